Context: an optimization exercise on an open-source flow, tuned for small area and a short achievable clock period. The choices shown serve that exercise and are no tape-out recipe.
Only simulation tests tie the RTL to the original design; equivalence was not proved.
Runs are listed by start time; runs that overlapped did not see each other's results, and the first one shown may already differ from the original design.
Some runs may be left out. An edit can pass the tests and still lose a function that they never use.

==> design.v <==
module fft008(
              fo_000,fo_001,fo_002,fo_003,fo_004,fo_005,fo_006,fo_007,
              xi_000,xi_001,xi_002,xi_003,xi_004,xi_005,xi_006,xi_007,
              Wi000,Wi001,Wi002,Wi003,ck,rst,vi,vo);
    input ck;
    input rst, vi;
    output reg vo;
    reg v_x;
    always @(posedge ck) begin
        if (rst) begin
            v_x <= 1'b0;
            vo  <= 1'b0;
        end else begin
            v_x <= vi;
            vo  <= v_x;
        end
    end
    output [31:0]
                  fo_000,fo_001,fo_002,fo_003,fo_004,fo_005,fo_006,fo_007;
    input [31:0]
                 xi_000,xi_001,xi_002,xi_003,xi_004,xi_005,xi_006,xi_007;
    input [31:0]
                 Wi000,Wi001,Wi002,Wi003;
    reg [31:0]
               x_000,x_001,x_002,x_003,x_004,x_005,x_006,x_007;
    reg [31:0]
               W000,W001,W002,W003;
    reg [31:0]
               fo_000,fo_001,fo_002,fo_003,fo_004,fo_005,fo_006,fo_007;
    wire [31:0]
                f_000,f_001,f_002,f_003,f_004,f_005,f_006,f_007;
    wire [31:0]
               x_00_000,x_00_001,x_00_002,x_00_003,x_00_004,x_00_005,x_00_006,x_00_007,
               x_01_000,x_01_001,x_01_002,x_01_003,x_01_004,x_01_005,x_01_006,x_01_007,
               x_02_000,x_02_001,x_02_002,x_02_003,x_02_004,x_02_005,x_02_006,x_02_007,
               x_03_000,x_03_001,x_03_002,x_03_003,x_03_004,x_03_005,x_03_006,x_03_007;
    assign x_00_000 = x_000;
    assign x_00_001 = x_001;
    assign x_00_002 = x_002;
    assign x_00_003 = x_003;
    assign x_00_004 = x_004;
    assign x_00_005 = x_005;
    assign x_00_006 = x_006;
    assign x_00_007 = x_007;
    always @(posedge ck) begin
        x_000 <= xi_000;
        fo_000 <= f_000;
        x_001 <= xi_001;
        fo_001 <= f_001;
        x_002 <= xi_002;
        fo_002 <= f_002;
        x_003 <= xi_003;
        fo_003 <= f_003;
        x_004 <= xi_004;
        fo_004 <= f_004;
        x_005 <= xi_005;
        fo_005 <= f_005;
        x_006 <= xi_006;
        fo_006 <= f_006;
        x_007 <= xi_007;
        fo_007 <= f_007;
        W000 <= Wi000;
        W001 <= Wi001;
        W002 <= Wi002;
        W003 <= Wi003;
    end
    butt2 xx_00_000( .x0(x_00_000), .x1(x_00_004), .y0(x_01_000), .y1(x_01_004), .W(W000) );
    butt2 xx_00_001( .x0(x_00_002), .x1(x_00_006), .y0(x_01_002), .y1(x_01_006), .W(W000) );
    butt2 xx_00_002( .x0(x_00_001), .x1(x_00_005), .y0(x_01_001), .y1(x_01_005), .W(W000) );
    butt2 xx_00_003( .x0(x_00_003), .x1(x_00_007), .y0(x_01_003), .y1(x_01_007), .W(W000) );
    butt2 xx_01_000( .x0(x_01_000), .x1(x_01_002), .y0(x_02_000), .y1(x_02_002), .W(W000) );
    butt2 xx_01_001( .x0(x_01_004), .x1(x_01_006), .y0(x_02_004), .y1(x_02_006), .W(W002) );
    butt2 xx_01_002( .x0(x_01_001), .x1(x_01_003), .y0(x_02_001), .y1(x_02_003), .W(W000) );
    butt2 xx_01_003( .x0(x_01_005), .x1(x_01_007), .y0(x_02_005), .y1(x_02_007), .W(W002) );
    butt2 xx_02_000( .x0(x_02_000), .x1(x_02_001), .y0(x_03_000), .y1(x_03_001), .W(W000) );
    assign f_000 = x_03_000;
    assign f_004 = x_03_001;
    butt2 xx_02_001( .x0(x_02_004), .x1(x_02_005), .y0(x_03_004), .y1(x_03_005), .W(W001) );
    assign f_001 = x_03_004;
    assign f_005 = x_03_005;
    butt2 xx_02_002( .x0(x_02_002), .x1(x_02_003), .y0(x_03_002), .y1(x_03_003), .W(W002) );
    assign f_002 = x_03_002;
    assign f_006 = x_03_003;
    butt2 xx_02_003( .x0(x_02_006), .x1(x_02_007), .y0(x_03_006), .y1(x_03_007), .W(W003) );
    assign f_003 = x_03_006;
    assign f_007 = x_03_007;
endmodule
module butt2(y0,y1,x0,x1,W);
    input [31:0] x0,x1,W;
    output[31:0] y0,y1;
    wire [31:0] x11;
    assign x11 = mulc(x1, W);
    assign y0 = addc( x0, x11 );
    assign y1 = subc( x0, x11 );
    function [31:0] addc;
        input [31:0] a, b;
        reg [15:0] yr, yi;
        begin
            yr = a[31:16] + b[31:16];
            yi = a[15:0] + b[15:0];
            addc = {yr, yi};
        end
    endfunction
    function [31:0] subc;
        input [31:0] a, b;
        reg [15:0] yr, yi;
        begin
            yr = a[31:16] - b[31:16];
            yi = a[15:0] - b[15:0];
            subc = {yr, yi};
        end
    endfunction
    function [31:0] mulc;
        input [31:0] a, b;
        reg [31:0] yr1, yr2, yi1, yi2;
        reg [15:0] ar, ai, br, bi, yyr1, yyr2, yyi1, yyi2, yr, yi;
        begin
            if( a[31] == 0 ) ar = a[31:16]; else ar = ~(a[31:16]-1);
            if( a[15] == 0 ) ai = a[15:0]; else ai = ~(a[15:0]-1);
            if( b[31] == 0 ) br = b[31:16]; else br = ~(b[31:16]-1);
            if( b[15] == 0 ) bi = b[15:0]; else bi = ~(b[15:0]-1);
            yr1 = ar * br;
            yr2 = ai * bi;
            yi1 = ar * bi;
            yi2 = ai * br;
            if( (a[31]^b[31])==0 ) yyr1 = yr1[26:11]; else yyr1 = ~yr1[26:11] + 1;
            if( (a[15]^b[15])==0 ) yyr2 = yr2[26:11]; else yyr2 = ~yr2[26:11] + 1;
            yr = yyr1 - yyr2;
            if( (a[31]^b[15])==0 ) yyi1 = yi1[26:11]; else yyi1 = ~yi1[26:11] + 1;
            if( (a[15]^b[31])==0 ) yyi2 = yi2[26:11]; else yyi2 = ~yi2[26:11] + 1;
            yi = yyi1 + yyi2;
            mulc = {yr, yi};
        end
    endfunction
endmodule
==> run.sh <==
#!/bin/bash
# synth_recipe.tcl (not shown) runs the flow's synth.tcl, then flattens the netlist and writes it again
# the make line also repeats each setting of config.mk as NAME=value (left out here)
make -C /OpenROAD-flow-scripts/flow DESIGN_CONFIG=/design/flow/config.mk WORK_HOME=/design/flow/orfs CLKGATE_MAP_FILE= SYNTH_SCRIPT=/design/flow/synth_recipe.tcl finish
==> config.mk <==
export PLATFORM = sky130hd
export DESIGN_NAME = fft008
export DESIGN_NICKNAME = fft008
export VERILOG_FILES = /design/flow/design.v
export SDC_FILE = /design/flow/constraint.sdc
export NUM_CORES = 8
export LEC_CHECK = 0
export CAP_MARGIN = 20
export CORE_MARGIN = 2
export CORE_UTILIZATION = 40
export SLEW_MARGIN = 20
==> constraint.sdc <==
create_clock -name core_clock -period 40.0 [get_ports {ck}]
set_input_delay 8.0000 -clock core_clock [delete_from_list [all_inputs] [get_ports {ck}]]
set_output_delay 8.0000 -clock core_clock [all_outputs]
set_load 0.01 [all_outputs]
==> out/qor.yml, run 1 <==
status:
  outcome: "finished clean"
sta:
  skew_ns: 0.111
  maxSlewViolCount: 0
  rsz0062_at_grt: "no"
  hold_viol_final: 0
  fmax_mhz: 26.9
  period_share_pct: 92.8
  setup_violations: 0
  tightest_slew_ns: 1.30
  period_minus_slack_ns: 37.13
  setup_tns_ns: 0
  max_slew_margin_pct: 13.4
global_route:
  globalRouteOverflowTotal: 0
  grt_pass1_wl_um: 2440000
  grtUsageTotal_pct: 30.6
  grt_max_degree: 85
  antenna_found_initial: 146
  grt_pass1_vias: 360000
logic_synthesis:
  yosys_warnings: 2
  synth_nets: 66500
  synthArstFlopShare_pct: 0
  seq_area_frac_synth_pct: 2.94
  synth_top_flop_cell: "dfxtp_1"
  syn_inst: 52400
  yosysTopAreaCell: "fa_1"
  synth_edf_count: 0
  synth_top_area_share_pct: 41.5
  syn_avg_cell_area_um2: 8.23
  synth_seq_cells: 634
  synth_area_um2: 431000
  yosysUniqueCellTypes: 125
  synth.top_cells.by_count: "inv_1 (11.6k), fa_1 (8952), nand2_1 (7341)"
  synth_area_leaders: "fa_1 (42%), ha_1 (14%), inv_1 (10%)"
  yosys.cell_count.top_type: "inv_1"
critical_path:
  crit_fanout: 38
  crit_path_top_delay_cell: "xor2_2"
  arrival_ns: 37.87
  cp-end-kind: "flop"
  path_depth: 142
  cp-start-kind: "flop"
  required_ns: 40.74
  worst_r2r_path_depth: 142
  crit_buf_inv: 14
  slowest_delay_ns: 0.92
  worst-setup-path-type: "reg2reg"
  crit_family: "adder cells"
clock_network:
  path_clk_slew_ns: 0.06
  cts.sinks: 634
  cts_hold_buf: 0
  clk_path_buf_depth: 4
  cts_tree: "built"
  post_cts_buffers: 0
  cts_root_buf: "clkbuf_16"
  cts_resized: 0
  cts_made_buffers: 96
  cts.htree.levels: 3
  clk_latency_ns: 0.98
placed_design:
  gp_congestion: 0.988
  hpwl_um: 1350000
  portBuffers: 643
drt:
  drt_iter0_drc: 31800
  wl_um: 1670000
  wl_per_cell_um: 25.1
  antenna_left: 0
  firstDrtPassIters: 7
  vias: 356000
  drc: 0
  vias_per_cell: 5.33
min_path:
  whs_path_depth: 1
  holdCritPathClass: "reg2reg"
floorplan:
  fp.dieW_um: 1040
  rows: 381
  die_area_um2: 1090000
  start_util_pct: 40.1
  core_area_um2: 1080000
  die_h_um: 1040
  io_pins: 644
final_layout:
  areaGrowthSynthToFinish_pct: 8.21
  final_layout_size_suffix_gt1_share_pct: 4.63
  nNetsFinal: 66300
  fillCellCount: 108000
job:
  max_cap_violations: 0
==> through the flow <==
step	setup slack (ns)	instances	util [%]	hold WS, ns	area, um2
after CTS	2.94	66600	43.3	0.453	466000
final	2.87	66800	43.4	0.448	467000
after global routing	0.690	66700	43.4	0.457	466000
after detailed placement	3.19	66400	43.0	0.437	463000
after floorplan	7.29	52400	-	0.414	431000
after global placement	3.56	66400	43.0	0.424	462000
==> final timing paths <==
check	startpoint	to	slack, ns
max	W000[16]	fo_005[31]	2.87
min	v_x	vo	0.45
max reg2reg	W000[16]	fo_005[31]	2.87
min reg2reg	v_x	vo	0.45
==> metal layers <==
layer,vias to the layer above,track usage [%],wire (um)
met2,18000,46.1,707000
met5,-,0,586
met4,86,20.3,143000
met1,179000,38.8,640000
met3,3785,7.97,184000
li1,155000,-,-
==> kinds of logic after synthesis <==
logic type      share of synthesized area [%]
simple gates                             15.0
buf+inv                                  12.2
fa+ha+maj                                55.4
compound gates                           6.70
xor+xnor                                 7.58
flops                                    2.94
mux                                     0.172
==> area by class of cell <==
cell class | count | area (um2) | area share, %
Antenna cell | 163 | 408 | 0.0874
Clock buffer | 115 | 2580 | 0.554
Clock inverter | 59 | 701 | 0.150
Inverter | 11600 | 43500 | 9.32
Multi-Input combinational cell | 37800 | 371000 | 79.6
Sequential cell | 634 | 12700 | 2.72
Tap cell | 14400 | 18000 | 3.85
Timing Repair Buffer | 2060 | 17400 | 3.73
==> placed cells by master (no fill, tap or decap), types with 165 or more instances in the layout <==
cell,netlist,routed
inv_1,11600,11600
fa_1,8952,8951
nand2_1,7341,7339
nor2_1,6398,6395
ha_1,4768,4763
xnor2_1,2328,1975
a21oi_1,1417,1416
buf_4,19,1386
xor2_1,1258,1081
o21ai_0,652,648
clkdlybuf4s50_1,0,643
dfxtp_1,634,626
a21o_1,600,600
o21bai_1,564,564
and2_1,382,382
xnor2_2,2,333
nor3_1,305,305
nand2b_1,292,292
nor2b_1,221,221
nand3_1,206,205
o31ai_1,165,165
Power of run 1 is not shown: default switching activity piles up to over one toggle a cycle in this logic, so the estimate is an artifact.
--- run 2: outline of the changes from run 1 ---
design.v: 135 -> 2804 lines; modules unchanged: 0
  fft008: edited, 87 -> 97 lines
  fft8_bfly: new, 2707 lines, shown in part
  removed: butt2
==> module fft008 as of run 2 <==
module fft008(fo_000,fo_001,fo_002,fo_003,fo_004,fo_005,fo_006,fo_007,xi_000,xi_001,xi_002,xi_003,xi_004,xi_005,xi_006,xi_007,Wi000,Wi001,Wi002,Wi003,ck,rst,vi,vo);
  input ck, rst, vi;
  output reg vo;
  input [31:0] xi_000,xi_001,xi_002,xi_003,xi_004,xi_005,xi_006,xi_007;
  input [31:0] Wi000,Wi001,Wi002,Wi003;
  output reg [31:0] fo_000,fo_001,fo_002,fo_003,fo_004,fo_005,fo_006,fo_007;
  reg [2:0] v_p;
  always @(posedge ck) begin
    if (rst) begin
      v_p <= 0; vo <= 1'b0;
    end else begin
      v_p <= {v_p[1:0], vi}; vo <= v_p[2];
    end
  end
  reg [31:0] x0_0,x0_1,x0_2,x0_3,x0_4,x0_5,x0_6,x0_7;
  reg [31:0] w0_0,w0_1,w0_2,w0_3;
  always @(posedge ck) begin
    x0_0 <= xi_000;
    x0_1 <= xi_001;
    x0_2 <= xi_002;
    x0_3 <= xi_003;
    x0_4 <= xi_004;
    x0_5 <= xi_005;
    x0_6 <= xi_006;
    x0_7 <= xi_007;
    w0_0 <= Wi000;
    w0_1 <= Wi001;
    w0_2 <= Wi002;
    w0_3 <= Wi003;
  end
  wire [31:0] y1_0, y1_4;
  fft8_bfly u_b00(.x0(x0_0), .x1(x0_4), .w(w0_0), .y0(y1_0), .y1(y1_4));
  wire [31:0] y1_2, y1_6;
  fft8_bfly u_b01(.x0(x0_2), .x1(x0_6), .w(w0_0), .y0(y1_2), .y1(y1_6));
  wire [31:0] y1_1, y1_5;
  fft8_bfly u_b02(.x0(x0_1), .x1(x0_5), .w(w0_0), .y0(y1_1), .y1(y1_5));
  wire [31:0] y1_3, y1_7;
  fft8_bfly u_b03(.x0(x0_3), .x1(x0_7), .w(w0_0), .y0(y1_3), .y1(y1_7));
  reg [31:0] x1_0,x1_1,x1_2,x1_3,x1_4,x1_5,x1_6,x1_7;
  reg [31:0] w1_0,w1_1,w1_2,w1_3;
  always @(posedge ck) begin
    x1_0 <= y1_0;
    x1_1 <= y1_1;
    x1_2 <= y1_2;
    x1_3 <= y1_3;
    x1_4 <= y1_4;
    x1_5 <= y1_5;
    x1_6 <= y1_6;
    x1_7 <= y1_7;
    w1_0 <= w0_0;
    w1_1 <= w0_1;
    w1_2 <= w0_2;
    w1_3 <= w0_3;
  end
  wire [31:0] y2_0, y2_2;
  fft8_bfly u_b10(.x0(x1_0), .x1(x1_2), .w(w1_0), .y0(y2_0), .y1(y2_2));
  wire [31:0] y2_4, y2_6;
  fft8_bfly u_b11(.x0(x1_4), .x1(x1_6), .w(w1_2), .y0(y2_4), .y1(y2_6));
  wire [31:0] y2_1, y2_3;
  fft8_bfly u_b12(.x0(x1_1), .x1(x1_3), .w(w1_0), .y0(y2_1), .y1(y2_3));
  wire [31:0] y2_5, y2_7;
  fft8_bfly u_b13(.x0(x1_5), .x1(x1_7), .w(w1_2), .y0(y2_5), .y1(y2_7));
  reg [31:0] x2_0,x2_1,x2_2,x2_3,x2_4,x2_5,x2_6,x2_7;
  reg [31:0] w2_0,w2_1,w2_2,w2_3;
  always @(posedge ck) begin
    x2_0 <= y2_0;
    x2_1 <= y2_1;
    x2_2 <= y2_2;
    x2_3 <= y2_3;
    x2_4 <= y2_4;
    x2_5 <= y2_5;
    x2_6 <= y2_6;
    x2_7 <= y2_7;
    w2_0 <= w1_0;
    w2_1 <= w1_1;
    w2_2 <= w1_2;
    w2_3 <= w1_3;
  end
  wire [31:0] y3_0, y3_1;
  fft8_bfly u_b20(.x0(x2_0), .x1(x2_1), .w(w2_0), .y0(y3_0), .y1(y3_1));
  wire [31:0] y3_4, y3_5;
  fft8_bfly u_b21(.x0(x2_4), .x1(x2_5), .w(w2_1), .y0(y3_4), .y1(y3_5));
  wire [31:0] y3_2, y3_3;
  fft8_bfly u_b22(.x0(x2_2), .x1(x2_3), .w(w2_2), .y0(y3_2), .y1(y3_3));
  wire [31:0] y3_6, y3_7;
  fft8_bfly u_b23(.x0(x2_6), .x1(x2_7), .w(w2_3), .y0(y3_6), .y1(y3_7));
  always @(posedge ck) begin
    fo_000 <= y3_0;
    fo_001 <= y3_4;
    fo_002 <= y3_2;
    fo_003 <= y3_6;
    fo_004 <= y3_1;
    fo_005 <= y3_5;
    fo_006 <= y3_3;
    fo_007 <= y3_7;
  end
endmodule
==> module fft8_bfly as of run 2, first 45 of 2707 lines <==
module fft8_bfly(input [31:0] x0, input [31:0] x1, input [31:0] w,
                 output [31:0] y0, output [31:0] y1);
  wire [15:0] ar = x1[31:16], ai = x1[15:0], br = w[31:16], bi = w[15:0];
  wire [15:0] x0r = x0[31:16], x0i = x0[15:0];
  wire [16:0] br_e = {br, 1'b0};
  wire [7:0] br_one, br_two, br_neg, br_ngn;
  genvar br_k;
  generate for (br_k = 0; br_k < 8; br_k = br_k + 1) begin : g_br
    wire b2 = br_e[2*br_k+2], b1 = br_e[2*br_k+1], b0 = br_e[2*br_k];
    assign br_one[br_k] = b1 ^ b0;
    assign br_two[br_k] = (b2 & ~b1 & ~b0) | (~b2 & b1 & b0);
    assign br_neg[br_k] = b2;
    assign br_ngn[br_k] = ~b2;
  end endgenerate
  wire [16:0] bi_e = {bi, 1'b0};
  wire [7:0] bi_one, bi_two, bi_neg, bi_ngn;
  genvar bi_k;
  generate for (bi_k = 0; bi_k < 8; bi_k = bi_k + 1) begin : g_bi
    wire b2 = bi_e[2*bi_k+2], b1 = bi_e[2*bi_k+1], b0 = bi_e[2*bi_k];
    assign bi_one[bi_k] = b1 ^ b0;
    assign bi_two[bi_k] = (b2 & ~b1 & ~b0) | (~b2 & b1 & b0);
    assign bi_neg[bi_k] = b2;
    assign bi_ngn[bi_k] = ~b2;
  end endgenerate
  wire [11:0] ar_z;
  assign ar_z[0] = 1'b1;
  assign ar_z[1] = ar_z[0] & ~ar[0];
  assign ar_z[2] = ar_z[1] & ~ar[1];
  assign ar_z[3] = ar_z[2] & ~ar[2];
  assign ar_z[4] = ar_z[3] & ~ar[3];
  assign ar_z[5] = ar_z[4] & ~ar[4];
  assign ar_z[6] = ar_z[5] & ~ar[5];
  assign ar_z[7] = ar_z[6] & ~ar[6];
  assign ar_z[8] = ar_z[7] & ~ar[7];
  assign ar_z[9] = ar_z[8] & ~ar[8];
  assign ar_z[10] = ar_z[9] & ~ar[9];
  assign ar_z[11] = ar_z[10] & ~ar[10];
  wire [11:0] ai_z;
  assign ai_z[0] = 1'b1;
  assign ai_z[1] = ai_z[0] & ~ai[0];
  assign ai_z[2] = ai_z[1] & ~ai[1];
  assign ai_z[3] = ai_z[2] & ~ai[2];
  assign ai_z[4] = ai_z[3] & ~ai[3];
  assign ai_z[5] = ai_z[4] & ~ai[4];
  assign ai_z[6] = ai_z[5] & ~ai[5];
--- a/config.mk
+++ b/config.mk
@@ -6,4 +6,5 @@
 export NUM_CORES = 8
 export LEC_CHECK = 0
+export ABC_AREA = 1
 export CAP_MARGIN = 20
 export CORE_MARGIN = 2
==> out/qor.yml, run 2 <==
floorplan:
  fp.dieW_um: 878
  rows: 321
  core_area_um2: 763000
  io_pins: 644
  die_h_um: 878
  die_area_um2: 771000
  start_util_pct: 40.1
clock_network:
  clk_latency_ns: 1.09
  cts.sinks: 1388
  path_clk_slew_ns: 0.06
  post_cts_buffers: 0
  clk_path_buf_depth: 4
  cts_hold_buf: 0
  cts_made_buffers: 184
  cts.htree.levels: 4
  cts_tree: "built"
  cts_root_buf: "clkbuf_16"
  cts_resized: 0
min_path:
  hold_path_startpoint: "w0_3[15]"
  min_to: "w1_3[15]"
  holdCritPathClass: "reg2reg"
  whs_path_depth: 0
logic_synthesis:
  seq_area_frac_synth_pct: 9.09
  syn_avg_cell_area_um2: 8.87
  synth_seq_cells: 1388
  synth_top_flop_cell: "dfxtp_1"
  synth_top_area_share_pct: 34.9
  syn_inst: 34500
  synth_area_um2: 306000
  yosysUniqueCellTypes: 64
  synth.top_cells.by_count: "xor2_1 (6051), o22ai_1 (5393), fa_1 (5328)"
  synth_edf_count: 0
  synth_area_leaders: "fa_1 (35%), xor2_1 (17%), o22ai_1 (11%)"
  synth_nets: 41900
  synthArstFlopShare_pct: 0
  yosysTopAreaCell: "fa_1"
  yosys_warnings: 1
  yosys.cell_count.top_type: "xor2_1"
global_route:
  antenna_found_initial: 185
  grtUsageTotal_pct: 37.5
  grt_max_degree: 97
  grt_pass1_wl_um: 2100000
  gr-max-usage-layer: "met2"
  grt_pass1_vias: 282000
  globalRouteOverflowTotal: 0
  use_met2_pct: 51.3
  met1_usage_pct: 45.4
  grt_util_met3_pct: 15.6
critical_path:
  cp-end-kind: "flop"
  r2r_slack_ns: 27.91
  arrival_ns: 13.00
  cp-start-kind: "flop"
  crit_buf_inv: 9
  required_ns: 40.90
  crit_fanout: 46
  crit_path_frequent_cell: "fa_1"
  worst_r2r_path_depth: 37
  crit_path_top_delay_cell: "dfxtp_4"
  slowest_delay_ns: 0.84
  worst_r2r_endpoint: "x1_4[15]"
  worst-setup-path-type: "reg2reg"
  crit_family: "adder cells"
  rr_startpoint: "w0_0[7]"
sta:
  setup_ws_ns: 27.91
  period_share_pct: 30.2
  maxSlewViolCount: 20
  period_minus_slack_ns: 12.09
  rsz0062_at_grt: "no"
  max_slew_margin_pct: -0.980
  tightest_slew_ns: 1.51
  fmax_mhz: 82.7
  setup_violations: 0
  setup_tns_ns: 0
  skew_ns: 0.132
  hold_viol_final: 0
drt:
  firstDrtPassIters: 8
  vias: 278000
  wl_um: 1490000
  wl_per_cell_um: 33.8
  drt_iter0_drc: 38100
  drc: 0
  vias_per_cell: 6.29
  antenna_left: 0
status:
  outcome: "finished with violations"
  violations: "max-capacitance violations, max-slew violations"
placed_design:
  hpwl_um: 1040000
  dp_slack_ns: 28.41
  portBuffers: 643
  gp_congestion: 1.05
  placedInstanceArea_um2: 322000
final_layout:
  final_layout_size_suffix_gt1_share_pct: 5.65
  nNetsFinal: 40700
  fillCellCount: 74600
  layout_commonest_cell: "xor2_1"
  regArea_um2: 27900
  most-common-layout-cells: "xor2_1 (6048), o22ai_1 (5393), fa_1 (5326)"
  multi_input_area_um2: 249000
  fin_area_um2: 329000
  areaGrowthSynthToFinish_pct: 7.77
job:
  max_cap_violations: 1
[run 2: worst max path at each step]
stage / from / to / depth (start not counted)
global placement: w0_0[21] / x1_4[31] / 38
finish: w0_0[7] / x1_4[15] / 37
CTS: w0_0[21] / x1_5[31] / 37
global route: w0_0[7] / x1_4[15] / 37
detailed placement: w0_0[21] / x1_5[31] / 37
floorplan: w0_0[23] / x1_5[30] / 31
[run 2: per-layer routing]
layer  share of wire (%)  up-vias
met5               0.061        -
met4                  11       96
met3                  15     6402
met2                  39    23500
met1                  35   137000
li1                    -   110000
[run 2: final cells by class]
type,instances,area share [%]
inverter,4730,5.41
antenna,523,0.397
multi-input combinational,25300,75.6
sequential,1388,8.47
timing repair buffer,1661,4.33
clock buffer,228,1.53
tap,10200,3.86
clock inverter,111,0.447
[run 2: cells by family after synthesis]
family | count (synthesis) | share of synthesized area, %
buffers and inverters | 7779 | 9.75
AO/OA/AOI/OAI | 7040 | 14.5
adder cells (fa/ha/maj) | 7008 | 41.8
XOR/XNOR | 6460 | 18.5
AND/OR/NAND/NOR | 4799 | 6.40
flip-flops | 1388 | 9.09
[run 2: through the flow]
| stage | std cells | util (%) | hold slack (ns) |
|---|---|---|---|
| floorplan | 34500 | - | 0.310 |
| global placement | 43300 | 42.2 | 0.312 |
| detailed placement | 43300 | 42.2 | 0.312 |
| CTS | 43600 | 43.0 | 0.305 |
| global route | 44000 | 43.2 | 0.328 |
| finish | 44100 | 43.2 | 0.320 |
Power of run 2 is left out for the same reason.
## Run 3: large edit since run 2, in outline
design.v: 2804 -> 2793 lines; modules unchanged: 1
  fft8_bfly: edited, 2707 -> 2696 lines, shown in part
==> module fft8_bfly, changes in run 3, first 43 of 4707 lines <==
@@ -23,4 +23,113 @@
     assign bi_ngn[bi_k] = ~b2;
   end endgenerate
+  wire [7:0] br_c;
+  wire [6:0] br_g, br_p, br_s1, br_s2, br_s3;
+  assign br_g[0] = br[1] & br[0];
+  assign br_p[0] = br[1];
+  assign br_g[1] = br[3] & br[2];
+  assign br_p[1] = br[3];
+  assign br_g[2] = br[5] & br[4];
+  assign br_p[2] = br[5];
+  assign br_g[3] = br[7] & br[6];
+  assign br_p[3] = br[7];
+  assign br_g[4] = br[9] & br[8];
+  assign br_p[4] = br[9];
+  assign br_g[5] = br[11] & br[10];
+  assign br_p[5] = br[11];
+  assign br_g[6] = br[13] & br[12];
+  assign br_p[6] = br[13];
+  assign br_c[0] = 1'b0;
+  assign br_c[1] = br_g[0];
+  wire br_G10 = br_g[1] | (br_p[1] & br_g[0]);
+  wire br_G32 = br_g[3] | (br_p[3] & br_g[2]);
+  wire br_P32 = br_p[3] & br_p[2];
+  wire br_G54 = br_g[5] | (br_p[5] & br_g[4]);
+  wire br_P54 = br_p[5] & br_p[4];
+  assign br_c[2] = br_G10;
+  assign br_c[3] = br_g[2] | (br_p[2] & br_G10);
+  assign br_c[4] = br_G32 | (br_P32 & br_G10);
+  assign br_c[5] = br_g[4] | (br_p[4] & br_c[4]);
+  assign br_c[6] = br_G54 | (br_P54 & br_c[4]);
+  assign br_c[7] = br_g[6] | (br_p[6] & br_c[6]);
+  assign br_s1[0] = ~br[1] & (br[0] ^ br_c[0]);
+  assign br_s2[0] = (br[1] & ~br[0] & ~br_c[0]) | (~br[1] & br[0] & br_c[0]);
+  assign br_s3[0] = br[1] & (br[0] ^ br_c[0]);
+  assign br_s1[1] = ~br[3] & (br[2] ^ br_c[1]);
+  assign br_s2[1] = (br[3] & ~br[2] & ~br_c[1]) | (~br[3] & br[2] & br_c[1]);
+  assign br_s3[1] = br[3] & (br[2] ^ br_c[1]);
+  assign br_s1[2] = ~br[5] & (br[4] ^ br_c[2]);
+  assign br_s2[2] = (br[5] & ~br[4] & ~br_c[2]) | (~br[5] & br[4] & br_c[2]);
+  assign br_s3[2] = br[5] & (br[4] ^ br_c[2]);
+  assign br_s1[3] = ~br[7] & (br[6] ^ br_c[3]);
+  assign br_s2[3] = (br[7] & ~br[6] & ~br_c[3]) | (~br[7] & br[6] & br_c[3]);
removed: run.sh
==> flow/run.sh (new file) <==
#!/bin/bash
# Standard ORFS layout, with timing repair (CTS and global route) asked to reach
# more setup slack than the default, so that the achieved period shrinks. The
# clock period and constraints are the design's.
set -uo pipefail
bash standard.sh finish SETUP_SLACK_MARGIN=31 > standard_finish.log 2>&1
==> standard.sh (new file) <==
#!/bin/bash
# synth_recipe.tcl (not shown) runs the flow's synth.tcl, then flattens the netlist and writes it again
# the make line also repeats each setting of config.mk as NAME=value (left out here)
make -C /OpenROAD-flow-scripts/flow DESIGN_CONFIG=/design/flow/config.mk WORK_HOME=/design/flow/orfs CLKGATE_MAP_FILE= SYNTH_SCRIPT=/design/flow/synth_recipe.tcl "${@:-finish}"
--- a/config.mk
+++ b/config.mk
@@ -7,6 +7,6 @@
 export LEC_CHECK = 0
 export ABC_AREA = 1
-export CAP_MARGIN = 20
+export CAP_MARGIN = 30
 export CORE_MARGIN = 2
 export CORE_UTILIZATION = 40
-export SLEW_MARGIN = 20
+export SLEW_MARGIN = 30
==> out/qor.yml, run 3 <==
status:
  outcome: "finished clean"
logic_synthesis:
  seq_area_frac_synth_pct: 9.25
  synth_seq_cells: 1388
  synth_area_um2: 300000
  synth_edf_count: 0
  yosys_warnings: 1
  yosysTopAreaCell: "fa_1"
  yosysUniqueCellTypes: 68
  syn_avg_cell_area_um2: 8.24
  syn_inst: 36500
  synth.top_cells.by_count: "inv_1 (6322), fa_1 (5736), a21oi_1 (4409)"
  synth_nets: 44100
  synth_area_leaders: "fa_1 (38%), dfxtp_1 (9.3%), o22ai_1 (8.7%)"
  synth_top_area_share_pct: 38.2
  synthArstFlopShare_pct: 0
  synth_top_flop_cell: "dfxtp_1"
  yosys.cell_count.top_type: "inv_1"
critical_path:
  cp-start-kind: "flop"
  cp-end-kind: "output port"
  crit_fanout: 2
  crit_path_top_delay_cell: "dfxtp_4"
  crit_path_cell_trace: "buf_6"
  crit_family: "flip-flops"
  slowest_delay_ns: 0.45
  arrival_ns: 1.69
  crit_buf_inv: 1
  worst-setup-path-type: "reg2out"
  required_ns: 32.00
global_route:
  grt_max_degree: 64
  grtUsageTotal_pct: 48.9
  grt_pass1_vias: 305000
  globalRouteOverflowTotal: 0
  gr-max-usage-layer: "met2"
  grt_pass1_wl_um: 2580000
  use_met2_pct: 65.9
  grt_util_met3_pct: 26.3
  antenna_found_initial: 254
  met1_usage_pct: 56.4
floorplan:
  core_area_um2: 749000
  start_util_pct: 40.1
  fp.dieW_um: 871
  rows: 318
  die_h_um: 871
  die_area_um2: 758000
  io_pins: 644
final_layout:
  final_layout_size_suffix_gt1_share_pct: 11.3
  fillCellCount: 73600
  layout_commonest_cell: "inv_1"
  most-common-layout-cells: "inv_1 (6192), fa_1 (5621), a21oi_1 (4314)"
  areaGrowthSynthToFinish_pct: 13.2
  nNetsFinal: 43600
clock_network:
  cts.htree.levels: 4
  cts_made_buffers: 193
  clk_path_buf_depth: 4
  cts_root_buf: "clkbuf_16"
  cts_tree: "built"
  path_clk_slew_ns: 0.08
  cts.sinks: 1388
  cts_hold_buf: 0
  clk_latency_ns: 1.12
drt:
  vias_per_cell: 6.87
  antenna_left: 0
  wl_um: 1940000
  firstDrtPassIters: 14
  wl_per_cell_um: 41.9
  drt_iter0_drc: 55300
  drc: 0
  vias: 318000
placed_design:
  gp_congestion: 1.11
  hpwl_um: 1360000
  portBuffers: 643
sta:
  skew_ns: 0.145
  tightest_slew_ns: 1.30
  period_minus_slack_ns: 9.69
  max_slew_margin_pct: 13.2
  period_share_pct: 24.2
  setup_violations: 0
  setup_tns_ns: 0
  hold_viol_final: 0
  fmax_mhz: 103
  maxSlewViolCount: 0
  rsz0062_at_grt: "yes"
job:
  max_cap_violations: 0
min_path:
  holdCritPathClass: "reg2reg"
## run 3: cell count changes after synthesis, moves of 227 or more
cell,previous run,this run
xor2_1,6051,871
a21oi_1,347,4409
inv_1,4503,6322
o22ai_1,5393,4180
o221ai_1,16,764
clkbuf_1,2233,2786
o21ai_0,494,1012
fa_1,5328,5736
a22oi_1,6,382
nand2_1,2981,3270
buf_2,316,89
## run 3: layout make-up
type                            instances  area [um2]  share of cell area (%)
Clock buffer                          223        5090                    1.50
Clock inverter                        129        1640                   0.482
Antenna cell                          349         873                   0.257
Tap cell                             9920       12400                    3.65
Timing Repair inverter                 11        77.6                  0.0228
Multi-Input combinational cell      25100      241000                    70.7
Inverter                             6592       25500                    7.50
Timing Repair Buffer                 2559       25700                    7.54
Sequential cell                      1388       28300                    8.33
## run 3: logic make-up (layout without fill, tap and decap cells)
family / Yosys count / count (layout) / share of synthesized area, %
AND/OR/NAND/NOR: 5094 / 5107 / 7.01
flip-flops: 1388 / 1388 / 9.25
AO/OA/AOI/OAI: 11600 / 11600 / 23.3
XOR/XNOR: 1126 / 1126 / 3.29
other: 0 / 349 / 0
adder cells (fa/ha/maj): 7277 / 7277 / 44.6
buffers and inverters: 9932 / 9514 / 12.5
## run 3: worst paths after layout
path,startpoint,slack [ns],depth (start not counted),endpoint
setup / recovery,fo_005[3],30.31,1,fo_005[3]
hold / removal,w0_1[31],0.32,0,w1_1[31]
hold reg to reg,w0_1[31],0.32,0,w1_1[31]
setup reg to reg,w0_0[0],30.69,38,x1_3[15]
## run 3: through the flow
stage	setup slack [ns]	hold WS, ns	area (um2)	utilization [%]	instances
global placement	28.89	0.310	318000	42.5	45100
global route	30.31	0.312	340000	45.3	46100
CTS	30.29	0.299	332000	44.3	45700
floorplan	31.36	0.310	300000	-	36500
finish	30.31	0.320	340000	45.4	46300
detailed placement	28.83	0.312	319000	42.5	45100
## run 3: per-layer routing
metal | wire length (um) | vias up
li1 | - | 121000
met1 | 651000 | 155000
met2 | 738000 | 32100
met3 | 328000 | 10100
met4 | 224000 | 153
met5 | 1820 | -
## run 3: timing repair
item / 4_1_cts / 5_1_grt
pin swaps: 98 / 168
cloned: 38 / 40
resized for setup: 2392 / 1165
endpoints found under the setup margin: 738 / 488
setup buffers: 176 / 245
## run 3: worst register-to-register path, delay by kind of cell, from the launching register on
family	cells	cell delay, ns
adders and majority gates	9	3.90
buffers and inverters	11	2.25
and+or+nand+nor	14	2.01
AOI/OAI and AO/OA	3	0.47
DFF	1	0.38
xor gates and xnor gates	1	0.22
Power of run 3 is left out for the same reason.
==> run 4: too many edits to list; what changed since run 3 <==
design.v: 2793 -> 2804 lines; modules unchanged: 0
  fft008: edited, 97 -> 173 lines
  fft8_wpre: new, 118 lines
  fft8_wsel: new, 253 lines
  fft8_bfly: edited, 2696 -> 2260 lines, shown in part
==> module fft008 as of run 4 <==
module fft008(fo_000,fo_001,fo_002,fo_003,fo_004,fo_005,fo_006,fo_007,xi_000,xi_001,xi_002,xi_003,xi_004,xi_005,xi_006,xi_007,Wi000,Wi001,Wi002,Wi003,ck,rst,vi,vo);
  input ck, rst, vi;
  output reg vo;
  input [31:0] xi_000,xi_001,xi_002,xi_003,xi_004,xi_005,xi_006,xi_007;
  input [31:0] Wi000,Wi001,Wi002,Wi003;
  output [31:0] fo_000,fo_001,fo_002,fo_003,fo_004,fo_005,fo_006,fo_007;
  reg [2:0] v_p;
  reg [31:0] x0_0,x0_1,x0_2,x0_3,x0_4,x0_5,x0_6,x0_7;
  reg [31:0] w0_0,w0_1,w0_2,w0_3;
  reg [31:0] x1_0;
  reg [31:0] x1_1;
  reg [31:0] x1_2;
  reg [31:0] x1_3;
  reg [29:0] x1_4;
  reg [29:0] x1_5;
  reg [29:0] x1_6;
  reg [29:0] x1_7;
  reg [31:0] w1_0;
  reg [31:0] w1_1;
  reg [31:0] w1_2;
  reg [31:0] w1_3;
  reg [31:0] x2_0;
  reg [31:0] x2_1;
  reg [29:0] x2_2;
  reg [29:0] x2_3;
  reg [31:0] x2_4;
  reg [31:0] x2_5;
  reg [29:0] x2_6;
  reg [29:0] x2_7;
  reg [31:0] w2_0;
  reg [31:0] w2_1;
  reg [31:0] w2_2;
  reg [31:0] w2_3;
  reg [31:0] r_fo0;
  reg [31:0] r_fo1;
  reg [31:0] r_fo2;
  reg [31:0] r_fo3;
  reg [29:0] r_fo4;
  reg [29:0] r_fo5;
  reg [29:0] r_fo6;
  reg [29:0] r_fo7;
  wire [35:0] p0_0;
  wire [117:0] e00;
  wire [31:0] y0_0, y0_4;
  wire [117:0] e01;
  wire [31:0] y0_2, y0_6;
  wire [117:0] e02;
  wire [31:0] y0_1, y0_5;
  wire [117:0] e03;
  wire [31:0] y0_3, y0_7;
  wire [31:0] v1_4 = {x1_4[29:15], x1_0[16], x1_4[14:0], x1_0[0]};
  wire [31:0] v1_6 = {x1_6[29:15], x1_2[16], x1_6[14:0], x1_2[0]};
  wire [31:0] v1_5 = {x1_5[29:15], x1_1[16], x1_5[14:0], x1_1[0]};
  wire [31:0] v1_7 = {x1_7[29:15], x1_3[16], x1_7[14:0], x1_3[0]};
  wire [35:0] p1_0;
  wire [35:0] p1_2;
  wire [117:0] e10;
  wire [31:0] y1_0, y1_2;
  wire [117:0] e11;
  wire [31:0] y1_4, y1_6;
  wire [117:0] e12;
  wire [31:0] y1_1, y1_3;
  wire [117:0] e13;
  wire [31:0] y1_5, y1_7;
  wire [31:0] v2_2 = {x2_2[29:15], x2_0[16], x2_2[14:0], x2_0[0]};
  wire [31:0] v2_6 = {x2_6[29:15], x2_4[16], x2_6[14:0], x2_4[0]};
  wire [31:0] v2_3 = {x2_3[29:15], x2_1[16], x2_3[14:0], x2_1[0]};
  wire [31:0] v2_7 = {x2_7[29:15], x2_5[16], x2_7[14:0], x2_5[0]};
  wire [35:0] p2_0;
  wire [35:0] p2_1;
  wire [35:0] p2_2;
  wire [35:0] p2_3;
  wire [117:0] e20;
  wire [31:0] y2_0, y2_1;
  wire [117:0] e21;
  wire [31:0] y2_4, y2_5;
  wire [117:0] e22;
  wire [31:0] y2_2, y2_3;
  wire [117:0] e23;
  wire [31:0] y2_6, y2_7;
  always @(posedge ck) begin
    if (rst) begin
      v_p <= 3'b000; vo <= 1'b0;
    end else begin
      v_p <= {v_p[1:0], vi}; vo <= v_p[2];
    end
  end
  always @(posedge ck) begin
    x0_0 <= xi_000;
    x0_1 <= xi_001;
    x0_2 <= xi_002;
    x0_3 <= xi_003;
    x0_4 <= xi_004;
    x0_5 <= xi_005;
    x0_6 <= xi_006;
    x0_7 <= xi_007;
    w0_0 <= Wi000;
    w0_1 <= Wi001;
    w0_2 <= Wi002;
    w0_3 <= Wi003;
    x1_0 <= y0_0;
    x1_1 <= y0_1;
    x1_2 <= y0_2;
    x1_3 <= y0_3;
    x1_4 <= {y0_4[31:17], y0_4[15:1]};
    x1_5 <= {y0_5[31:17], y0_5[15:1]};
    x1_6 <= {y0_6[31:17], y0_6[15:1]};
    x1_7 <= {y0_7[31:17], y0_7[15:1]};
    w1_0 <= w0_0;
    w1_1 <= w0_1;
    w1_2 <= w0_2;
    w1_3 <= w0_3;
    x2_0 <= y1_0;
    x2_1 <= y1_1;
    x2_2 <= {y1_2[31:17], y1_2[15:1]};
    x2_3 <= {y1_3[31:17], y1_3[15:1]};
    x2_4 <= y1_4;
    x2_5 <= y1_5;
    x2_6 <= {y1_6[31:17], y1_6[15:1]};
    x2_7 <= {y1_7[31:17], y1_7[15:1]};
    w2_0 <= w1_0;
    w2_1 <= w1_1;
    w2_2 <= w1_2;
    w2_3 <= w1_3;
    r_fo0 <= y2_0;
    r_fo1 <= y2_4;
    r_fo2 <= y2_2;
    r_fo3 <= y2_6;
    r_fo4 <= {y2_1[31:17], y2_1[15:1]};
    r_fo5 <= {y2_5[31:17], y2_5[15:1]};
    r_fo6 <= {y2_3[31:17], y2_3[15:1]};
    r_fo7 <= {y2_7[31:17], y2_7[15:1]};
  end
  fft8_wpre u_p0_0(.w(w0_0), .p(p0_0));
  fft8_wsel u_s00(.w(w0_0), .p(p0_0), .e(e00));
  fft8_wsel u_s01(.w(w0_0), .p(p0_0), .e(e01));
  fft8_wsel u_s02(.w(w0_0), .p(p0_0), .e(e02));
  fft8_wsel u_s03(.w(w0_0), .p(p0_0), .e(e03));
  fft8_wpre u_p1_0(.w(w1_0), .p(p1_0));
  fft8_wpre u_p1_2(.w(w1_2), .p(p1_2));
  fft8_wsel u_s10(.w(w1_0), .p(p1_0), .e(e10));
  fft8_wsel u_s11(.w(w1_2), .p(p1_2), .e(e11));
  fft8_wsel u_s12(.w(w1_0), .p(p1_0), .e(e12));
  fft8_wsel u_s13(.w(w1_2), .p(p1_2), .e(e13));
  fft8_wpre u_p2_0(.w(w2_0), .p(p2_0));
  fft8_wpre u_p2_1(.w(w2_1), .p(p2_1));
  fft8_wpre u_p2_2(.w(w2_2), .p(p2_2));
  fft8_wpre u_p2_3(.w(w2_3), .p(p2_3));
  fft8_wsel u_s20(.w(w2_0), .p(p2_0), .e(e20));
  fft8_wsel u_s21(.w(w2_1), .p(p2_1), .e(e21));
  fft8_wsel u_s22(.w(w2_2), .p(p2_2), .e(e22));
  fft8_wsel u_s23(.w(w2_3), .p(p2_3), .e(e23));
  fft8_bfly u_b00(.x0(x0_0), .x1(x0_4), .w(w0_0), .e(e00), .y0(y0_0), .y1(y0_4));
  fft8_bfly u_b01(.x0(x0_2), .x1(x0_6), .w(w0_0), .e(e01), .y0(y0_2), .y1(y0_6));
  fft8_bfly u_b02(.x0(x0_1), .x1(x0_5), .w(w0_0), .e(e02), .y0(y0_1), .y1(y0_5));
  fft8_bfly u_b03(.x0(x0_3), .x1(x0_7), .w(w0_0), .e(e03), .y0(y0_3), .y1(y0_7));
  fft8_bfly u_b10(.x0(x1_0), .x1(x1_2), .w(w1_0), .e(e10), .y0(y1_0), .y1(y1_2));
  fft8_bfly u_b11(.x0(v1_4), .x1(v1_6), .w(w1_2), .e(e11), .y0(y1_4), .y1(y1_6));
  fft8_bfly u_b12(.x0(x1_1), .x1(x1_3), .w(w1_0), .e(e12), .y0(y1_1), .y1(y1_3));
  fft8_bfly u_b13(.x0(v1_5), .x1(v1_7), .w(w1_2), .e(e13), .y0(y1_5), .y1(y1_7));
  fft8_bfly u_b20(.x0(x2_0), .x1(x2_1), .w(w2_0), .e(e20), .y0(y2_0), .y1(y2_1));
  fft8_bfly u_b21(.x0(x2_4), .x1(x2_5), .w(w2_1), .e(e21), .y0(y2_4), .y1(y2_5));
  fft8_bfly u_b22(.x0(v2_2), .x1(v2_3), .w(w2_2), .e(e22), .y0(y2_2), .y1(y2_3));
  fft8_bfly u_b23(.x0(v2_6), .x1(v2_7), .w(w2_3), .e(e23), .y0(y2_6), .y1(y2_7));
  assign fo_000 = r_fo0;
  assign fo_004 = {r_fo4[29:15], r_fo0[16], r_fo4[14:0], r_fo0[0]};
  assign fo_001 = r_fo1;
  assign fo_005 = {r_fo5[29:15], r_fo1[16], r_fo5[14:0], r_fo1[0]};
  assign fo_002 = r_fo2;
  assign fo_006 = {r_fo6[29:15], r_fo2[16], r_fo6[14:0], r_fo2[0]};
  assign fo_003 = r_fo3;
  assign fo_007 = {r_fo7[29:15], r_fo3[16], r_fo7[14:0], r_fo3[0]};
endmodule
==> module fft8_wpre as of run 4 <==
module fft8_wpre(w, p);
  input [31:0] w;
  output [35:0] p;
  wire n1 = ~(w[17] & w[16]);
  wire n2 = ~(w[19] & w[18]);
  wire n3 = ~(w[21] & w[20]);
  wire n4 = ~(w[23] & w[22]);
  wire n5 = ~(w[25] & w[24]);
  wire n6 = ~(w[27] & w[26]);
  wire n7 = ~(w[29] & w[28]);
  wire n8 = ~n1;
  wire n9 = ~((w[19] & n8) | ~n2);
  wire n10 = ~n3;
  wire n11 = ~((w[23] & n10) | ~n4);
  wire n12 = ~(w[23] & w[21]);
  wire n13 = ~n5;
  wire n14 = ~((w[27] & n13) | ~n6);
  wire n15 = ~(w[27] & w[25]);
  wire n16 = ~n9;
  wire n17 = ~((w[21] & n16) | ~n3);
  wire n18 = ~((n12 | n9) & n11);
  wire n19 = ~n14;
  wire n20 = ~((w[29] & n19) | ~n7);
  wire n21 = ~n15 & w[29];
  wire n22 = ~((w[25] & n18) | ~n5);
  wire n23 = ~n18;
  wire n24 = ~((n15 | n23) & n14);
  wire n25 = ~((n21 & n18) | ~n20);
  wire n26 = ~n17;
  wire n27 = ~n22;
  wire n28 = ~n25;
  wire n29 = ~w[16];
  wire n30 = ~w[17] & n29;
  wire n31 = ~w[18] & n30;
  wire n32 = ~w[19] & n31;
  wire n33 = ~w[20] & n32;
  wire n34 = ~w[21] & n33;
  wire n35 = ~w[22] & n34;
  wire n36 = ~w[23] & n35;
  wire n37 = ~w[24] & n36;
  wire n38 = ~w[25] & n37;
  wire n39 = ~w[26] & n38;
  wire n40 = ~(w[1] & w[0]);
  wire n41 = ~(w[3] & w[2]);
  wire n42 = ~(w[5] & w[4]);
  wire n43 = ~(w[7] & w[6]);
  wire n44 = ~(w[9] & w[8]);
  wire n45 = ~(w[11] & w[10]);
  wire n46 = ~(w[13] & w[12]);
  wire n47 = ~n40;
  wire n48 = ~((w[3] & n47) | ~n41);
  wire n49 = ~n42;
  wire n50 = ~((w[7] & n49) | ~n43);
  wire n51 = ~(w[7] & w[5]);
  wire n52 = ~n44;
  wire n53 = ~((w[11] & n52) | ~n45);
  wire n54 = ~(w[11] & w[9]);
  wire n55 = ~n48;
  wire n56 = ~((w[5] & n55) | ~n42);
  wire n57 = ~((n51 | n48) & n50);
  wire n58 = ~n53;
  wire n59 = ~((w[13] & n58) | ~n46);
  wire n60 = ~n54 & w[13];
  wire n61 = ~((w[9] & n57) | ~n44);
  wire n62 = ~n57;
  wire n63 = ~((n54 | n62) & n53);
  wire n64 = ~((n60 & n57) | ~n59);
  wire n65 = ~n56;
  wire n66 = ~n61;
  wire n67 = ~n64;
  wire n68 = ~w[0];
  wire n69 = ~w[1] & n68;
  wire n70 = ~w[2] & n69;
  wire n71 = ~w[3] & n70;
  wire n72 = ~w[4] & n71;
  wire n73 = ~w[5] & n72;
  wire n74 = ~w[6] & n73;
  wire n75 = ~w[7] & n74;
  wire n76 = ~w[8] & n75;
  wire n77 = ~w[9] & n76;
  wire n78 = ~w[10] & n77;
  assign p[0] = n8;
  assign p[1] = n16;
  assign p[2] = n26;
  assign p[3] = n18;
  assign p[4] = n27;
  assign p[5] = n24;
  assign p[6] = n28;
  assign p[7] = n29;
  assign p[8] = n30;
  assign p[9] = n31;
  assign p[10] = n32;
  assign p[11] = n33;
  assign p[12] = n34;
  assign p[13] = n35;
  assign p[14] = n36;
  assign p[15] = n37;
  assign p[16] = n38;
  assign p[17] = n39;
  assign p[18] = n47;
  assign p[19] = n55;
  assign p[20] = n65;
  assign p[21] = n57;
  assign p[22] = n66;
  assign p[23] = n63;
  assign p[24] = n67;
  assign p[25] = n68;
  assign p[26] = n69;
  assign p[27] = n70;
  assign p[28] = n71;
  assign p[29] = n72;
  assign p[30] = n73;
  assign p[31] = n74;
  assign p[32] = n75;
  assign p[33] = n76;
  assign p[34] = n77;
  assign p[35] = n78;
endmodule
==> module fft8_wsel as of run 4 <==
module fft8_wsel(w, p, e);
  input [31:0] w;
  input [35:0] p;
  output [117:0] e;
  wire n1 = ~w[17] & w[16];
  wire n2 = w[17] & w[16];
  wire n3 = ~(w[17] & w[16]);
  wire n4 = w[17] ^ w[16];
  wire n5 = ~w[16] & n4;
  wire n6 = ~(n1 | n5);
  wire n7 = ~n6;
  wire n8 = w[18] ^ p[0];
  wire n9 = ~w[19] & n8;
  wire n10 = w[19] & n8;
  wire n11 = ~(w[19] & n8);
  wire n12 = w[19] ^ w[18];
  wire n13 = ~n8 & n12;
  wire n14 = ~(n9 | n13);
  wire n15 = ~n14;
  wire n16 = w[20] ^ p[1];
  wire n17 = ~w[21] & n16;
  wire n18 = w[21] & n16;
  wire n19 = ~(w[21] & n16);
  wire n20 = w[21] ^ w[20];
  wire n21 = ~n16 & n20;
  wire n22 = ~(n17 | n21);
  wire n23 = ~n22;
  wire n24 = w[22] ^ p[2];
  wire n25 = ~w[23] & n24;
  wire n26 = w[23] & n24;
  wire n27 = ~(w[23] & n24);
  wire n28 = w[23] ^ w[22];
  wire n29 = ~n24 & n28;
  wire n30 = ~(n25 | n29);
  wire n31 = ~n30;
  wire n32 = w[24] ^ p[3];
  wire n33 = ~w[25] & n32;
  wire n34 = w[25] & n32;
  wire n35 = ~(w[25] & n32);
  wire n36 = w[25] ^ w[24];
  wire n37 = ~n32 & n36;
  wire n38 = ~(n33 | n37);
  wire n39 = ~n38;
  wire n40 = w[26] ^ p[4];
  wire n41 = ~w[27] & n40;
  wire n42 = w[27] & n40;
  wire n43 = ~(w[27] & n40);
  wire n44 = w[27] ^ w[26];
  wire n45 = ~n40 & n44;
  wire n46 = ~(n41 | n45);
  wire n47 = ~n46;
  wire n48 = w[28] ^ p[5];
  wire n49 = ~w[29] & n48;
  wire n50 = w[29] & n48;
  wire n51 = ~(w[29] & n48);
  wire n52 = w[29] ^ w[28];
  wire n53 = ~n48 & n52;
  wire n54 = ~(n49 | n53);
  wire n55 = ~n54;
  wire n56 = w[30] ^ p[6];
  wire n57 = w[30] & p[6];
  wire n58 = ~w[31] & n57;
  wire n59 = w[30] | p[6];
  wire n60 = ~n59 & w[31];
  wire n61 = n58 | n60;
  wire n62 = ~n57 & w[31];
  wire n63 = ~w[31] & n59;
  wire n64 = ~n62;
  wire n65 = ~n63;
  wire n66 = ~w[1] & w[0];
  wire n67 = w[1] & w[0];
  wire n68 = ~(w[1] & w[0]);
  wire n69 = w[1] ^ w[0];
  wire n70 = ~w[0] & n69;
  wire n71 = ~(n66 | n70);
  wire n72 = ~n71;
  wire n73 = w[2] ^ p[18];
  wire n74 = ~w[3] & n73;
  wire n75 = w[3] & n73;
  wire n76 = ~(w[3] & n73);
  wire n77 = w[3] ^ w[2];
  wire n78 = ~n73 & n77;
  wire n79 = ~(n74 | n78);
  wire n80 = ~n79;
  wire n81 = w[4] ^ p[19];
  wire n82 = ~w[5] & n81;
  wire n83 = w[5] & n81;
  wire n84 = ~(w[5] & n81);
  wire n85 = w[5] ^ w[4];
  wire n86 = ~n81 & n85;
  wire n87 = ~(n82 | n86);
  wire n88 = ~n87;
  wire n89 = w[6] ^ p[20];
  wire n90 = ~w[7] & n89;
  wire n91 = w[7] & n89;
  wire n92 = ~(w[7] & n89);
  wire n93 = w[7] ^ w[6];
  wire n94 = ~n89 & n93;
  wire n95 = ~(n90 | n94);
  wire n96 = ~n95;
  wire n97 = w[8] ^ p[21];
  wire n98 = ~w[9] & n97;
  wire n99 = w[9] & n97;
  wire n100 = ~(w[9] & n97);
  wire n101 = w[9] ^ w[8];
  wire n102 = ~n97 & n101;
  wire n103 = ~(n98 | n102);
  wire n104 = ~n103;
  wire n105 = w[10] ^ p[22];
  wire n106 = ~w[11] & n105;
  wire n107 = w[11] & n105;
  wire n108 = ~(w[11] & n105);
  wire n109 = w[11] ^ w[10];
  wire n110 = ~n105 & n109;
  wire n111 = ~(n106 | n110);
  wire n112 = ~n111;
  wire n113 = w[12] ^ p[23];
  wire n114 = ~w[13] & n113;
  wire n115 = w[13] & n113;
  wire n116 = ~(w[13] & n113);
  wire n117 = w[13] ^ w[12];
  wire n118 = ~n113 & n117;
  wire n119 = ~(n114 | n118);
  wire n120 = ~n119;
  wire n121 = w[14] ^ p[24];
  wire n122 = w[14] & p[24];
  wire n123 = ~w[15] & n122;
  wire n124 = w[14] | p[24];
  wire n125 = ~n124 & w[15];
  wire n126 = n123 | n125;
  wire n127 = ~n122 & w[15];
  wire n128 = ~w[15] & n124;
  wire n129 = ~n127;
  wire n130 = ~n128;
  assign e[0] = n1;
  assign e[1] = n9;
  assign e[2] = n17;
  assign e[3] = n25;
  assign e[4] = n33;
  assign e[5] = n41;
  assign e[6] = n49;
  assign e[7] = n5;
  assign e[8] = n13;
  assign e[9] = n21;
  assign e[10] = n29;
  assign e[11] = n37;
  assign e[12] = n45;
  assign e[13] = n53;
  assign e[14] = n2;
  assign e[15] = n10;
  assign e[16] = n18;
  assign e[17] = n26;
  assign e[18] = n34;
  assign e[19] = n42;
  assign e[20] = n50;
  assign e[21] = n7;
  assign e[22] = n15;
  assign e[23] = n23;
  assign e[24] = n31;
  assign e[25] = n39;
  assign e[26] = n47;
  assign e[27] = n55;
  assign e[28] = n3;
  assign e[29] = n11;
  assign e[30] = n19;
  assign e[31] = n27;
  assign e[32] = n35;
  assign e[33] = n43;
  assign e[34] = n51;
  assign e[35] = n6;
  assign e[36] = n14;
  assign e[37] = n22;
  assign e[38] = n30;
  assign e[39] = n38;
  assign e[40] = n46;
  assign e[41] = n54;
  assign e[42] = n56;
  assign e[43] = n61;
  assign e[44] = n62;
  assign e[45] = n63;
  assign e[46] = n64;
  assign e[47] = n65;
  assign e[48] = p[7];
  assign e[49] = p[8];
  assign e[50] = p[9];
  assign e[51] = p[10];
  assign e[52] = p[11];
  assign e[53] = p[12];
  assign e[54] = p[13];
  assign e[55] = p[14];
  assign e[56] = p[15];
  assign e[57] = p[16];
  assign e[58] = p[17];
  assign e[59] = n66;
  assign e[60] = n74;
  assign e[61] = n82;
  assign e[62] = n90;
  assign e[63] = n98;
  assign e[64] = n106;
  assign e[65] = n114;
  assign e[66] = n70;
  assign e[67] = n78;
  assign e[68] = n86;
  assign e[69] = n94;
  assign e[70] = n102;
  assign e[71] = n110;
  assign e[72] = n118;
  assign e[73] = n67;
  assign e[74] = n75;
  assign e[75] = n83;
  assign e[76] = n91;
  assign e[77] = n99;
  assign e[78] = n107;
  assign e[79] = n115;
  assign e[80] = n72;
  assign e[81] = n80;
  assign e[82] = n88;
  assign e[83] = n96;
  assign e[84] = n104;
  assign e[85] = n112;
  assign e[86] = n120;
  assign e[87] = n68;
  assign e[88] = n76;
  assign e[89] = n84;
  assign e[90] = n92;
  assign e[91] = n100;
  assign e[92] = n108;
  assign e[93] = n116;
  assign e[94] = n71;
  assign e[95] = n79;
  assign e[96] = n87;
  assign e[97] = n95;
  assign e[98] = n103;
  assign e[99] = n111;
  assign e[100] = n119;
  assign e[101] = n121;
  assign e[102] = n126;
  assign e[103] = n127;
  assign e[104] = n128;
  assign e[105] = n129;
  assign e[106] = n130;
  assign e[107] = p[25];
  assign e[108] = p[26];
  assign e[109] = p[27];
  assign e[110] = p[28];
  assign e[111] = p[29];
  assign e[112] = p[30];
  assign e[113] = p[31];
  assign e[114] = p[32];
  assign e[115] = p[33];
  assign e[116] = p[34];
  assign e[117] = p[35];
endmodule
==> module fft8_bfly as of run 4, first 70 of 2260 lines <==
module fft8_bfly(x0, x1, w, e, y0, y1);
  input [31:0] x0;
  input [31:0] x1;
  input [31:0] w;
  input [117:0] e;
  output [31:0] y0;
  output [31:0] y1;
  wire n1 = ~x1[16];
  wire n2 = ~x1[17];
  wire n3 = ~x1[18];
  wire n4 = ~x1[19];
  wire n5 = ~x1[20];
  wire n6 = ~x1[21];
  wire n7 = ~x1[22];
  wire n8 = ~x1[23];
  wire n9 = ~x1[24];
  wire n10 = ~x1[25];
  wire n11 = ~x1[26];
  wire n12 = ~x1[27];
  wire n13 = ~x1[28];
  wire n14 = ~x1[29];
  wire n15 = ~x1[30];
  wire n16 = ~x1[31];
  wire n17 = ~x1[0];
  wire n18 = ~x1[1];
  wire n19 = ~x1[2];
  wire n20 = ~x1[3];
  wire n21 = ~x1[4];
  wire n22 = ~x1[5];
  wire n23 = ~x1[6];
  wire n24 = ~x1[7];
  wire n25 = ~x1[8];
  wire n26 = ~x1[9];
  wire n27 = ~x1[10];
  wire n28 = ~x1[11];
  wire n29 = ~x1[12];
  wire n30 = ~x1[13];
  wire n31 = ~x1[14];
  wire n32 = ~x1[15];
  wire n33 = ~x1[17] & n1;
  wire n34 = ~x1[18] & n33;
  wire n35 = ~x1[19] & n34;
  wire n36 = ~x1[20] & n35;
  wire n37 = ~x1[21] & n36;
  wire n38 = ~x1[22] & n37;
  wire n39 = ~x1[23] & n38;
  wire n40 = ~x1[24] & n39;
  wire n41 = ~x1[25] & n40;
  wire n42 = ~x1[26] & n41;
  wire n43 = ~x1[1] & n17;
  wire n44 = ~x1[2] & n43;
  wire n45 = ~x1[3] & n44;
  wire n46 = ~x1[4] & n45;
  wire n47 = ~x1[5] & n46;
  wire n48 = ~x1[6] & n47;
  wire n49 = ~x1[7] & n48;
  wire n50 = ~x1[8] & n49;
  wire n51 = ~x1[9] & n50;
  wire n52 = ~x1[10] & n51;
  wire n53 = x1[31] ^ w[31];
  wire n54 = ~((n1 & e[57]) | (n33 & e[56]));
  wire n55 = ~((n34 & e[55]) | (n35 & e[54]));
  wire n56 = ~((n36 & e[53]) | (n37 & e[52]));
  wire n57 = ~((n38 & e[51]) | (n39 & e[50]));
  wire n58 = ~((n40 & e[49]) | (n41 & e[48]));
  wire n59 = ~(n42 | e[58]);
  wire n60 = ~(n54 & n55 & n56);
  wire n61 = ~(n57 & n58 & n59);
  wire n62 = ~(n60 | n61);
  wire n63 = n53 & n62;
new, not shown: flow/gen2.py
==> flow/run.sh (replaced) <==
#!/bin/bash
set -uo pipefail
R=orfs/results/${FLOW_PLATFORM:-sky130hd}/fft008/base
bash standard.sh synth > log_1_synth.txt 2>&1 || exit 1
python3 flow/gen2.py -o gen_rtl.v --netlist gen_net.v > log_2_gen.txt 2>&1
if python3 flow/check.py design.v gen_rtl.v $R/1_2_yosys.v gen_net.v > log_3_check.txt 2>&1; then
  cp $R/1_2_yosys.v std_1_2_yosys.v
  cp gen_net.v $R/1_2_yosys.v
  rm -f $R/1_synth.odb $R/1_synth.sdc
fi
CTS="-sink_clustering_enable -repair_clock_nets -sink_clustering_size 25 -sink_clustering_max_diameter 100 -dont_use_dummy_load -distance_between_buffers 400"
bash standard.sh ${STOP_AT:-finish} SETUP_SLACK_MARGIN=${MARGIN:-31} "CTS_ARGS=$CTS" \
  "BUFFER_PORTS_ARGS=-buffer_cell sky130_fd_sc_hd__buf_1" > log_4_layout.txt 2>&1
==> flow/check.py (new file) <==
#!/usr/bin/env python3
"""check.py DESIGN GENRTL STDNET GENNET: exit 0 when the generated netlist may replace the
standard synthesis: the generator's RTL is the design (up to white space) and both netlists
hold the same flip-flops (instance names and cell types)."""
import re
import sys

design, genrtl, stdnet, gennet = sys.argv[1:5]


def norm(p):
    return re.sub(r'\s+', ' ', open(p).read()).strip()


if norm(design) != norm(genrtl):
    print('design.v differs from the generator RTL')
    sys.exit(1)


def flops(p):
    txt = open(p).read()
    out = {}
    for m in re.finditer(r'^\s*(sky130_fd_sc_hd__\w+)\s+(\\\S+|\w+)\s*\(', txt, re.M):
        ct, nm = m.group(1), m.group(2)
        if re.search(r'__(df|sdf|edf|dl)', ct):
            out[nm.lstrip('\\')] = re.sub(r'_\d+$', '', ct)
    return out


a, b = flops(stdnet), flops(gennet)
if a != b:
    print('flip-flops differ:', len(a), len(b))
    print(' only in standard:', sorted(set(a) - set(b))[:10])
    print(' only in generated:', sorted(set(b) - set(a))[:10])
    print(' type differs:', [k for k in a if k in b and a[k] != b[k]][:10])
    sys.exit(1)
print('ok', len(a), 'flip-flops')
--- a/config.mk
+++ b/config.mk
@@ -8,5 +8,8 @@
 export ABC_AREA = 1
 export CAP_MARGIN = 30
+export CELL_PAD_IN_SITES_DETAIL_PLACEMENT = 2
+export CELL_PAD_IN_SITES_GLOBAL_PLACEMENT = 2
 export CORE_MARGIN = 2
-export CORE_UTILIZATION = 40
+export CORE_UTILIZATION = 28
+export GPL_ROUTABILITY_DRIVEN = 1
 export SLEW_MARGIN = 30
==> out/qor.yml, run 4 <==
status:
  outcome: "finished clean"
clock_network:
  clk_latency_ns: 1.17
  cts_tree: "built"
  cts.htree.levels: 4
  cts.sinks: 1388
  clk_path_buf_depth: 4
  cts_root_buf: "clkbuf_16"
  path_clk_slew_ns: 0.09
  cts_made_buffers: 135
final_layout:
  instances_no_fill: 37800
  regArea_um2: 28300
  most-common-layout-cells: "fa_1 (5205), a222oi_1 (4992), inv_1 (1499)"
  layout_commonest_cell: "fa_1"
  areaGrowthSynthToFinish_pct: 14.6
  fillCellCount: 100000
  final_layout_size_suffix_gt1_share_pct: 12.1
  nNetsFinal: 31800
  multi_input_area_um2: 232000
sta:
  hold_viol_final: 0
  period_share_pct: 24.0
  setup_violations: 0
  tightest_slew_ns: 1.20
  maxSlewViolCount: 0
  period_minus_slack_ns: 9.59
  setup_ws_ns: 30.41
  fmax_mhz: 104
  max_slew_margin_pct: 20.0
  skew_ns: 0.183
  setup_tns_ns: 0
  rsz0062_at_grt: "yes"
floorplan:
  start_util_pct: 28.1
  io_pins: 644
  rows: 355
  die_h_um: 973
  core_area_um2: 935000
  fp.dieW_um: 973
  die_area_um2: 946000
global_route:
  grt_pass1_vias: 287000
  globalRouteOverflowTotal: 0
  grtUsageTotal_pct: 32.9
  grt_pass1_wl_um: 2250000
  grt_max_degree: 35
  antenna_found_initial: 131
critical_path:
  worst-setup-path-type: "reg2out"
  cp-start-kind: "flop"
  slowest_delay_ns: 0.39
  r2r_slack_ns: 31.05
  worst_r2r_endpoint: "x2_4[15]"
  crit_family: "flip-flops"
  crit_path_cell_trace: "buf_6"
  crit_fanout: 1
  required_ns: 32.00
  worst_r2r_path_depth: 25
  rr_startpoint: "w1_2[21]"
  arrival_ns: 1.59
  crit_buf_inv: 1
  cp-end-kind: "output port"
  crit_path_top_delay_cell: "dfxtp_4"
drt:
  wl_um: 1640000
  firstDrtPassIters: 22
  drc: 0
  vias_per_cell: 7.06
  antenna_left: 0
  vias: 267000
  wl_per_cell_um: 43.3
  drt_iter0_drc: 61900
logic_synthesis:
  synth_nets: 29800
  yosys_warnings: 1
  syn_inst: 23100
  synth_area_um2: 263000
  syn_avg_cell_area_um2: 11.4
min_path:
  holdCritPathClass: "reg2reg"
  min_to: "w2_1[15]"
  hold_path_startpoint: "w1_1[15]"
  whs_path_depth: 0
placed_design:
  hpwl_um: 1110000
  gp_congestion: 0.961
  dp_slack_ns: 27.31
  portBuffers: 643
  place_inst: 37400
job:
  max_cap_violations: 0
## run 4: worst max-delay path by stage
stage,start,endpoint,slack (ns),depth (start not counted)
6_report,r_fo5[27],fo_005[29],30.41,1
5_1_grt,r_fo5[27],fo_005[29],30.36,1
4_1_cts,r_fo1[27],fo_001[27],30.40,1
3_5_place_dp,w0_0[16],x1_0[31],27.31,31
3_3_place_gp,w0_0[0],x1_0[31],27.51,29
2_1_floorplan,w0_0[0],x1_0[15],31.05,30
## run 4: routing by layer
layer	up-vias	track usage, %	share of wire, %
met5	-	0.0849	0.030
met1	139000	38.7	35
met4	62	22.7	8.7
met3	6267	12.3	14
li1	97900	-	-
met2	23400	49.7	43
## run 4: area by class of cell
class                           count  share of cell area [%]
Multi-Input combinational cell  20000                    77.0
Sequential cell                  1388                    9.39
Tap cell                        12500                    5.19
Timing Repair Buffer             2105                    5.17
Inverter                         1520                    1.90
Clock buffer                      135                    1.12
Antenna cell                      221                   0.184
## run 4: per-stage QoR
| stage | hold WS (ns) | utilization [%] | cell area, um2 |
|---|---|---|---|
| 2_1_floorplan | 0.310 | - | 263000 |
| 3_3_place_gp | 0.313 | 31.2 | 292000 |
| 3_5_place_dp | 0.313 | 31.3 | 292000 |
| 4_1_cts | 0.275 | 32.0 | 299000 |
| 5_1_grt | 0.271 | 32.2 | 301000 |
| 6_report | 0.269 | 32.2 | 301000 |
## run 4: repair_timing
action,CTS,global route
buffers inserted,39,34
gates cloned,2,0
endpoints found under the setup margin,797,583
gates resized for setup,923,381
pin swaps,15,20
hold buffers,0,0
Power of run 4 is left out for the same reason.
==> run 5, diff against run 4 <==
--- a/design.v
+++ b/design.v
@@ -40,12 +40,8 @@
   reg [29:0] r_fo6;
   reg [29:0] r_fo7;
-  wire [35:0] p0_0;
-  wire [117:0] e00;
+  wire [117:0] e0_0;
   wire [31:0] y0_0, y0_4;
-  wire [117:0] e01;
   wire [31:0] y0_2, y0_6;
-  wire [117:0] e02;
   wire [31:0] y0_1, y0_5;
-  wire [117:0] e03;
   wire [31:0] y0_3, y0_7;
   wire [31:0] v1_4 = {x1_4[29:15], x1_0[16], x1_4[14:0], x1_0[0]};
@@ -53,13 +49,9 @@
   wire [31:0] v1_5 = {x1_5[29:15], x1_1[16], x1_5[14:0], x1_1[0]};
   wire [31:0] v1_7 = {x1_7[29:15], x1_3[16], x1_7[14:0], x1_3[0]};
-  wire [35:0] p1_0;
-  wire [35:0] p1_2;
-  wire [117:0] e10;
+  wire [117:0] e1_0;
+  wire [117:0] e1_2;
   wire [31:0] y1_0, y1_2;
-  wire [117:0] e11;
   wire [31:0] y1_4, y1_6;
-  wire [117:0] e12;
   wire [31:0] y1_1, y1_3;
-  wire [117:0] e13;
   wire [31:0] y1_5, y1_7;
   wire [31:0] v2_2 = {x2_2[29:15], x2_0[16], x2_2[14:0], x2_0[0]};
@@ -67,15 +59,11 @@
   wire [31:0] v2_3 = {x2_3[29:15], x2_1[16], x2_3[14:0], x2_1[0]};
   wire [31:0] v2_7 = {x2_7[29:15], x2_5[16], x2_7[14:0], x2_5[0]};
-  wire [35:0] p2_0;
-  wire [35:0] p2_1;
-  wire [35:0] p2_2;
-  wire [35:0] p2_3;
-  wire [117:0] e20;
+  wire [117:0] e2_0;
+  wire [117:0] e2_1;
+  wire [117:0] e2_2;
+  wire [117:0] e2_3;
   wire [31:0] y2_0, y2_1;
-  wire [117:0] e21;
   wire [31:0] y2_4, y2_5;
-  wire [117:0] e22;
   wire [31:0] y2_2, y2_3;
-  wire [117:0] e23;
   wire [31:0] y2_6, y2_7;
   always @(posedge ck) begin
@@ -132,35 +120,23 @@
     r_fo7 <= {y2_7[31:17], y2_7[15:1]};
   end
-  fft8_wpre u_p0_0(.w(w0_0), .p(p0_0));
-  fft8_wsel u_s00(.w(w0_0), .p(p0_0), .e(e00));
-  fft8_wsel u_s01(.w(w0_0), .p(p0_0), .e(e01));
-  fft8_wsel u_s02(.w(w0_0), .p(p0_0), .e(e02));
-  fft8_wsel u_s03(.w(w0_0), .p(p0_0), .e(e03));
-  fft8_wpre u_p1_0(.w(w1_0), .p(p1_0));
-  fft8_wpre u_p1_2(.w(w1_2), .p(p1_2));
-  fft8_wsel u_s10(.w(w1_0), .p(p1_0), .e(e10));
-  fft8_wsel u_s11(.w(w1_2), .p(p1_2), .e(e11));
-  fft8_wsel u_s12(.w(w1_0), .p(p1_0), .e(e12));
-  fft8_wsel u_s13(.w(w1_2), .p(p1_2), .e(e13));
-  fft8_wpre u_p2_0(.w(w2_0), .p(p2_0));
-  fft8_wpre u_p2_1(.w(w2_1), .p(p2_1));
-  fft8_wpre u_p2_2(.w(w2_2), .p(p2_2));
-  fft8_wpre u_p2_3(.w(w2_3), .p(p2_3));
-  fft8_wsel u_s20(.w(w2_0), .p(p2_0), .e(e20));
-  fft8_wsel u_s21(.w(w2_1), .p(p2_1), .e(e21));
-  fft8_wsel u_s22(.w(w2_2), .p(p2_2), .e(e22));
-  fft8_wsel u_s23(.w(w2_3), .p(p2_3), .e(e23));
-  fft8_bfly u_b00(.x0(x0_0), .x1(x0_4), .w(w0_0), .e(e00), .y0(y0_0), .y1(y0_4));
-  fft8_bfly u_b01(.x0(x0_2), .x1(x0_6), .w(w0_0), .e(e01), .y0(y0_2), .y1(y0_6));
-  fft8_bfly u_b02(.x0(x0_1), .x1(x0_5), .w(w0_0), .e(e02), .y0(y0_1), .y1(y0_5));
-  fft8_bfly u_b03(.x0(x0_3), .x1(x0_7), .w(w0_0), .e(e03), .y0(y0_3), .y1(y0_7));
-  fft8_bfly u_b10(.x0(x1_0), .x1(x1_2), .w(w1_0), .e(e10), .y0(y1_0), .y1(y1_2));
-  fft8_bfly u_b11(.x0(v1_4), .x1(v1_6), .w(w1_2), .e(e11), .y0(y1_4), .y1(y1_6));
-  fft8_bfly u_b12(.x0(x1_1), .x1(x1_3), .w(w1_0), .e(e12), .y0(y1_1), .y1(y1_3));
-  fft8_bfly u_b13(.x0(v1_5), .x1(v1_7), .w(w1_2), .e(e13), .y0(y1_5), .y1(y1_7));
-  fft8_bfly u_b20(.x0(x2_0), .x1(x2_1), .w(w2_0), .e(e20), .y0(y2_0), .y1(y2_1));
-  fft8_bfly u_b21(.x0(x2_4), .x1(x2_5), .w(w2_1), .e(e21), .y0(y2_4), .y1(y2_5));
-  fft8_bfly u_b22(.x0(v2_2), .x1(v2_3), .w(w2_2), .e(e22), .y0(y2_2), .y1(y2_3));
-  fft8_bfly u_b23(.x0(v2_6), .x1(v2_7), .w(w2_3), .e(e23), .y0(y2_6), .y1(y2_7));
+  fft8_wenc u_e0_0(.w(w0_0), .e(e0_0));
+  fft8_wenc u_e1_0(.w(w1_0), .e(e1_0));
+  fft8_wenc u_e1_2(.w(w1_2), .e(e1_2));
+  fft8_wenc u_e2_0(.w(w2_0), .e(e2_0));
+  fft8_wenc u_e2_1(.w(w2_1), .e(e2_1));
+  fft8_wenc u_e2_2(.w(w2_2), .e(e2_2));
+  fft8_wenc u_e2_3(.w(w2_3), .e(e2_3));
+  fft8_bfly u_b00(.x0(x0_0), .x1(x0_4), .w(w0_0), .e(e0_0), .y0(y0_0), .y1(y0_4));
+  fft8_bfly u_b01(.x0(x0_2), .x1(x0_6), .w(w0_0), .e(e0_0), .y0(y0_2), .y1(y0_6));
+  fft8_bfly u_b02(.x0(x0_1), .x1(x0_5), .w(w0_0), .e(e0_0), .y0(y0_1), .y1(y0_5));
+  fft8_bfly u_b03(.x0(x0_3), .x1(x0_7), .w(w0_0), .e(e0_0), .y0(y0_3), .y1(y0_7));
+  fft8_bfly u_b10(.x0(x1_0), .x1(x1_2), .w(w1_0), .e(e1_0), .y0(y1_0), .y1(y1_2));
+  fft8_bfly u_b11(.x0(v1_4), .x1(v1_6), .w(w1_2), .e(e1_2), .y0(y1_4), .y1(y1_6));
+  fft8_bfly u_b12(.x0(x1_1), .x1(x1_3), .w(w1_0), .e(e1_0), .y0(y1_1), .y1(y1_3));
+  fft8_bfly u_b13(.x0(v1_5), .x1(v1_7), .w(w1_2), .e(e1_2), .y0(y1_5), .y1(y1_7));
+  fft8_bfly u_b20(.x0(x2_0), .x1(x2_1), .w(w2_0), .e(e2_0), .y0(y2_0), .y1(y2_1));
+  fft8_bfly u_b21(.x0(x2_4), .x1(x2_5), .w(w2_1), .e(e2_1), .y0(y2_4), .y1(y2_5));
+  fft8_bfly u_b22(.x0(v2_2), .x1(v2_3), .w(w2_2), .e(e2_2), .y0(y2_2), .y1(y2_3));
+  fft8_bfly u_b23(.x0(v2_6), .x1(v2_7), .w(w2_3), .e(e2_3), .y0(y2_6), .y1(y2_7));
   assign fo_000 = r_fo0;
   assign fo_004 = {r_fo4[29:15], r_fo0[16], r_fo4[14:0], r_fo0[0]};
@@ -172,7 +148,7 @@
   assign fo_007 = {r_fo7[29:15], r_fo3[16], r_fo7[14:0], r_fo3[0]};
 endmodule
-module fft8_wpre(w, p);
+module fft8_wenc(w, e);
   input [31:0] w;
-  output [35:0] p;
+  output [117:0] e;
   wire n1 = ~(w[17] & w[16]);
   wire n2 = ~(w[19] & w[18]);
@@ -203,343 +179,300 @@
   wire n27 = ~n22;
   wire n28 = ~n25;
-  wire n29 = ~w[16];
-  wire n30 = ~w[17] & n29;
-  wire n31 = ~w[18] & n30;
-  wire n32 = ~w[19] & n31;
-  wire n33 = ~w[20] & n32;
-  wire n34 = ~w[21] & n33;
-  wire n35 = ~w[22] & n34;
-  wire n36 = ~w[23] & n35;
-  wire n37 = ~w[24] & n36;
-  wire n38 = ~w[25] & n37;
-  wire n39 = ~w[26] & n38;
-  wire n40 = ~(w[1] & w[0]);
-  wire n41 = ~(w[3] & w[2]);
-  wire n42 = ~(w[5] & w[4]);
-  wire n43 = ~(w[7] & w[6]);
-  wire n44 = ~(w[9] & w[8]);
-  wire n45 = ~(w[11] & w[10]);
-  wire n46 = ~(w[13] & w[12]);
-  wire n47 = ~n40;
-  wire n48 = ~((w[3] & n47) | ~n41);
-  wire n49 = ~n42;
-  wire n50 = ~((w[7] & n49) | ~n43);
-  wire n51 = ~(w[7] & w[5]);
-  wire n52 = ~n44;
-  wire n53 = ~((w[11] & n52) | ~n45);
-  wire n54 = ~(w[11] & w[9]);
-  wire n55 = ~n48;
-  wire n56 = ~((w[5] & n55) | ~n42);
-  wire n57 = ~((n51 | n48) & n50);
-  wire n58 = ~n53;
-  wire n59 = ~((w[13] & n58) | ~n46);
-  wire n60 = ~n54 & w[13];
-  wire n61 = ~((w[9] & n57) | ~n44);
-  wire n62 = ~n57;
-  wire n63 = ~((n54 | n62) & n53);
-  wire n64 = ~((n60 & n57) | ~n59);
-  wire n65 = ~n56;
-  wire n66 = ~n61;
-  wire n67 = ~n64;
-  wire n68 = ~w[0];
-  wire n69 = ~w[1] & n68;
-  wire n70 = ~w[2] & n69;
-  wire n71 = ~w[3] & n70;
-  wire n72 = ~w[4] & n71;
-  wire n73 = ~w[5] & n72;
-  wire n74 = ~w[6] & n73;
-  wire n75 = ~w[7] & n74;
-  wire n76 = ~w[8] & n75;
-  wire n77 = ~w[9] & n76;
-  wire n78 = ~w[10] & n77;
-  assign p[0] = n8;
-  assign p[1] = n16;
-  assign p[2] = n26;
-  assign p[3] = n18;
-  assign p[4] = n27;
-  assign p[5] = n24;
-  assign p[6] = n28;
-  assign p[7] = n29;
-  assign p[8] = n30;
-  assign p[9] = n31;
-  assign p[10] = n32;
-  assign p[11] = n33;
-  assign p[12] = n34;
-  assign p[13] = n35;
-  assign p[14] = n36;
-  assign p[15] = n37;
-  assign p[16] = n38;
-  assign p[17] = n39;
-  assign p[18] = n47;
-  assign p[19] = n55;
-  assign p[20] = n65;
-  assign p[21] = n57;
-  assign p[22] = n66;
-  assign p[23] = n63;
-  assign p[24] = n67;
-  assign p[25] = n68;
-  assign p[26] = n69;
-  assign p[27] = n70;
-  assign p[28] = n71;
-  assign p[29] = n72;
-  assign p[30] = n73;
-  assign p[31] = n74;
-  assign p[32] = n75;
-  assign p[33] = n76;
-  assign p[34] = n77;
-  assign p[35] = n78;
-endmodule
-module fft8_wsel(w, p, e);
-  input [31:0] w;
-  input [35:0] p;
-  output [117:0] e;
-  wire n1 = ~w[17] & w[16];
-  wire n2 = w[17] & w[16];
-  wire n3 = ~(w[17] & w[16]);
-  wire n4 = w[17] ^ w[16];
-  wire n5 = ~w[16] & n4;
-  wire n6 = ~(n1 | n5);
-  wire n7 = ~n6;
-  wire n8 = w[18] ^ p[0];
-  wire n9 = ~w[19] & n8;
-  wire n10 = w[19] & n8;
-  wire n11 = ~(w[19] & n8);
-  wire n12 = w[19] ^ w[18];
-  wire n13 = ~n8 & n12;
-  wire n14 = ~(n9 | n13);
-  wire n15 = ~n14;
-  wire n16 = w[20] ^ p[1];
-  wire n17 = ~w[21] & n16;
-  wire n18 = w[21] & n16;
-  wire n19 = ~(w[21] & n16);
-  wire n20 = w[21] ^ w[20];
-  wire n21 = ~n16 & n20;
-  wire n22 = ~(n17 | n21);
-  wire n23 = ~n22;
-  wire n24 = w[22] ^ p[2];
-  wire n25 = ~w[23] & n24;
-  wire n26 = w[23] & n24;
-  wire n27 = ~(w[23] & n24);
-  wire n28 = w[23] ^ w[22];
-  wire n29 = ~n24 & n28;
-  wire n30 = ~(n25 | n29);
-  wire n31 = ~n30;
-  wire n32 = w[24] ^ p[3];
-  wire n33 = ~w[25] & n32;
-  wire n34 = w[25] & n32;
-  wire n35 = ~(w[25] & n32);
-  wire n36 = w[25] ^ w[24];
-  wire n37 = ~n32 & n36;
-  wire n38 = ~(n33 | n37);
-  wire n39 = ~n38;
-  wire n40 = w[26] ^ p[4];
-  wire n41 = ~w[27] & n40;
-  wire n42 = w[27] & n40;
-  wire n43 = ~(w[27] & n40);
-  wire n44 = w[27] ^ w[26];
-  wire n45 = ~n40 & n44;
-  wire n46 = ~(n41 | n45);
-  wire n47 = ~n46;
-  wire n48 = w[28] ^ p[5];
-  wire n49 = ~w[29] & n48;
-  wire n50 = w[29] & n48;
-  wire n51 = ~(w[29] & n48);
-  wire n52 = w[29] ^ w[28];
-  wire n53 = ~n48 & n52;
-  wire n54 = ~(n49 | n53);
-  wire n55 = ~n54;
-  wire n56 = w[30] ^ p[6];
-  wire n57 = w[30] & p[6];
-  wire n58 = ~w[31] & n57;
-  wire n59 = w[30] | p[6];
-  wire n60 = ~n59 & w[31];
-  wire n61 = n58 | n60;
-  wire n62 = ~n57 & w[31];
-  wire n63 = ~w[31] & n59;
-  wire n64 = ~n62;
-  wire n65 = ~n63;
-  wire n66 = ~w[1] & w[0];
-  wire n67 = w[1] & w[0];
-  wire n68 = ~(w[1] & w[0]);
-  wire n69 = w[1] ^ w[0];
-  wire n70 = ~w[0] & n69;
-  wire n71 = ~(n66 | n70);
-  wire n72 = ~n71;
-  wire n73 = w[2] ^ p[18];
-  wire n74 = ~w[3] & n73;
-  wire n75 = w[3] & n73;
-  wire n76 = ~(w[3] & n73);
-  wire n77 = w[3] ^ w[2];
-  wire n78 = ~n73 & n77;
-  wire n79 = ~(n74 | n78);
-  wire n80 = ~n79;
-  wire n81 = w[4] ^ p[19];
-  wire n82 = ~w[5] & n81;
-  wire n83 = w[5] & n81;
-  wire n84 = ~(w[5] & n81);
-  wire n85 = w[5] ^ w[4];
-  wire n86 = ~n81 & n85;
-  wire n87 = ~(n82 | n86);
-  wire n88 = ~n87;
-  wire n89 = w[6] ^ p[20];
-  wire n90 = ~w[7] & n89;
-  wire n91 = w[7] & n89;
-  wire n92 = ~(w[7] & n89);
-  wire n93 = w[7] ^ w[6];
-  wire n94 = ~n89 & n93;
-  wire n95 = ~(n90 | n94);
-  wire n96 = ~n95;
-  wire n97 = w[8] ^ p[21];
-  wire n98 = ~w[9] & n97;
-  wire n99 = w[9] & n97;
-  wire n100 = ~(w[9] & n97);
-  wire n101 = w[9] ^ w[8];
-  wire n102 = ~n97 & n101;
-  wire n103 = ~(n98 | n102);
-  wire n104 = ~n103;
-  wire n105 = w[10] ^ p[22];
-  wire n106 = ~w[11] & n105;
-  wire n107 = w[11] & n105;
-  wire n108 = ~(w[11] & n105);
-  wire n109 = w[11] ^ w[10];
-  wire n110 = ~n105 & n109;
-  wire n111 = ~(n106 | n110);
-  wire n112 = ~n111;
-  wire n113 = w[12] ^ p[23];
-  wire n114 = ~w[13] & n113;
-  wire n115 = w[13] & n113;
-  wire n116 = ~(w[13] & n113);
-  wire n117 = w[13] ^ w[12];
-  wire n118 = ~n113 & n117;
-  wire n119 = ~(n114 | n118);
-  wire n120 = ~n119;
-  wire n121 = w[14] ^ p[24];
-  wire n122 = w[14] & p[24];
-  wire n123 = ~w[15] & n122;
-  wire n124 = w[14] | p[24];
-  wire n125 = ~n124 & w[15];
-  wire n126 = n123 | n125;
-  wire n127 = ~n122 & w[15];
-  wire n128 = ~w[15] & n124;
-  wire n129 = ~n127;
-  wire n130 = ~n128;
-  assign e[0] = n1;
-  assign e[1] = n9;
-  assign e[2] = n17;
-  assign e[3] = n25;
-  assign e[4] = n33;
-  assign e[5] = n41;
-  assign e[6] = n49;
-  assign e[7] = n5;
-  assign e[8] = n13;
-  assign e[9] = n21;
-  assign e[10] = n29;
-  assign e[11] = n37;
-  assign e[12] = n45;
-  assign e[13] = n53;
-  assign e[14] = n2;
-  assign e[15] = n10;
-  assign e[16] = n18;
-  assign e[17] = n26;
-  assign e[18] = n34;
-  assign e[19] = n42;
-  assign e[20] = n50;
-  assign e[21] = n7;
-  assign e[22] = n15;
-  assign e[23] = n23;
-  assign e[24] = n31;
-  assign e[25] = n39;
-  assign e[26] = n47;
-  assign e[27] = n55;
-  assign e[28] = n3;
-  assign e[29] = n11;
-  assign e[30] = n19;
-  assign e[31] = n27;
-  assign e[32] = n35;
-  assign e[33] = n43;
-  assign e[34] = n51;
-  assign e[35] = n6;
-  assign e[36] = n14;
-  assign e[37] = n22;
-  assign e[38] = n30;
-  assign e[39] = n38;
-  assign e[40] = n46;
-  assign e[41] = n54;
-  assign e[42] = n56;
-  assign e[43] = n61;
-  assign e[44] = n62;
-  assign e[45] = n63;
-  assign e[46] = n64;
-  assign e[47] = n65;
-  assign e[48] = p[7];
-  assign e[49] = p[8];
-  assign e[50] = p[9];
-  assign e[51] = p[10];
-  assign e[52] = p[11];
-  assign e[53] = p[12];
-  assign e[54] = p[13];
-  assign e[55] = p[14];
-  assign e[56] = p[15];
-  assign e[57] = p[16];
-  assign e[58] = p[17];
-  assign e[59] = n66;
-  assign e[60] = n74;
-  assign e[61] = n82;
-  assign e[62] = n90;
-  assign e[63] = n98;
-  assign e[64] = n106;
-  assign e[65] = n114;
-  assign e[66] = n70;
-  assign e[67] = n78;
-  assign e[68] = n86;
-  assign e[69] = n94;
-  assign e[70] = n102;
-  assign e[71] = n110;
-  assign e[72] = n118;
-  assign e[73] = n67;
-  assign e[74] = n75;
-  assign e[75] = n83;
-  assign e[76] = n91;
-  assign e[77] = n99;
-  assign e[78] = n107;
-  assign e[79] = n115;
-  assign e[80] = n72;
-  assign e[81] = n80;
-  assign e[82] = n88;
-  assign e[83] = n96;
-  assign e[84] = n104;
-  assign e[85] = n112;
-  assign e[86] = n120;
-  assign e[87] = n68;
-  assign e[88] = n76;
-  assign e[89] = n84;
-  assign e[90] = n92;
-  assign e[91] = n100;
-  assign e[92] = n108;
-  assign e[93] = n116;
-  assign e[94] = n71;
-  assign e[95] = n79;
-  assign e[96] = n87;
-  assign e[97] = n95;
-  assign e[98] = n103;
-  assign e[99] = n111;
-  assign e[100] = n119;
-  assign e[101] = n121;
-  assign e[102] = n126;
-  assign e[103] = n127;
-  assign e[104] = n128;
-  assign e[105] = n129;
-  assign e[106] = n130;
-  assign e[107] = p[25];
-  assign e[108] = p[26];
-  assign e[109] = p[27];
-  assign e[110] = p[28];
-  assign e[111] = p[29];
-  assign e[112] = p[30];
-  assign e[113] = p[31];
-  assign e[114] = p[32];
-  assign e[115] = p[33];
-  assign e[116] = p[34];
-  assign e[117] = p[35];
+  wire n29 = ~w[17] & w[16];
+  wire n30 = w[17] & w[16];
+  wire n31 = w[17] ^ w[16];
+  wire n32 = ~w[16] & n31;
+  wire n33 = ~(n29 | n32);
+  wire n34 = ~n33;
+  wire n35 = w[18] ^ n8;
+  wire n36 = ~w[19] & n35;
+  wire n37 = w[19] & n35;
+  wire n38 = ~(w[19] & n35);
+  wire n39 = w[19] ^ w[18];
+  wire n40 = ~n35 & n39;
+  wire n41 = ~(n36 | n40);
+  wire n42 = ~n41;
+  wire n43 = w[20] ^ n16;
+  wire n44 = ~w[21] & n43;
+  wire n45 = w[21] & n43;
+  wire n46 = ~(w[21] & n43);
+  wire n47 = w[21] ^ w[20];
+  wire n48 = ~n43 & n47;
+  wire n49 = ~(n44 | n48);
+  wire n50 = ~n49;
+  wire n51 = w[22] ^ n26;
+  wire n52 = ~w[23] & n51;
+  wire n53 = w[23] & n51;
+  wire n54 = ~(w[23] & n51);
+  wire n55 = w[23] ^ w[22];
+  wire n56 = ~n51 & n55;
+  wire n57 = ~(n52 | n56);
+  wire n58 = ~n57;
+  wire n59 = w[24] ^ n18;
+  wire n60 = ~w[25] & n59;
+  wire n61 = w[25] & n59;
+  wire n62 = ~(w[25] & n59);
+  wire n63 = w[25] ^ w[24];
+  wire n64 = ~n59 & n63;
+  wire n65 = ~(n60 | n64);
+  wire n66 = ~n65;
+  wire n67 = w[26] ^ n27;
+  wire n68 = ~w[27] & n67;
+  wire n69 = w[27] & n67;
+  wire n70 = ~(w[27] & n67);
+  wire n71 = w[27] ^ w[26];
+  wire n72 = ~n67 & n71;
+  wire n73 = ~(n68 | n72);
+  wire n74 = ~n73;
+  wire n75 = w[28] ^ n24;
+  wire n76 = ~w[29] & n75;
+  wire n77 = w[29] & n75;
+  wire n78 = ~(w[29] & n75);
+  wire n79 = w[29] ^ w[28];
+  wire n80 = ~n75 & n79;
+  wire n81 = ~(n76 | n80);
+  wire n82 = ~n81;
+  wire n83 = w[30] ^ n28;
+  wire n84 = w[30] & n28;
+  wire n85 = ~w[31] & n84;
+  wire n86 = w[30] | n28;
+  wire n87 = ~n86 & w[31];
+  wire n88 = n85 | n87;
+  wire n89 = ~n84 & w[31];
+  wire n90 = ~w[31] & n86;
+  wire n91 = ~w[16];
+  wire n92 = ~w[17] & n91;
+  wire n93 = ~w[18] & n92;
+  wire n94 = ~w[19] & n93;
+  wire n95 = ~w[20] & n94;
+  wire n96 = ~w[21] & n95;
+  wire n97 = ~w[22] & n96;
+  wire n98 = ~w[23] & n97;
+  wire n99 = ~w[24] & n98;
+  wire n100 = ~w[25] & n99;
+  wire n101 = ~w[26] & n100;
+  wire n102 = ~n89;
+  wire n103 = ~n90;
+  wire n104 = ~(w[1] & w[0]);
+  wire n105 = ~(w[3] & w[2]);
+  wire n106 = ~(w[5] & w[4]);
+  wire n107 = ~(w[7] & w[6]);
+  wire n108 = ~(w[9] & w[8]);
+  wire n109 = ~(w[11] & w[10]);
+  wire n110 = ~(w[13] & w[12]);
+  wire n111 = ~n104;
+  wire n112 = ~((w[3] & n111) | ~n105);
+  wire n113 = ~n106;
+  wire n114 = ~((w[7] & n113) | ~n107);
+  wire n115 = ~(w[7] & w[5]);
+  wire n116 = ~n108;
+  wire n117 = ~((w[11] & n116) | ~n109);
+  wire n118 = ~(w[11] & w[9]);
+  wire n119 = ~n112;
+  wire n120 = ~((w[5] & n119) | ~n106);
+  wire n121 = ~((n115 | n112) & n114);
+  wire n122 = ~n117;
+  wire n123 = ~((w[13] & n122) | ~n110);
+  wire n124 = ~n118 & w[13];
+  wire n125 = ~((w[9] & n121) | ~n108);
+  wire n126 = ~n121;
+  wire n127 = ~((n118 | n126) & n117);
+  wire n128 = ~((n124 & n121) | ~n123);
+  wire n129 = ~n120;
+  wire n130 = ~n125;
+  wire n131 = ~n128;
+  wire n132 = ~w[1] & w[0];
+  wire n133 = w[1] & w[0];
+  wire n134 = w[1] ^ w[0];
+  wire n135 = ~w[0] & n134;
+  wire n136 = ~(n132 | n135);
+  wire n137 = ~n136;
+  wire n138 = w[2] ^ n111;
+  wire n139 = ~w[3] & n138;
+  wire n140 = w[3] & n138;
+  wire n141 = ~(w[3] & n138);
+  wire n142 = w[3] ^ w[2];
+  wire n143 = ~n138 & n142;
+  wire n144 = ~(n139 | n143);
+  wire n145 = ~n144;
+  wire n146 = w[4] ^ n119;
+  wire n147 = ~w[5] & n146;
+  wire n148 = w[5] & n146;
+  wire n149 = ~(w[5] & n146);
+  wire n150 = w[5] ^ w[4];
+  wire n151 = ~n146 & n150;
+  wire n152 = ~(n147 | n151);
+  wire n153 = ~n152;
+  wire n154 = w[6] ^ n129;
+  wire n155 = ~w[7] & n154;
+  wire n156 = w[7] & n154;
+  wire n157 = ~(w[7] & n154);
+  wire n158 = w[7] ^ w[6];
+  wire n159 = ~n154 & n158;
+  wire n160 = ~(n155 | n159);
+  wire n161 = ~n160;
+  wire n162 = w[8] ^ n121;
+  wire n163 = ~w[9] & n162;
+  wire n164 = w[9] & n162;
+  wire n165 = ~(w[9] & n162);
+  wire n166 = w[9] ^ w[8];
+  wire n167 = ~n162 & n166;
+  wire n168 = ~(n163 | n167);
+  wire n169 = ~n168;
+  wire n170 = w[10] ^ n130;
+  wire n171 = ~w[11] & n170;
+  wire n172 = w[11] & n170;
+  wire n173 = ~(w[11] & n170);
+  wire n174 = w[11] ^ w[10];
+  wire n175 = ~n170 & n174;
+  wire n176 = ~(n171 | n175);
+  wire n177 = ~n176;
+  wire n178 = w[12] ^ n127;
+  wire n179 = ~w[13] & n178;
+  wire n180 = w[13] & n178;
+  wire n181 = ~(w[13] & n178);
+  wire n182 = w[13] ^ w[12];
+  wire n183 = ~n178 & n182;
+  wire n184 = ~(n179 | n183);
+  wire n185 = ~n184;
+  wire n186 = w[14] ^ n131;
+  wire n187 = w[14] & n131;
+  wire n188 = ~w[15] & n187;
+  wire n189 = w[14] | n131;
+  wire n190 = ~n189 & w[15];
+  wire n191 = n188 | n190;
+  wire n192 = ~n187 & w[15];
+  wire n193 = ~w[15] & n189;
+  wire n194 = ~w[0];
+  wire n195 = ~w[1] & n194;
+  wire n196 = ~w[2] & n195;
+  wire n197 = ~w[3] & n196;
+  wire n198 = ~w[4] & n197;
+  wire n199 = ~w[5] & n198;
+  wire n200 = ~w[6] & n199;
+  wire n201 = ~w[7] & n200;
+  wire n202 = ~w[8] & n201;
+  wire n203 = ~w[9] & n202;
+  wire n204 = ~w[10] & n203;
+  wire n205 = ~n192;
+  wire n206 = ~n193;
+  assign e[0] = n29;
+  assign e[1] = n36;
+  assign e[2] = n44;
+  assign e[3] = n52;
+  assign e[4] = n60;
+  assign e[5] = n68;
+  assign e[6] = n76;
+  assign e[7] = n32;
+  assign e[8] = n40;
+  assign e[9] = n48;
+  assign e[10] = n56;
+  assign e[11] = n64;
+  assign e[12] = n72;
+  assign e[13] = n80;
+  assign e[14] = n30;
+  assign e[15] = n37;
+  assign e[16] = n45;
+  assign e[17] = n53;
+  assign e[18] = n61;
+  assign e[19] = n69;
+  assign e[20] = n77;
+  assign e[21] = n34;
+  assign e[22] = n42;
+  assign e[23] = n50;
+  assign e[24] = n58;
+  assign e[25] = n66;
+  assign e[26] = n74;
+  assign e[27] = n82;
+  assign e[28] = n1;
+  assign e[29] = n38;
+  assign e[30] = n46;
+  assign e[31] = n54;
+  assign e[32] = n62;
+  assign e[33] = n70;
+  assign e[34] = n78;
+  assign e[35] = n33;
+  assign e[36] = n41;
+  assign e[37] = n49;
+  assign e[38] = n57;
+  assign e[39] = n65;
+  assign e[40] = n73;
+  assign e[41] = n81;
+  assign e[42] = n83;
+  assign e[43] = n88;
+  assign e[44] = n89;
+  assign e[45] = n90;
+  assign e[46] = n102;
+  assign e[47] = n103;
+  assign e[48] = n91;
+  assign e[49] = n92;
+  assign e[50] = n93;
+  assign e[51] = n94;
+  assign e[52] = n95;
+  assign e[53] = n96;
+  assign e[54] = n97;
+  assign e[55] = n98;
+  assign e[56] = n99;
+  assign e[57] = n100;
+  assign e[58] = n101;
+  assign e[59] = n132;
+  assign e[60] = n139;
+  assign e[61] = n147;
+  assign e[62] = n155;
+  assign e[63] = n163;
+  assign e[64] = n171;
+  assign e[65] = n179;
+  assign e[66] = n135;
+  assign e[67] = n143;
+  assign e[68] = n151;
+  assign e[69] = n159;
+  assign e[70] = n167;
+  assign e[71] = n175;
+  assign e[72] = n183;
+  assign e[73] = n133;
+  assign e[74] = n140;
+  assign e[75] = n148;
+  assign e[76] = n156;
+  assign e[77] = n164;
+  assign e[78] = n172;
+  assign e[79] = n180;
+  assign e[80] = n137;
+  assign e[81] = n145;
+  assign e[82] = n153;
+  assign e[83] = n161;
+  assign e[84] = n169;
+  assign e[85] = n177;
+  assign e[86] = n185;
+  assign e[87] = n104;
+  assign e[88] = n141;
+  assign e[89] = n149;
+  assign e[90] = n157;
+  assign e[91] = n165;
+  assign e[92] = n173;
+  assign e[93] = n181;
+  assign e[94] = n136;
+  assign e[95] = n144;
+  assign e[96] = n152;
+  assign e[97] = n160;
+  assign e[98] = n168;
+  assign e[99] = n176;
+  assign e[100] = n184;
+  assign e[101] = n186;
+  assign e[102] = n191;
+  assign e[103] = n192;
+  assign e[104] = n193;
+  assign e[105] = n205;
+  assign e[106] = n206;
+  assign e[107] = n194;
+  assign e[108] = n195;
+  assign e[109] = n196;
+  assign e[110] = n197;
+  assign e[111] = n198;
+  assign e[112] = n199;
+  assign e[113] = n200;
+  assign e[114] = n201;
+  assign e[115] = n202;
+  assign e[116] = n203;
+  assign e[117] = n204;
 endmodule
 module fft8_bfly(x0, x1, w, e, y0, y1);
--- a/flow/gen2.py
+++ b/flow/gen2.py
@@ -469,7 +469,7 @@
 # twiddle encoder (module fft8_wenc): per 16-bit half b of w
 
-def wpre(nl, w):
-    """recoding carries and trailing-zero thermometers of both halves of w."""
-    P = {}
+def wenc(nl, w):
+    """Returns dict of nets for the two halves 'r' (w[31:16]) and 'i' (w[15:0])."""
+    E = {}
     for h, base in (('r', 16), ('i', 0)):
         b = [f'{w}[{base + k}]' for k in range(16)]
@@ -480,28 +480,4 @@
         grp = prefix(nl, gp, 'sk')
         c = ['0'] + [Pol(nl).get(grp[k][0], 0) for k in range(7)]
-        # trailing-zero thermometer z[k] = (b[k-1:0] == 0)
-        z = ['1']
-        for k in range(1, 12):
-            z.append(nl.andnot(b[k - 1], z[k - 1]) if k > 1 else nl.inv(b[0]))
-        P[h] = dict(c=c, z=z)
-    return P
-
-
-def pre_port_list():
-    L = []
-    for h in ('r', 'i'):
-        for k in range(1, 8):
-            L.append((h, 'c', k))
-        for k in range(1, 12):
-            L.append((h, 'z', k))
-    return L
-
-
-def wsel(nl, w, P):
-    """digit selects of both halves of w, given the carries and thermometers P."""
-    E = {}
-    for h, base in (('r', 16), ('i', 0)):
-        b = [f'{w}[{base + k}]' for k in range(16)]
-        c = P[h]['c']
         s1, s2, s3, s12, ns3, ns12 = [], [], [], [], [], []
         for k in range(7):
@@ -520,6 +496,10 @@
         en7 = nl.andnot(nl.and2(b14, c7), b15)
         ep7 = nl.andnot(b15, nl.or2(b14, c7))
+        # trailing-zero thermometer z[k] = (b[k-1:0] == 0)
+        z = ['1']
+        for k in range(1, 12):
+            z.append(nl.andnot(b[k - 1], z[k - 1]) if k > 1 else nl.inv(b[0]))
         E[h] = dict(s1=s1, s2=s2, s3=s3, s12=s12, ns3=ns3, ns12=ns12, one7=one7, two7=two7,
-                    en7=en7, ep7=ep7, nen7=nl.inv(en7), nep7=nl.inv(ep7), z=P[h]['z'], b15=b15)
+                    en7=en7, ep7=ep7, nen7=nl.inv(en7), nep7=nl.inv(ep7), z=z, b15=b15)
     return E
 
@@ -717,22 +697,17 @@
 
 def build_all():
-    sect('wpre')
-    pnl = NL('n')
-    P = wpre(pnl, 'w')
-    pre_nets = [P[h][f][k] for (h, f, k) in pre_port_list()]
-    sect('wsel')
-    snl = NL('n')
-    Pin = {'r': {'c': ['0'] + [None] * 7, 'z': ['1'] + [None] * 11},
-           'i': {'c': ['0'] + [None] * 7, 'z': ['1'] + [None] * 11}}
-    for idx, (h, f, k) in enumerate(pre_port_list()):
-        Pin[h][f][k] = f'p[{idx}]'
-    E = wsel(snl, 'w', Pin)
+    # encoder module
+    sect('wenc')
+    enl = NL('n')
+    E = wenc(enl, 'w')
+    EP = enc_port_list()
     enc_nets = []
-    for (h, f, k) in enc_port_list():
-        enc_nets.append(E[h][f] if k is None else E[h][f][k])
+    for (h, f, k) in EP:
+        v = E[h][f] if k is None else E[h][f][k]
+        enc_nets.append(v)
     sect('bfly')
     bnl = NL('n')
     y0, y1 = bfly(bnl)
-    return pnl, pre_nets, snl, enc_nets, bnl, y0, y1
+    return enl, enc_nets, bnl, y0, y1
 
 
@@ -744,5 +719,4 @@
 FMAP = {0: 0, 1: 4, 2: 2, 3: 6, 4: 1, 5: 5, 6: 3, 7: 7}   # fo_00f = stage-3 value FMAP[f]
 NENC = len(enc_port_list())
-NPRE = len(pre_port_list())
 
 
@@ -763,12 +737,10 @@
         used = sorted(set(w for (_, _, w) in STAGES[s]))
         for wi in used:
-            wires.append(f'  wire [{NPRE-1}:0] p{s}_{wi};')
-            einst.append(('pre', f'u_p{s}_{wi}', curw[wi], None, f'p{s}_{wi}'))
+            wires.append(f'  wire [{NENC-1}:0] e{s}_{wi};')
+            einst.append((f'u_e{s}_{wi}', curw[wi], f'e{s}_{wi}'))
         nx = [None] * 8
         for b, (i0, i1, wi) in enumerate(STAGES[s]):
-            wires.append(f'  wire [{NENC-1}:0] e{s}{b};')
-            einst.append(('sel', f'u_s{s}{b}', curw[wi], f'p{s}_{wi}', f'e{s}{b}'))
             wires.append(f'  wire [31:0] y{s}_{i0}, y{s}_{i1};')
-            binst.append((f'u_b{s}{b}', cur[i0], cur[i1], curw[wi], f'e{s}{b}',
+            binst.append((f'u_b{s}{b}', cur[i0], cur[i1], curw[wi], f'e{s}_{wi}',
                           f'y{s}_{i0}', f'y{s}_{i1}'))
             nx[i0], nx[i1] = (f'y{s}_{i0}', 'y0'), (f'y{s}_{i1}', 'y1')
@@ -811,5 +783,5 @@
 
 
-def gen_rtl(pnl, pre_nets, snl, enc_nets, bnl, y0, y1):
+def gen_rtl(enl, enc_nets, bnl, y0, y1):
     ports = ('fo_000,fo_001,fo_002,fo_003,fo_004,fo_005,fo_006,fo_007,'
              'xi_000,xi_001,xi_002,xi_003,xi_004,xi_005,xi_006,xi_007,'
@@ -834,9 +806,6 @@
     o += alw
     o.append('  end')
-    for (kind, nm, w, p, e) in einst:
-        if kind == 'pre':
-            o.append(f'  fft8_wpre {nm}(.w({w}), .p({e}));')
-        else:
-            o.append(f'  fft8_wsel {nm}(.w({w}), .p({p}), .e({e}));')
+    for (nm, w, e) in einst:
+        o.append(f'  fft8_wenc {nm}(.w({w}), .e({e}));')
     for (nm, x0, x1, w, e, y0n, y1n) in binst:
         o.append(f'  fft8_bfly {nm}(.x0({x0}), .x1({x1}), .w({w}), .e({e}), .y0({y0n}), .y1({y1n}));')
@@ -844,10 +813,6 @@
     o.append('endmodule')
     text = '\n'.join(o) + '\n\n'
-    asg = [f'  assign p[{i}] = {fix(n)};' for i, n in enumerate(pre_nets)]
-    text += emit_module_rtl('fft8_wpre', [('input', 'w', 32), ('output', 'p', NPRE)], pnl, asg)
-    text += '\n'
     asg = [f'  assign e[{i}] = {fix(n)};' for i, n in enumerate(enc_nets)]
-    text += emit_module_rtl('fft8_wsel', [('input', 'w', 32), ('input', 'p', NPRE),
-                                          ('output', 'e', NENC)], snl, asg)
+    text += emit_module_rtl('fft8_wenc', [('input', 'w', 32), ('output', 'e', NENC)], enl, asg)
     text += '\n'
     asg = [f'  assign y0[{i}] = {fix(n)};' for i, n in enumerate(y0)]
@@ -871,5 +836,5 @@
 
 
-def gen_netlist(pnl, pre_nets, snl, enc_nets, bnl, y0, y1):
+def gen_netlist(enl, enc_nets, bnl, y0, y1):
     """Flat cell netlist of the same gates; flops named as the standard synthesis names them."""
     decl, alw, wires, assigns, binst, einst = top_plan()
@@ -936,9 +901,6 @@
             inst(ct, pins)
         return [mp(n) for n in outs]
-    for (kind, nm, w, p, e) in einst:
-        if kind == 'pre':
-            encnet[e] = place(pnl, nm, {'w': vec(w)}, pre_nets)
-        else:
-            encnet[e] = place(snl, nm, {'w': vec(w), 'p': encnet[p]}, enc_nets)
+    for (nm, w, e) in einst:
+        encnet[e] = place(enl, nm, {'w': vec(w)}, enc_nets)
     for (nm, x0, x1, w, e, y0n, y1n) in binst:
         outs = place(bnl, nm, {'x0': vec(x0), 'x1': vec(x1), 'w': vec(w), 'e': encnet[e]},
==> out/qor.yml, run 5 <==
status:
  outcome: "finished clean"
sta:
  period_share_pct: 23.9
  fmax_mhz: 105
  maxSlewViolCount: 0
  skew_ns: 0.137
  tightest_slew_ns: 1.29
  period_minus_slack_ns: 9.54
  setup_tns_ns: 0
  hold_viol_final: 0
  rsz0062_at_grt: "yes"
  max_slew_margin_pct: 13.9
  setup_violations: 0
clock_network:
  clk_path_buf_depth: 4
  clk_latency_ns: 1.05
  cts.htree.levels: 4
  cts_made_buffers: 142
  cts_tree: "built"
  path_clk_slew_ns: 0.09
  cts.sinks: 1388
  cts_root_buf: "clkbuf_16"
critical_path:
  cp-end-kind: "output port"
  required_ns: 32.00
  crit_fanout: 1
  crit_family: "flip-flops"
  arrival_ns: 1.54
  slowest_delay_ns: 0.41
  crit_path_cell_trace: "buf_6"
  worst-setup-path-type: "reg2out"
  crit_path_top_delay_cell: "dfxtp_4"
  r2r_slack_ns: 30.90
  crit_buf_inv: 1
  cp-start-kind: "flop"
placed_design:
  gp_congestion: 0.981
  portBuffers: 643
  hpwl_um: 1170000
floorplan:
  core_area_um2: 923000
  fp.dieW_um: 966
  start_util_pct: 28.1
  rows: 353
  die_area_um2: 933000
  die_h_um: 966
  io_pins: 644
final_layout:
  final_layout_size_suffix_gt1_share_pct: 12.1
  nNetsFinal: 31200
  layout_commonest_cell: "fa_1"
  most-common-layout-cells: "fa_1 (5194), a222oi_1 (4992), inv_1 (1428)"
  fillCellCount: 98500
  areaGrowthSynthToFinish_pct: 15.4
logic_synthesis:
  syn_inst: 22500
  yosys_warnings: 1
  synth_nets: 29200
  syn_avg_cell_area_um2: 11.5
  synth_area_um2: 259000
drt:
  wl_met3_um: 276000
  drt_iter0_drc: 68800
  wl_per_cell_um: 47.2
  highest_layer: "met5"
  antenna_left: 0
  vias: 271000
  dr_wl_met2_um: 690000
  vias_per_cell: 7.33
  firstDrtPassIters: 21
  drc: 0
  wl_um: 1740000
  wl_met1_um: 623000
global_route:
  grtUsageTotal_pct: 35.4
  globalRouteOverflowTotal: 0
  grt_pass1_vias: 287000
  antenna_found_initial: 138
  grt_pass1_wl_um: 2360000
  grt_max_degree: 106
min_path:
  holdCritPathClass: "reg2reg"
job:
  max_cap_violations: 0
run 5: area by class of cell:
type                       instances  area (um2)  share of cell area, %
tap                            12200       15300                   5.13
inverter                        1445        5440                   1.82
clock buffer                     142        3550                   1.19
antenna                          140         350                  0.117
multi-input combinational      19500      229000                   76.6
sequential                      1388       28300                   9.45
timing repair buffer            2108       17000                   5.69
run 5: path summary, 6_finish.rpt:
| kind | start | to | cells after the start |
|---|---|---|---|
| worst max-delay path | r_fo1[30] | fo_001[30] | 1 |
| worst max register to register | w0_0[17] | x1_1[15] | 26 |
| worst min-delay path | w0_3[0] | w1_3[0] | 0 |
| worst min register to register | w0_3[0] | w1_3[0] | 0 |
run 5: metrics by stage:
stage	utilization, %	cells	setup WS, ns	hold slack [ns]	area [um2]
global route	32.4	36900	30.41	0.334	299000
CTS	32.0	36700	30.38	0.329	296000
global placement	31.2	36500	27.03	0.312	288000
finish	32.4	36900	30.46	0.329	299000
floorplan	-	22500	30.94	0.310	259000
detailed placement	31.2	36500	27.57	0.313	288000
run 5: metal layers:
layer	up-vias	track usage, %
met2	26700	49.3
li1	96200	-
met4	90	24.4
met5	-	0.888
met3	6421	16.5
met1	141000	43.2
run 5: what timing repair did:
action | in CTS | in global routing
pin swaps | 13 | 29
hold buffers | 0 | 0
resized for setup | 1131 | 562
hold endpoints to repair | 0 | 0
endpoints found under the setup margin | 778 | 575
gates cloned | 13 | 13
setup buffers | 49 | 68
Power of run 5 is left out for the same reason.
==> run 6, diff against run 5 <==
==> design.v: back to that of run 3 <==
==> flow/run.sh (replaced) <==
#!/bin/bash
set -uo pipefail
CTS="-sink_clustering_enable -repair_clock_nets -sink_clustering_size 25 -sink_clustering_max_diameter 100 -dont_use_dummy_load -distance_between_buffers 400"
bash standard.sh finish SETUP_SLACK_MARGIN=31 "CTS_ARGS=$CTS" \
  "BUFFER_PORTS_ARGS=-buffer_cell sky130_fd_sc_hd__buf_1" > log_layout.txt 2>&1
removed: flow/check.py
removed: flow/gen2.py
==> out/qor.yml, run 6 <==
drt:
  antenna_left: 1
  vias_per_cell: 6.22
  wl_per_cell_um: 42.8
  drc: 0
  vias: 323000
  wl_um: 2220000
  drt_iter0_drc: 41100
  firstDrtPassIters: 9
sta:
  max_slew_margin_pct: -7.74
  skew_ns: 0.145
  rsz0062_at_grt: "yes"
  hold_viol_final: 0
  tightest_slew_ns: 1.61
  period_minus_slack_ns: 9.56
  maxSlewViolCount: 38
  fmax_mhz: 105
  period_share_pct: 23.9
  setup_violations: 0
  setup_tns_ns: 0
critical_path:
  crit_fanout: 1
  crit_path_top_delay_cell: "dfxtp_4"
  worst-setup-path-type: "reg2out"
  arrival_ns: 1.56
  crit_family: "flip-flops"
  cp-end-kind: "output port"
  slowest_delay_ns: 0.40
  cp-start-kind: "flop"
  crit_buf_inv: 1
  crit_path_cell_trace: "buf_6"
  required_ns: 32.00
job:
  max_cap_violations: 1
logic_synthesis:
  synthArstFlopShare_pct: 0
  syn_avg_cell_area_um2: 8.24
  yosys.cell_count.top_type: "inv_1"
  synth_top_flop_cell: "dfxtp_1"
  synth_area_um2: 300000
  synth.top_cells.by_count: "inv_1 (6322), fa_1 (5736), a21oi_1 (4409)"
  seq_area_frac_synth_pct: 9.25
  synth_seq_cells: 1388
  yosysTopAreaCell: "fa_1"
  synth_area_leaders: "fa_1 (38%), dfxtp_1 (9.3%), o22ai_1 (8.7%)"
  syn_inst: 36500
  yosys_warnings: 1
  yosysUniqueCellTypes: 68
  synth_nets: 44100
  synth_edf_count: 0
  synth_top_area_share_pct: 38.2
global_route:
  globalRouteOverflowTotal: 0
  grt_pass1_vias: 331000
  antenna_found_initial: 313
  grt_pass1_wl_um: 2910000
  grt_max_degree: 68
  grtUsageTotal_pct: 39.0
final_layout:
  most-common-layout-cells: "inv_1 (6165), fa_1 (5565), a21oi_1 (4312)"
  final_layout_size_suffix_gt1_share_pct: 12.2
  nNetsFinal: 43800
  multi_input_area_um2: 242000
  areaGrowthSynthToFinish_pct: 15.9
  layout_commonest_cell: "inv_1"
  regArea_um2: 28300
  fillCellCount: 121000
floorplan:
  start_util_pct: 28.1
  die_area_um2: 1080000
  rows: 380
  fp.dieW_um: 1040
  io_pins: 644
  die_h_um: 1040
  core_area_um2: 1070000
clock_network:
  clk_path_buf_depth: 4
  cts_tree: "built"
  path_clk_slew_ns: 0.09
  clk_latency_ns: 1.11
  cts.htree.levels: 4
  cts.sinks: 1388
  cts_root_buf: "clkbuf_16"
  cts_made_buffers: 143
  cts_hold_buf: 0
placed_design:
  hpwl_um: 1580000
  gp_congestion: 1.02
  portBuffers: 643
min_path:
  holdCritPathClass: "reg2reg"
status:
  violations: "antenna violations"
  outcome: "finished with violations"
run 6: cell families after synthesis:
logic type,synth area share (%)
AOI/OAI and AO/OA,23.3
xor gates and xnor gates,3.29
adders and majority gates,44.6
buffers and inverters,12.5
DFF,9.25
and+or+nand+nor,7.01
run 6: layer usage:
layer	GRT usage (%)	vias to the layer above	part of all wire [%]	routed length, um
met5	0.126	-	0.068	1510
met4	30.7	115	9.6	214000
met3	14.0	6412	13	282000
met2	55.3	23800	41	905000
met1	47.8	171000	37	822000
li1	-	122000	-	-
run 6: path summary, 6_finish.rpt:
check / cells past startpoint / slack [ns] / startpoint / end
min reg2reg: 0 / 0.29 / w1_1[22] / w2_1[22]
min: 0 / 0.29 / w1_1[22] / w2_1[22]
max reg2reg: 36 / 30.62 / w0_0[18] / x1_2[31]
max: 1 / 30.44 / fo_001[17] / fo_001[17]
run 6: timing repair:
| action | 4_1_cts | 5_1_grt |
|---|---|---|
| pin swaps | 135 | 255 |
| setup buffers | 222 | 311 |
| gates resized for setup | 1944 | 1389 |
| endpoints found under the setup margin | 800 | 442 |
| cloned | 48 | 58 |
run 6: final cells by class:
| type | count | area share [%] |
|---|---|---|
| Clock buffer | 143 | 1.03 |
| Multi-Input combinational cell | 25200 | 69.6 |
| Antenna cell | 1517 | 1.09 |
| Timing Repair inverter | 6 | 0.0151 |
| Sequential cell | 1388 | 8.12 |
| Timing Repair Buffer | 2833 | 7.65 |
| Tap cell | 14300 | 5.15 |
| Inverter | 6592 | 7.35 |
run 6: through the flow:
stage	cell area (um2)	util (%)	hold slack, ns	cells	worst slack, ns
3_5_place_dp	321000	30.0	0.313	49700	28.41
6_report	348000	32.5	0.286	52000	30.44
2_1_floorplan	300000	-	0.310	36500	31.36
3_3_place_gp	321000	30.0	0.311	49600	28.21
5_1_grt	347000	32.5	0.279	51700	30.35
4_1_cts	335000	31.3	0.294	50100	30.29
Power of run 6 is left out for the same reason.
==> run 7, diff against run 6 <==
--- a/config.mk
+++ b/config.mk
@@ -8,8 +8,5 @@
 export ABC_AREA = 1
 export CAP_MARGIN = 30
-export CELL_PAD_IN_SITES_DETAIL_PLACEMENT = 2
-export CELL_PAD_IN_SITES_GLOBAL_PLACEMENT = 2
 export CORE_MARGIN = 2
-export CORE_UTILIZATION = 28
-export GPL_ROUTABILITY_DRIVEN = 1
+export CORE_UTILIZATION = 40
 export SLEW_MARGIN = 30
==> out/qor.yml, run 7 <==
status:
  outcome: "finished clean"
drt:
  wl_per_cell_um: 41.1
  wl_um: 1900000
  vias_per_cell: 6.87
  vias: 317000
  drc: 0
  antenna_left: 0
  firstDrtPassIters: 15
  drt_iter0_drc: 56400
sta:
  max_slew_margin_pct: 16.9
  skew_ns: 0.147
  maxSlewViolCount: 0
  setup_tns_ns: 0
  hold_viol_final: 0
  period_minus_slack_ns: 9.65
  rsz0062_at_grt: "yes"
  period_share_pct: 24.1
  tightest_slew_ns: 1.25
  setup_violations: 0
  fmax_mhz: 104
critical_path:
  arrival_ns: 1.65
  crit_path_top_delay_cell: "dfxtp_4"
  cp-start-kind: "flop"
  crit_fanout: 1
  crit_buf_inv: 1
  crit_family: "flip-flops"
  rr_startpoint: "w0_0[16]"
  required_ns: 32.00
  slowest_delay_ns: 0.45
  cp-end-kind: "output port"
  worst-setup-path-type: "reg2out"
  crit_path_cell_trace: "buf_6"
  cp-startpoint: "fo_001[3]"
logic_synthesis:
  synth_nets: 44100
  yosys.cell_count.top_type: "inv_1"
  syn_inst: 36500
  yosys_warnings: 1
  synth_area_um2: 300000
  synth_seq_cells: 1388
  synth_top_flop_cell: "dfxtp_1"
  synth_edf_count: 0
  yosysTopAreaCell: "fa_1"
  yosysUniqueCellTypes: 68
  synth_top_area_share_pct: 38.2
  synthArstFlopShare_pct: 0
  synth.top_cells.by_count: "inv_1 (6322), fa_1 (5736), a21oi_1 (4409)"
  syn_avg_cell_area_um2: 8.24
  synth_area_leaders: "fa_1 (38%), dfxtp_1 (9.3%), o22ai_1 (8.7%)"
  seq_area_frac_synth_pct: 9.25
floorplan:
  rows: 318
  die_h_um: 871
  die_area_um2: 758000
  core_area_um2: 749000
  start_util_pct: 40.1
  fp.dieW_um: 871
  io_pins: 644
final_layout:
  nNetsFinal: 43400
  regArea_um2: 28300
  most-common-layout-cells: "inv_1 (6192), fa_1 (5649), a21oi_1 (4314)"
  multi_input_area_um2: 240000
  final_layout_size_suffix_gt1_share_pct: 10.6
  layout_commonest_cell: "inv_1"
  fillCellCount: 74000
  areaGrowthSynthToFinish_pct: 11.0
global_route:
  globalRouteOverflowTotal: 0
  grt_pass1_wl_um: 2510000
  grtUsageTotal_pct: 47.5
  grt_pass1_vias: 302000
  grt_max_degree: 65
  antenna_found_initial: 249
placed_design:
  hpwl_um: 1330000
  portBuffers: 643
  gp_congestion: 1.10
clock_network:
  path_clk_slew_ns: 0.09
  cts_tree: "built"
  cts_made_buffers: 120
  clk_latency_ns: 1.10
  cts.htree.levels: 3
  cts.sinks: 1388
  clk_path_buf_depth: 4
  cts_root_buf: "clkbuf_16"
min_path:
  hold_path_startpoint: "w1_3[1]"
  holdCritPathClass: "reg2reg"
job:
  max_cap_violations: 0
run 7: cell families (layout without fill, tap and decap cells):
family	count (synthesis)	after routing	synth area share [%]
other	0	391	0
AOI/OAI and AO/OA	11600	11600	23.3
xor gates and xnor gates	1126	1126	3.29
adders and majority gates	7277	7277	44.6
DFF	1388	1388	9.25
and+or+nand+nor	5094	5110	7.01
buffers and inverters	9932	9244	12.5
run 7: worst register-to-register path, delay by kind of cell, from the launching register on:
| kind | cells | cell delay, ns |
|---|---|---|
| buffers and inverters | 11 | 2.10 |
| adder cells (fa/ha/maj) | 10 | 5.43 |
| flip-flops | 1 | 0.39 |
| AO/OA/AOI/OAI | 5 | 1.10 |
run 7: through the flow:
step	area, um2	util [%]	worst slack [ns]	std cells	hold slack [ns]
final	333000	44.5	30.35	46100	0.298
after global routing	333000	44.4	30.33	45900	0.290
after CTS	324000	43.3	30.33	45400	0.293
after detailed placement	314000	41.9	28.85	45100	0.312
after global placement	314000	41.9	28.85	45100	0.312
after floorplan	300000	-	31.36	36500	0.310
run 7: path summary, 6_finish.rpt:
check	endpoint	cells after the start	slack [ns]
worst max-delay path	fo_001[3]	1	30.35
worst max register to register	x1_5[26]	26	30.86
worst min-delay path	w2_3[1]	0	0.30
worst min register to register	w2_3[1]	0	0.30
run 7: cell type report:
class / instances / share of cell area [%]
multi-input combinational: 25200 / 72.1
sequential: 1388 / 8.48
inverter: 6592 / 7.65
timing repair buffer: 2523 / 6.79
tap: 9920 / 3.72
clock buffer: 120 / 0.901
antenna: 391 / 0.294
timing repair inverter: 9 / 0.0221
run 7: what timing repair did:
item                       4_1_cts  5_1_grt
setup buffers                  139      271
gates cloned                    31       52
setup endpoints to repair      721      469
resized for setup             1437     1171
hold buffers                     0        0
pin swaps                       84      146
run 7: metal layers:
layer  track usage (%)  routed length (um)  vias to the layer above
met3              25.2              323000                     9975
li1                  -                   -                   120000
met5              2.81                3600                        -
met1              55.0              634000                   154000
met2              63.8              717000                    31500
met4              39.6              219000                      161
Power of run 7 is left out for the same reason.

==> separate check: timing with driven ports <==
In the flow no input, the clock included, has a driving cell. The finished layouts below were timed again as built, in two steps.
Step 1, drivers: a clkbuf_16 drives ck and a buf_2 each remaining input, both assumed.
Step 2 moves the port delays by t, midway between the first and last clock arrival at a register: inputs arrive t later, outputs are due t later. That takes back most of the time a late clock gives input paths.
Three values: ideal ports, drivers, drivers and shift; two values: the first two.
run	t (ns)	setup slack, ns	hold slack, ns
run 1	1.093	2.871 / 2.871 / 2.871	0.448 / 0.448 / 0.448
run 2	1.177	27.907 / 27.907 / 27.907	0.320 / 0.320 / 0.320
run 3	1.204	30.310 / 30.157 / 30.568	0.320 / 0.320 / 0.320
run 4	1.190	30.414 / 30.291 / 31.050	0.269 / 0.269 / 0.269
run 5	1.148	30.459 / 30.300 / 30.899	0.329 / 0.329 / 0.329
run 6	1.208	30.438 / 30.264 / 30.621	0.286 / 0.286 / 0.286
run 7	1.183	30.351 / 30.196 / 30.863	0.298 / 0.298 / 0.298
